This design comes from an exercise in tuning for small area on the open sky130 flow, not from production work.
The RTL was checked by simulation tests, not by an equivalence proof against the original design.
The runs stand in the order in which they began. Some may have run side by side, so a run need not build on the results above it, and the first need not be the original design.
Some runs may be left out. An edit can pass the tests and still lose a function that they never use.
In runs 9 to 15 the design's own scripts or RTL, not TritonCTS, make the clock network.
The clock input has no modelled driver; a real chip could not lean on it and would need a root buffer or a full tree.

===== flow/run.sh =====
#!/bin/bash
# synth_recipe.tcl (not shown) runs the flow's synth.tcl, then flattens the netlist and writes it again
# the make line also repeats each setting of config.mk as NAME=value (left out here)
make -C /OpenROAD-flow-scripts/flow DESIGN_CONFIG=/design/flow/config.mk WORK_HOME=/design/flow/orfs CLKGATE_MAP_FILE= SYNTH_SCRIPT=/design/flow/synth_recipe.tcl finish

===== flow/config.mk =====
export PLATFORM = sky130hd
export DESIGN_NAME = dino_game
export DESIGN_NICKNAME = dino_game
export VERILOG_FILES = /design/flow/design.v
export SDC_FILE = /design/flow/constraint.sdc
export NUM_CORES = 4
export LEC_CHECK = 0
export CAP_MARGIN = 20
export CORE_MARGIN = 2
export CORE_UTILIZATION = 40
export SLEW_MARGIN = 20

===== flow/constraint.sdc =====
create_clock -name core_clock -period 10.0 [get_ports {clk}]
set_input_delay 2.0000 -clock core_clock [delete_from_list [all_inputs] [get_ports {clk}]]
set_output_delay 2.0000 -clock core_clock [all_outputs]
set_load 0.01 [all_outputs]

===== flow/design.v =====
module datapath
	(
		input clk,
		input ld_x, ld_y,
		input draw,
		input count_enable,
		input frame_counter,
		input reset_n,
		input jump,
		input is_erase,
		input is_change,
		output [7:0] x_out,
		output [6:0] y_out,
		output [2:0] color_out,
		output finish_dino,
		output reg finish_erase,
		output reg frame_updated,
		output reg is_jump
	);
	reg [4:0] count;
	wire enable_frame;
	reg [2:0] frame_count;
	reg [27:0] frame_counter_value;
	reg [2:0] count_x, count_y;
	reg [7:0] x;
	reg [6:0] y;
	reg [7:0] x_orig;
	reg [6:0] y_orig;
	reg [2:0] color;
	reg dir;
	always @(posedge clk) begin
		if (!reset_n)
			frame_counter_value <= 28'd0;
		else if(frame_counter_value == 28'd100000)
			frame_counter_value <= 28'd0;
		else if(frame_counter == 1'b1)
			frame_counter_value <= frame_counter_value + 1'b1;
	end
	assign finish_dino = (frame_counter_value == 28'd100000) ? 1 : 0;
		always @(posedge clk) begin
		if (!reset_n)
			is_jump <= 1'b0;
		else if (!jump)
			is_jump <= 1'b1;
	end
	always @(posedge clk) begin
		if (!reset_n) begin
			finish_erase <= 1'b0;
			count <= 5'd0;
			x_orig <= {1'b0, 7'b0001111};
			y_orig <= 7'b1100100;
			dir <= 1'b0;
			x <= 8'd0;
			y <= 7'd0;
			color <= 3'b000;
		end
		else begin
		if (finish_erase)begin
			count <= 5'd0;
			finish_erase <= 1'b0;
		end
		if (count_enable)
			count <= count + 1;
		if (ld_x)
				x_orig <= {1'b0, 7'b0001111};
		if (ld_y)
				y_orig <= 7'b1100100;
		if (y_orig == 7'b1101010)
				dir <= 1'b0;
		else if (y_orig == 7'b0111100)
				dir <= 1'b1;
		if (is_change)
			if (!dir)
				y_orig <= y_orig - 1;
			else
				y_orig <= y_orig + 1;
		if (draw || is_erase) begin
			if (draw)
				color <= 3'b111;
			else if(is_erase)
				color <= 3'b000;
			if (count == 0) begin
				x <= x_orig;
				y <= y_orig;
			end
			if (count == 1) begin
				x <= x_orig-1'b1;
				y <= y_orig;
			end
			if (count == 2) begin
				x <= x_orig-2'd2;
				y <= y_orig;
			end
			if (count == 3) begin
				x <= x_orig+1'b1;
				y <= y_orig;
			end
			if (count == 4) begin
				x <= x_orig+2'd2;
				y <= y_orig;
			end
			if (count == 5) begin
				x <= x_orig;
				y <= y_orig+1'b1;
			end
			if (count == 6) begin
				x <= x_orig;
				y <= y_orig + 2'd2;
			end
			if (count == 7) begin
				x <= x_orig;
				y <= y_orig - 1'b1;
			end
			if (count == 8) begin
				x <= x_orig;
				y <= y_orig - 2'd2;
			end
			if (count == 9) begin
				x <= x_orig - 1'b1;
				y <= y_orig + 2'd3;
			end
			if (count == 10) begin
				x <= x_orig + 1'b1;
				y <= y_orig + 2'd3;
			end
			if (count == 11) begin
				x <= x_orig + 2'd2;
				y <= y_orig + 3'd4;
			end
			if (count == 12) begin
				x <= x_orig - 2'd2;
				y <= y_orig + 3'd4;
			end
			if (count == 13) begin
				x <= x_orig + 2'd3;
				y <= y_orig + 3'd5;
			end
			if (count == 14) begin
				x <= x_orig - 2'd3;
				y <= y_orig + 3'd5;
			end
			if (count == 15) begin
				x <= x_orig - 2'd2;
				y <= y_orig - 3'd6;
			end
			if (count == 16) begin
				x <= x_orig - 2'd2;
				y <= y_orig - 3'd5;
			end
			if (count == 17) begin
				x <= x_orig - 2'd2;
				y <= y_orig - 3'd4;
			end
			if (count == 18) begin
				x <= x_orig - 2'd2;
				y <= y_orig - 3'd3;
			end
			if (count == 19) begin
				x <= x_orig - 1'b1;
				y <= y_orig - 3'd6;
			end
			if (count == 20) begin
				x <= x_orig - 1'b1;
				y <= y_orig - 3'd5;
			end
			if (count == 21) begin
				x <= x_orig - 1'b1;
				y <= y_orig - 3'd4;
			end
			if (count == 22) begin
				x <= x_orig - 1'b1;
				y <= y_orig - 3'd3;
			end
			if (count == 23) begin
				x <= x_orig;
				y <= y_orig - 3'd6;
			end
			if (count == 24) begin
				x <= x_orig;
				y <= y_orig - 3'd5;
			end
			if (count == 25) begin
				x <= x_orig;
				y <= y_orig - 3'd4;
			end
			if (count == 26) begin
				x <= x_orig;
				y <= y_orig - 3'd3;
			end
			if (count == 27) begin
				x <= x_orig + 1'b1;
				y <= y_orig - 3'd6;
			end
			if (count == 28) begin
				x <= x_orig + 1'b1;
				y <= y_orig - 3'd5;
			end
			if (count == 29) begin
				x <= x_orig + 1'b1;
				y <= y_orig - 3'd4;
			end
			if (count == 30) begin
				x <= x_orig + 1'b1;
				y <= y_orig - 3'd3;
				if(is_erase) begin
					finish_erase <= 1'b1;
				end
			end
		end
		end
	end
	assign x_out = x; 
	assign y_out = y;
   assign color_out = color;
endmodule
module control
	(
		input clk,
		input reset_n,
		input go,
		input finish_dino,
		input is_jump,
		input frame_updated,
		input finish_erase,
		output reg ld_x, ld_y, writeEn, draw, count_enable, is_erase, is_change, frame_counter
	);
	reg [2:0] current_state, next_state;
	localparam 	start = 3'd0,
					start_wait = 3'd1,
					draw_dino = 3'd2,
					wait_jump = 3'd3,
					erase = 3'd4,
					change_x_y = 3'd5;
	always @(*) begin
		case (current_state)
			start: next_state = go ? start : start_wait;
			start_wait: next_state = go ? draw_dino : start_wait;
			draw_dino: next_state = finish_dino ? wait_jump : draw_dino;
			wait_jump: next_state = is_jump  ? erase: wait_jump;
			erase : next_state = finish_erase ? change_x_y : erase;
			change_x_y : next_state = draw_dino;
			default : next_state = start;
		endcase
	end
	always @(*) begin
		ld_x = 1'b0;
		ld_y = 1'b0;
		writeEn = 1'b0;
		draw = 1'b0;
		count_enable = 1'b0;
		is_erase = 1'b0;
		is_change = 1'b0;
		frame_counter = 1'b0;
		case (current_state)
			start: begin
				ld_x = 1'b1;
				ld_y = 1'b1;
			end
			start_wait: begin
				ld_x = 1'b1;
				ld_y = 1'b1;
			end
			draw_dino: begin
				writeEn = 1'b1;
				draw = 1'b1;
				count_enable = 1'b1;
				frame_counter = 1'b1;
			end
			erase: begin
				writeEn = 1'b1;
				is_erase = 1'b1;
				count_enable = 1'b1;
			end
				change_x_y: begin
				is_change = 1'b1;
			end
		endcase
	end
	always @(posedge clk) begin
		if (!reset_n)
			current_state <= start;
		else
			current_state <= next_state;
	end
endmodule
module dino_game
	(
		input        clk,
		input        resetn,
		input        go,
		input        jump,
		output [7:0] x,
		output [6:0] y,
		output [2:0] colour,
		output       plot
	);
	wire ldx;
	wire ldy;
	wire finish_dino;
	wire draw;
	wire count_enable;
	wire erase;
	wire is_jump;
	wire change;
	wire finish_erase;
	wire frame_updated;
	wire frame_counter;
	datapath d0(
					.clk(clk),
					.ld_x(ldx),
					.ld_y(ldy),
					.reset_n(resetn),
					.is_erase(erase),
					.is_change(change),
					.x_out(x),
					.y_out(y),
					.jump(jump),
					.color_out(colour),
					.is_jump(is_jump),
					.finish_dino(finish_dino),
					.finish_erase(finish_erase),
					.draw(draw),
					.count_enable(count_enable),
					.frame_counter(frame_counter),
					.frame_updated(frame_updated));
    control c0(
				.clk(clk),
				.reset_n(resetn),
				.go(go),
				.finish_erase(finish_erase),
				.ld_x(ldx),
				.ld_y(ldy),
				.writeEn(plot),
				.draw(draw),
				.finish_dino(finish_dino),
				.count_enable(count_enable),
				.is_erase(erase),
				.is_change(change),
				.is_jump(is_jump),
				.frame_counter(frame_counter),
				.frame_updated(frame_updated));
endmodule

==> impl_metrics.json, run 1 <==
{
  "wire_per_inst_um": 19.9,
  "cts_buffers": 9,
  "status": "finished clean",
  "final.period_utilization_pct": 42.3,
  "antenna_found_initial": 0,
  "io_buffer_count": 19,
  "worstSetupStartpoint": "c0.current_state[2]",
  "place_congestion": 0.970,
  "path_cells": "nand2b_1 > a21o_1 > clkinv_1 > clkdlybuf4s50_1",
  "grt_usage_pct": 24.9,
  "start_kind": "register",
  "via_count": 6244,
  "synth-edff-count": 0,
  "viasPerCell": 6.33,
  "placementRows": 44,
  "io-pin-count": 23,
  "die_y_um": 125,
  "slew-limit-headroom_pct": 37.7,
  "dp_hpwl_mm": 13.9,
  "synth.distinct_cells": 88,
  "cp.depth": 4,
  "area_growth_pct": 7.49,
  "cts_tree": "yes",
  "clk-insertion-delay-late_ns": 0.34,
  "drc": 0,
  "drt_iter0_drc": 625,
  "grt_pass1_wl_mm": 31.7,
  "overflow": 0,
  "syn_avg_cell_area_um2": 7.14,
  "hold_depth": 2,
  "cts.htree.levels": 3,
  "tightest_slew_ns": 0.932,
  "maxCapViolations": 0,
  "synthCells": 823,
  "regToRegSetupSlack_ns": 6.39,
  "worstRegToRegCells": 8,
  "synth_ff_type": "dfxtp_1",
  "period_needed_ns": 4.23,
  "rsz0062_at_grt": "no",
  "syn_area_um2": 5880,
  "cts_num_sinks": 58,
  "cts-resized-gates": 0,
  "cts.clk_slew.worst_paths_ns": 0.06,
  "finalHoldViolCount": 0,
  "drv_slew": 0,
  "critPathKind": "reg -> out",
  "initial_core_util_pct": 40.7,
  "final_antenna_net_count": 0,
  "worst_path_max_delay_cell": "clkdlybuf4s50_1",
  "critical_path.top_delay_family": "buffers and inverters",
  "synth.yosys.seq_area_share_pct": 19.8,
  "clock.fmax_ghz": 0.236,
  "max_stage_delay_ns": 0.55,
  "hold_buffers": 0,
  "clockBufferDepth": 2,
  "required_ns": 8.00,
  "grt_max_degree": 45,
  "reg2reg_from": "d0.y_orig[3]",
  "grt_pass1_vias": 5779,
  "yosysWarnings": 2,
  "fin_setup_tns_ns": 0,
  "worstPathArrival_ns": 2.23,
  "hold_start": "d0.x[1]",
  "die_w_um": 125,
  "nFillCells": 1559,
  "drive_gt1_share_pct": 6.60,
  "setup_violations": 0,
  "fp.dieArea_um2": 15700,
  "root_buffer": "clkbuf_16",
  "antennaDiodeCount": 0,
  "nets": 823,
  "ys_ff_latch": 58,
  "wirelength_mm": 19.7,
  "drt_pass1_iterations": 10,
  "coreArea_um2": 14400,
  "hold_class": "reg -> reg",
  "async_flop_share_pct": 0,
  "path_max_fanout": 12,
  "finClkSkew_ns": 0.0137,
  "critPathBufInv": 2,
  "crit_path_end_kind": "output port",
  "post-cts-setup-buffers": 0
}
[area by class of cell]
type / count / area (um^2) / share of cell area (%)
tap: 184 / 230 / 3.64
sequential: 58 / 1160 / 18.4
inverter: 21 / 78.8 / 1.25
timing repair buffer: 29 / 265 / 4.20
multi-input combinational: 679 / 4290 / 67.9
clock buffer: 9 / 225 / 3.57
clock inverter: 7 / 68.8 / 1.09
[synthesized netlist by cell type, types with 10 or more instances]
master    count  area share [%]
nor3_1       21             1.8
a31oi_1      10             1.1
nand2_1      82             5.2
buf_4        10             1.3
and3_1       11             1.2
o221ai_1     10             1.5
nand3_1      42             3.6
xor2_1       23             3.4
nor2_1       92             5.9
buf_2        21             1.8
o211ai_1     11             1.4
nor2b_1      10             1.1
ha_1         21             4.5
o22ai_1      13             1.4
clkbuf_1     29             1.9
nand2b_1     14             1.5
a211oi_1     11             1.4
nand4_1      10             1.1
dfxtp_1      58              20
inv_1        19             1.2
o21ai_0      58             4.9
a21oi_1      62             5.3
xnor2_1      30             4.5
[tightest hold or removal path, cell delays in order, from the launching register on]
cell	delay (ns)
dfxtp_1	0.31
nand2_1	0.05
a21oi_1	0.05
[path summary, 6_finish.rpt]
path,endpoint
setup / recovery,plot
hold / removal,d0.x[1]
setup reg to reg,d0.y[6]
hold reg to reg,d0.x[1]
[cell families (layout without fill, tap and decap cells)]
group	after synthesis	after routing	share of synthesized area [%]
adder cells (fa/ha/maj)	21	21	4.47
buffers and inverters	88	66	7.41
flip-flops	58	58	19.8
XOR/XNOR	53	53	7.90
AND/OR/NAND/NOR	344	344	30.2
multiplexers	1	1	0.192
AO/OA/AOI/OAI	257	257	30.0
other	1	3	0.0638
[through the flow]
| step | instance area (um^2) | instances | util [%] | worst slack (ns) | hold WS (ns) |
|---|---|---|---|---|---|
| global placement | 6020 | 971 | 41.8 | 5.79 | 0.443 |
| finish | 6320 | 987 | 43.8 | 5.77 | 0.457 |
| CTS | 6320 | 987 | 43.8 | 5.77 | 0.463 |
| detailed placement | 6020 | 971 | 41.8 | 5.70 | 0.449 |
| floorplan | 5880 | 825 | - | 7.06 | 0.460 |
| global route | 6320 | 987 | 43.8 | 5.65 | 0.481 |
[registers in the layout, indices dropped and copies added (netlist names)]
signal / cells
d0.frame_counter_value: 28
d0.dir: 1
d0.y_orig: 7
d0.y: 7
d0.finish_erase: 1
d0.is_jump: 1
d0.count: 5
d0.x: 4
c0.current_state: 3
d0.color: 1
[cell usage in the layout, fill, tap and decap left out, types with 5 or more instances in the layout]
master	n
a221oi_1	7
clkdlybuf4s50_1	19
xnor2_1	30
a21oi_1	62
a21boi_0	5
a21o_1	8
nand4_1	10
nand3_1	42
nand2_1	82
a31oi_1	10
and3_1	11
nor3_1	21
nor4_1	6
o22ai_1	13
o21ai_0	58
and2_1	6
nand4b_1	5
a211oi_1	11
dfxtp_1	58
nand2b_1	14
nor2_1	92
ha_1	21
o221ai_1	10
clkbuf_16	9
or3_1	6
xor2_1	23
buf_4	10
inv_1	19
nor2b_1	10
o211ai_1	11
[per-layer routing]
metal	part of all wire (%)	GRT usage (%)
met4	3.6	11.0
met3	8.3	5.78
met2	44	37.7
met5	0	0
met1	44	33.8
Power of run 1 is not shown: the default activity estimate is doubtful for this run.
==> run 2, diff against run 1 <==
==> flow/design.v (replaced) <==
module dino_game
	(
		input        clk,
		input        resetn,
		input        go,
		input        jump,
		output [7:0] x,
		output [6:0] y,
		output [2:0] colour,
		output       plot
	);
	localparam S_START = 3'b000,
	           S_WAIT  = 3'b001,    
	           S_JUMP  = 3'b010,    
	           S_CHG   = 3'b011,    
	           S_DS    = 3'b100,    
	           S_DC    = 3'b101,    
	           S_DRAW  = 3'b110,
	           S_ERASE = 3'b111;
	reg [2:0]  state;
	reg        is_jump;
	reg [4:0]  L;         
	reg [11:0] U;         
	reg [6:0]  yo;        
	reg        dir;       
	wire drawing = (state == S_DS) | (state == S_DC) | (state == S_DRAW);
	wire finish  = (state == S_DRAW) & U[11] & U[10] & U[5] & U[4] & U[2] & U[0];
	always @(posedge clk) begin
		if (!resetn)
			state <= S_START;
		else case (state)
			S_START: state <= go ? S_START : S_WAIT;
			S_WAIT:  state <= go ? S_DS : S_WAIT;
			S_DS:    state <= S_DRAW;
			S_DC:    state <= S_DRAW;
			S_DRAW:  state <= finish ? S_JUMP : S_DRAW;
			S_JUMP:  state <= is_jump ? S_ERASE : S_JUMP;
			S_ERASE: state <= (&L) ? S_CHG : S_ERASE;
			default: state <= S_DC;
		endcase
	end
	always @(posedge clk) begin
		if (!resetn)
			is_jump <= 1'b0;
		else if (!jump)
			is_jump <= 1'b1;
	end
	always @(posedge clk) begin
		if (!resetn)
			L <= 5'd0;
		else if (state[2])
			L <= L + 1'b1;
	end
	always @(posedge clk) begin
		if (!drawing || finish)
			U <= 12'd0;
		else if (&L)
			U <= U + 1'b1;
	end
	always @(posedge clk) begin
		if (!resetn) begin
			yo  <= 7'd100;
			dir <= 1'b0;
		end else begin
			if (state == S_DC)
				yo <= dir ? yo + 1'b1 : yo - 1'b1;
			if (yo[6] & yo[5] & yo[3] & yo[1])         
				dir <= 1'b0;
			else if (!yo[6] & !yo[1] & !yo[0])         
				dir <= 1'b1;
		end
	end
	reg signed [3:0] dx, dy;
	always @(*) begin
		case (L)
			5'd1:  begin dx =  0; dy =  0; end
			5'd2:  begin dx = -1; dy =  0; end
			5'd3:  begin dx = -2; dy =  0; end
			5'd4:  begin dx =  1; dy =  0; end
			5'd5:  begin dx =  2; dy =  0; end
			5'd6:  begin dx =  0; dy =  1; end
			5'd7:  begin dx =  0; dy =  2; end
			5'd8:  begin dx =  0; dy = -1; end
			5'd9:  begin dx =  0; dy = -2; end
			5'd10: begin dx = -1; dy =  3; end
			5'd11: begin dx =  1; dy =  3; end
			5'd12: begin dx =  2; dy =  4; end
			5'd13: begin dx = -2; dy =  4; end
			5'd14: begin dx =  3; dy =  5; end
			5'd15: begin dx = -3; dy =  5; end
			5'd0:  begin dx =  1; dy = -3; end
			default: begin
				dx = {2'b00, L[3:2]} - 4'sd2;
				dy = {2'b00, L[1:0]} - 4'sd6;
			end
		endcase
	end
	wire blank = (state == S_DS);    
	wire [7:0] px = 8'd15 + {{4{dx[3]}}, dx};
	wire [6:0] py = yo + {{3{dy[3]}}, dy};
	assign x = blank ? 8'd0 : px;
	assign y = blank ? 7'd0 : py;
	assign colour = {3{(state == S_DRAW) | ((state == S_ERASE) & (L == 5'd1))}};
	assign plot = state[2];
endmodule
--- a/flow/config.mk
+++ b/flow/config.mk
@@ -5,6 +5,7 @@
 export SDC_FILE = /design/flow/constraint.sdc
 export NUM_CORES = 4
 export LEC_CHECK = 0
+export ABC_AREA = 1
 export CAP_MARGIN = 20
 export CORE_MARGIN = 2
 export CORE_UTILIZATION = 40
==> run 2 against run 1 <==
Net effect:
- critical path type unchanged
- synthesized cell count shrank 60%
- utilization grew 3.5 points
- cell count shrank 57%
- clock skew shrank 0.0081 ns
- critical path depth grew 15
- maximum frequency shrank 26%
- global-route usage shrank 8.8 points
- register-to-register slack gained 1.5 ns
- first-iteration DRC count shrank 84%
==> impl_metrics.json, run 2 <==
{
  "cts.htree.levels": 2,
  "reg.largest.list": "U (12), yo (7), L (5)",
  "regToRegSetupSlack_ns": 7.85,
  "syn_area_um2": 2240,
  "via_count": 2066,
  "coreArea_um2": 5470,
  "required_ns": 8.00,
  "die_w_um": 78.9,
  "drv_slew": 0,
  "place_congestion": 0.880,
  "grt_pass1_wl_mm": 8.05,
  "max_stage_delay_ns": 0.53,
  "regMostFlops": "U",
  "grt_max_degree": 13,
  "final.period_utilization_pct": 57.0,
  "worst_path_max_delay_cell": "clkdlybuf4s50_1",
  "ys_ff_latch": 29,
  "clockBufferDepth": 2,
  "synth.yosys.seq_area_share_pct": 25.9,
  "largest_reg_flops": 12,
  "path_max_fanout": 8,
  "wire_per_inst_um": 11.2,
  "synth-edff-count": 0,
  "slew-limit-headroom_pct": 58.5,
  "rsz0062_at_grt": "no",
  "nets": 373,
  "pre_cts_ws_ns": 4.60,
  "viasPerCell": 4.92,
  "top_layer_used": "met4",
  "initial_core_util_pct": 40.9,
  "drt_pass1_iterations": 4,
  "grt_usage_pct": 16.1,
  "antennaDiodeCount": 0,
  "setup_slack_ns": 4.30,
  "setup_violations": 0,
  "worstPathArrival_ns": 3.70,
  "synth.top_cell.area_share_pct": 25.9,
  "wl_met3_um": 131,
  "finalHoldViolCount": 0,
  "cts_num_sinks": 29,
  "yosysTopAreaCell": "dfxtp_1",
  "netlist_top_cells_area": "dfxtp_1 26%, ha_1 11%, nand2_1 11%, inv_1 7.7%, a21oi_1 6.0%",
  "hold_class": "reg -> reg",
  "worstSetupStartpoint": "L[0]",
  "clock.fmax_ghz": 0.175,
  "io-pin-count": 23,
  "dp_hpwl_mm": 3.59,
  "cts_buffers": 5,
  "m1WireLength_mm": 2.47,
  "io_buffer_count": 19,
  "area_growth_pct": 15.5,
  "nFillCells": 555,
  "wl_met2_mm": 2.03,
  "post-cts-setup-buffers": 0,
  "synthMostInstantiatedCell": "nand2_1",
  "tightest_slew_ns": 0.621,
  "async_flop_share_pct": 0,
  "cts.clk_slew.worst_paths_ns": 0.06,
  "mostFrequentLayoutCells": "63 x nand2_1, 46 x inv_1, 35 x nor2_1",
  "hold_start": "is_jump",
  "clk-insertion-delay-late_ns": 0.27,
  "antenna_found_initial": 0,
  "syn_avg_cell_area_um2": 6.85,
  "wirelength_mm": 4.72,
  "drt_iter0_drc": 103,
  "fp.dieArea_um2": 6220,
  "die_y_um": 78.9,
  "status": "finished clean",
  "synth_common_cells": "63 x nand2_1, 46 x inv_1, 35 x nor2_1, 29 x dfxtp_1, 27 x a21oi_1",
  "synth.distinct_cells": 34,
  "crit_path_end_kind": "output port",
  "start_kind": "register",
  "drive_gt1_share_pct": 8.91,
  "cts_tree": "yes",
  "maxCapViolations": 0,
  "synthCells": 327,
  "synth_ff_type": "dfxtp_1",
  "hold_buffers": 0,
  "period_needed_ns": 5.70,
  "final_antenna_net_count": 0,
  "overflow": 0,
  "reg2reg_from": "L[2]",
  "grt_pass1_vias": 1820,
  "placementRows": 27,
  "critPathKind": "reg -> out",
  "yosysWarnings": 1,
  "cts-resized-gates": 0,
  "finClkSkew_ns": 0.00564,
  "final_common_cell": "nand2_1",
  "path_cells": "ha_1 > inv_1 > nor2_1 > ha_1 > inv_1 > nand2_1 > nor2_1 > nand3_4 > nor2_1 > a21oi_1 > ha_1 > fa_1 > nand4_1 > nand3_1 > xor2_1 > nand2_1 > nand2_1 > nor2_2 > clkdlybuf4s50_1",
  "fin_setup_tns_ns": 0,
  "root_buffer": "clkbuf_8",
  "drc": 0
}
[run 2: cell count changes after synthesis, sizes merged, moves of 12 or more]
cell / change
nand2b: -14
o21ai: -49
xor2: -15
xnor2: -25
nor2: -54
o22ai: -12
nand3: -26
nand2: -17
a21oi: -37
nor3: -13
dfxtp: -29
inv: +34
buf: -32
clkbuf: -27
[run 2: final cells by class]
cell class                 instances  area, um^2  share of cell area, %
multi-input combinational        239        1410                   54.6
sequential                        29         581                   22.4
inverter                          53         199                   7.68
timing repair buffer              19         190                   7.35
tap                               72        90.1                   3.48
clock buffer                       7        86.3                   3.33
clock inverter                     1        30.0                   1.16
[run 2: path summary, 6_finish.rpt]
| check | endpoint | depth (start not counted) |
|---|---|---|
| setup reg to reg | U[11] | 9 |
| hold / removal | is_jump | 2 |
| hold reg to reg | is_jump | 2 |
| setup / recovery | y[6] | 19 |
[run 2: critical path: cells and delay by family, from the launching register on]
kind	cells	cell delay, ns
AO/OA/AOI/OAI	1	0.05
XOR/XNOR	1	0.17
adder cells (fa/ha/maj)	4	1.04
buffers and inverters	3	0.72
flip-flops	1	0.36
AND/OR/NAND/NOR	10	1.08
[run 2: layer usage]
metal / up-vias / track usage, %
li1: 1107 / -
met1: 917 / 21.8
met2: 35 / 25.6
met3: 7 / 2.73
met4: 0 / 6.21
met5: - / 0
[run 2: per-stage QoR]
stage                     util (%)  std cells  area [um^2]  hold WS [ns]
after floorplan                  -        329         2250         0.432
after global placement        45.2        412         2470         0.448
after detailed placement      45.2        412         2470         0.456
after CTS                     47.3        420         2590         0.463
after global routing          47.3        420         2590         0.508
final                         47.3        420         2590         0.460
[run 2: kinds of logic (layout without fill, tap and decap cells)]
family	count (synthesis)	count (layout)	synth area share [%]
other	1	3	0.167
xor gates and xnor gates	13	13	5.08
DFF	29	29	25.9
adders and majority gates	22	22	13.0
and+or+nand+nor	149	149	31.5
buffers and inverters	61	80	11.4
AOI/OAI and AO/OA	52	52	13.0
Power of run 2 is not shown: the default activity estimate is doubtful for this run.
==> run 3, diff against run 2 <==
==> flow/flow/run.sh (new file) <==
#!/bin/bash
# Own layout flow: the standard synthesis, then the combinational logic
# between the (unchanged) registers is re-mapped by ABC for area, then the
# standard ORFS layout, with small port buffers.
set -euo pipefail
W=$PWD
F=$W/flow
R=$W/orfs/results/$FLOW_PLATFORM/dino_game/base
LIB=$FLOW_HOME/platforms/$FLOW_PLATFORM/lib/sky130_fd_sc_hd__tt_025C_1v80.lib
YOSYS=${YOSYS_EXE:-$FLOW_HOME/../tools/install/yosys/bin/yosys}

# 1. standard synthesis
bash standard.sh synth > $W/log_synth.log 2>&1

# 2. re-map the combinational logic; registers keep their cells and names
cp $R/1_2_yosys.v $W/std_1_2_yosys.v
sed -e "s#@LIB@#$LIB#g" -e "s#@IN@#$W/std_1_2_yosys.v#g" -e "s#@OUT@#$W/reopt.v#g" \
    -e "s#@ABC@#$F/area.abc#g" $F/reopt.ys > $W/reopt.ys
$YOSYS -c $W/reopt.ys > $W/log_reopt.log 2>&1 || $YOSYS -s $W/reopt.ys > $W/log_reopt.log 2>&1
cp $W/reopt.v $R/1_2_yosys.v
rm -f $R/1_synth.odb $R/1_synth.sdc

# 3. layout
export BUFFER_PORTS_ARGS="-buffer_cell sky130_fd_sc_hd__buf_1"
bash standard.sh > $W/log_layout.log 2>&1
==> flow/flow/area.abc (new file) <==
strash
&get -n
&deepsyn -T 20
&put
dch -f
amap
topo
==> flow/flow/reopt.ys (new file) <==
read_liberty -ignore_miss_func @LIB@
read_verilog @IN@
hierarchy -top dino_game
setattr -mod -set keep_hierarchy 1 sky130_fd_sc_hd__dfxtp_1 sky130_fd_sc_hd__dfxtp_2 sky130_fd_sc_hd__dfxtp_4 sky130_fd_sc_hd__edfxtp_1
flatten
opt_clean -purge
abc -liberty @LIB@ -dont_use sky130_fd_sc_hd__probe_p_8 -dont_use sky130_fd_sc_hd__probec_p_8 -dont_use sky130_fd_sc_hd__lpflow_* -script @ABC@
opt_clean -purge
hilomap -singleton -hicell sky130_fd_sc_hd__conb_1 HI -locell sky130_fd_sc_hd__conb_1 LO
splitnets
opt_clean -purge
stat -liberty @LIB@
select dino_game
write_verilog -selected -noattr -nohex -nodec @OUT@
==> flow/standard.sh (new file) <==
#!/bin/bash
# synth_recipe.tcl (not shown) runs the flow's synth.tcl, then flattens the netlist and writes it again
# the make line also repeats each setting of config.mk as NAME=value (left out here)
make -C /OpenROAD-flow-scripts/flow DESIGN_CONFIG=/design/flow/config.mk WORK_HOME=/design/flow/orfs CLKGATE_MAP_FILE= SYNTH_SCRIPT=/design/flow/synth_recipe.tcl "${@:-finish}"
--- a/flow/config.mk
+++ b/flow/config.mk
@@ -9,4 +9,5 @@
 export CAP_MARGIN = 20
 export CORE_MARGIN = 2
 export CORE_UTILIZATION = 40
+export CTS_BUF_LIST = sky130_fd_sc_hd__clkbuf_4
 export SLEW_MARGIN = 20
removed: flow/run.sh
==> run 3 against run 2 <==
Net effect:
- sequential share of layout area grew 13 points
- clock-buffer cell count shrank 1
- utilization grew 1.3 points
- clock skew grew 0.0053 ns
- critical path depth shrank 4
- cell count shrank 33%
- wire length shrank 35%
- register-to-register slack lost 0.65 ns
- global-route usage grew 1.5 points
- critical path type unchanged
- flip-flop and latch count is the same
- non-clock buffer count grew 2
- highest routed layer unchanged
- via count shrank 31%
- largest cell class unchanged
==> impl_metrics.json, run 3 <==
{
  "grt_pass1_vias": 1383,
  "placementRows": 21,
  "drv_slew": 0,
  "regToRegSetupSlack_ns": 7.20,
  "coreArea_um2": 3390,
  "final.period_utilization_pct": 53.1,
  "grt_max_degree": 12,
  "setup_violations": 0,
  "start_kind": "register",
  "crit_path_end_kind": "output port",
  "die_w_um": 64.1,
  "antennaDiodeCount": 0,
  "drive_gt1_share_pct": 4.22,
  "cts_tree": "yes",
  "viasPerCell": 5.04,
  "reg.largest.list": "U (12), yo (7), L (5)",
  "final_common_cell": "nor2_1",
  "cts.htree.levels": 2,
  "clockBufferDepth": 2,
  "nets": 240,
  "finClkSkew_ns": 0.0109,
  "overflow": 0,
  "finalHoldViolCount": 0,
  "fin_setup_tns_ns": 0,
  "grt_usage_pct": 17.6,
  "cts_num_sinks": 29,
  "drc": 0,
  "drt_iter0_drc": 131,
  "grt_pass1_wl_mm": 5.73,
  "mostFrequentLayoutCells": "52 x nor2_1, 29 x dfxtp_1, 28 x clkinv_1",
  "cts-resized-gates": 0,
  "wirelength_mm": 3.06,
  "yosysWarnings": 1,
  "nFillCells": 364,
  "initial_core_util_pct": 42.6,
  "fp.dieArea_um2": 4110,
  "antenna_found_initial": 0,
  "root_buffer": "clkbuf_4",
  "drt_pass1_iterations": 4,
  "hold_class": "reg -> reg",
  "maxCapViolations": 0,
  "wire_per_inst_um": 10.8,
  "path_max_fanout": 10,
  "cts.clk_slew.worst_paths_ns": 0.09,
  "critPathKind": "reg -> out",
  "syn_area_um2": 1440,
  "io-pin-count": 23,
  "via_count": 1425,
  "clock.fmax_ghz": 0.188,
  "syn_avg_cell_area_um2": 6.98,
  "fin_cells": 283,
  "fin_util_pct": 48.6,
  "cts_buffers": 5,
  "rsz0062_at_grt": "no",
  "die_y_um": 64.1,
  "clk-insertion-delay-late_ns": 0.33,
  "place_congestion": 0.791,
  "status": "finished clean",
  "area_growth_pct": 14.0,
  "hold_buffers": 0,
  "final_antenna_net_count": 0,
  "dp.cells": 275,
  "regMostFlops": "U",
  "required_ns": 8.00,
  "synthCells": 207,
  "io_buffer_count": 19,
  "period_needed_ns": 5.31,
  "largest_reg_flops": 12,
  "worstPathArrival_ns": 3.31,
  "dp_hpwl_mm": 2.31,
  "post-cts-setup-buffers": 0
}
## run 3: critical path, stage by stage, from the launching register on
cell      delay [ns]
dfxtp_1         0.50
clkinv_1        0.14
nor4_1          0.37
a222oi_1        0.14
nor2_1          0.20
a21oi_1         0.08
and2_0          0.21
o21a_1          0.21
nor2_1          0.18
o32ai_1         0.16
nor2_1          0.17
clkinv_1        0.11
nor2_1          0.13
nor2_1          0.05
a211oi_1        0.16
buf_1           0.17
## run 3: worst paths after layout
kind	start	cells after the start	end
setup / recovery	L[1]	15	y[6]
hold / removal	is_jump	2	is_jump
setup reg to reg	L[4]	14	U[11]
hold reg to reg	is_jump	2	is_jump
## run 3: final cells by class
| class | count | area [um^2] | area share [%] |
|---|---|---|---|
| clock inverter | 2 | 10.0 | 0.608 |
| sequential | 29 | 581 | 35.3 |
| clock buffer | 6 | 45.0 | 2.74 |
| multi-input combinational | 151 | 762 | 46.3 |
| inverter | 28 | 105 | 6.38 |
| timing repair buffer | 21 | 86.3 | 5.24 |
| tap | 46 | 57.6 | 3.50 |
## run 3: metal layers
layer  part of all wire [%]  GRT usage, %
met1                     50          20.5
met2                     43          29.0
met3                    4.9          5.63
met4                    1.6          8.42
met5                      0             0
## run 3: per-stage QoR
step | hold WS, ns | setup slack, ns | area (um^2)
floorplan | 0.422 | 5.42 | 1450
global placement | 0.442 | 5.19 | 1590
detailed placement | 0.443 | 5.09 | 1590
CTS | 0.456 | 4.67 | 1650
global route | 0.471 | 4.15 | 1650
finish | 0.453 | 4.69 | 1650
Power of run 3 is not shown: the default activity estimate is doubtful for this run.
==> run 4, diff against run 3 <==
==> flow/design.v (replaced) <==
module dino_game
	(
		input        clk,
		input        resetn,
		input        go,
		input        jump,
		output [7:0] x,
		output [6:0] y,
		output [2:0] colour,
		output       plot
	);
	localparam S_START = 3'b000,
	           S_WAIT  = 3'b001,    
	           S_JUMP  = 3'b010,    
	           S_CHG   = 3'b011,    
	           S_DS    = 3'b100,    
	           S_DC    = 3'b101,    
	           S_DRAW  = 3'b110,
	           S_ERASE = 3'b111;
	reg [2:0]  state;
	reg        is_jump;
	reg [4:0]  L;         
	reg [11:0] U;         
	reg [6:0]  yb;        
	reg        dir;       
	wire drawing = (state == S_DS) | (state == S_DC) | (state == S_DRAW);
	wire finish  = (state == S_DRAW) & U[11] & U[10] & U[5] & U[4] & U[2] & U[0];
	always @(posedge clk) begin
		if (!resetn)
			state <= S_START;
		else case (state)
			S_START: state <= go ? S_START : S_WAIT;
			S_WAIT:  state <= go ? S_DS : S_WAIT;
			S_DS:    state <= S_DRAW;
			S_DC:    state <= S_DRAW;
			S_DRAW:  state <= finish ? S_JUMP : S_DRAW;
			S_JUMP:  state <= is_jump ? S_ERASE : S_JUMP;
			S_ERASE: state <= (&L) ? S_CHG : S_ERASE;
			default: state <= S_DC;
		endcase
	end
	always @(posedge clk) begin
		if (!resetn)
			is_jump <= 1'b0;
		else if (!jump)
			is_jump <= 1'b1;
	end
	always @(posedge clk) begin
		if (!resetn)
			L <= 5'd0;
		else if (state[2])
			L <= L + 1'b1;
	end
	always @(posedge clk) begin
		if (!drawing || finish)
			U <= 12'd0;
		else if (&L)
			U <= U + 1'b1;
	end
	reg [4:0] px;
	reg [3:0] dy;
	always @(*) begin
		case (L)
			5'd0:  begin px = 16; dy = 3;  end
			5'd1:  begin px = 15; dy = 6;  end
			5'd2:  begin px = 14; dy = 6;  end
			5'd3:  begin px = 13; dy = 6;  end
			5'd4:  begin px = 16; dy = 6;  end
			5'd5:  begin px = 17; dy = 6;  end
			5'd6:  begin px = 15; dy = 7;  end
			5'd7:  begin px = 15; dy = 8;  end
			5'd8:  begin px = 15; dy = 5;  end
			5'd9:  begin px = 15; dy = 4;  end
			5'd10: begin px = 14; dy = 9;  end
			5'd11: begin px = 16; dy = 9;  end
			5'd12: begin px = 17; dy = 10; end
			5'd13: begin px = 13; dy = 10; end
			5'd14: begin px = 18; dy = 11; end
			5'd15: begin px = 12; dy = 11; end
			default: begin
				px = 5'd13 + L[3:2];
				dy = {2'b00, L[1:0]};
			end
		endcase
	end
	reg [6:0] A;
	always @(*) begin
		if (state == S_CHG)
			A = dir ? 7'd1 : 7'd127;
		else if (state == S_DC)
			A = dir ? 7'd2 : 7'd4;
		else
			A = {3'b000, dy};
	end
	wire [6:0] row = yb + A;
	always @(posedge clk) begin
		if (!resetn) begin
			yb  <= 7'd94;
			dir <= 1'b0;
		end else begin
			if (state == S_CHG)
				yb <= row;
			if (yb[6] & yb[5] & yb[2])                 
				dir <= 1'b0;
			else if (!yb[6] & !yb[3] & !yb[0])         
				dir <= 1'b1;
		end
	end
	wire blank = (state == S_DS);
	assign x = {3'b000, px[4] & !blank, px[3:0]};
	assign y = blank ? 7'd0 : row;
	assign colour = {3{(state == S_DRAW) | ((state == S_ERASE) & (L == 5'd1))}};
	assign plot = state[2];
endmodule
--- a/flow/config.mk
+++ b/flow/config.mk
@@ -9,5 +9,7 @@
 export CAP_MARGIN = 20
 export CORE_MARGIN = 2
 export CORE_UTILIZATION = 40
-export CTS_BUF_LIST = sky130_fd_sc_hd__clkbuf_4
+export CTS_BUF_LIST = sky130_fd_sc_hd__clkbuf_8
+export CTS_CLUSTER_DIAMETER = 500
+export CTS_CLUSTER_SIZE = 30
 export SLEW_MARGIN = 20
==> run 4 against run 3 <==
Net effect:
- flip-flop and latch count unchanged
- cell area increased by 2.1%
- first-iteration DRC count shrank 63%
==> impl_metrics.json, run 4 <==
{
  "status": "finished clean",
  "placementRows": 21,
  "cts.clk_slew.worst_paths_ns": 0.06,
  "mostFrequentLayoutCells": "50 x nor2_1, 29 x dfxtp_1, 26 x clkinv_1",
  "die_w_um": 63.6,
  "coreArea_um2": 3360,
  "final_antenna_net_count": 0,
  "die_y_um": 63.6,
  "dp_hpwl_mm": 2.42,
  "initial_core_util_pct": 42.2,
  "drt_pass1_iterations": 6,
  "drt_iter0_drc": 49,
  "reg.largest.list": "U (12), yb (7), L (5)",
  "cts.htree.levels": 2,
  "whs_ns": 0.458,
  "synthCells": 202,
  "finalHoldViolCount": 0,
  "grt_usage_pct": 16.3,
  "drv_slew": 0,
  "fin_setup_tns_ns": 0,
  "drive_gt1_share_pct": 3.45,
  "maxCapViolations": 0,
  "via_count": 1404,
  "io-pin-count": 23,
  "largest_reg_flops": 12,
  "tightest_slew_ns": 0.735,
  "path_max_fanout": 9,
  "wire_per_inst_um": 11.3,
  "area_growth_pct": 18.3,
  "setup_violations": 0,
  "fin_util_pct": 50.0,
  "worstPathArrival_ns": 3.51,
  "slew-limit-headroom_pct": 50.2,
  "drc": 0,
  "place_area_um2": 1560,
  "critPathKind": "reg -> out",
  "fp.dieArea_um2": 4040,
  "period_needed_ns": 5.51,
  "regMostFlops": "U",
  "viasPerCell": 5.05,
  "cts-resized-gates": 0,
  "worst_path_max_delay_cell": "dfxtp_1",
  "nets": 235,
  "overflow": 0,
  "grt_pass1_vias": 1170,
  "cts_tree": "yes",
  "wirelength_mm": 3.15,
  "hold_class": "reg -> reg",
  "crit_path_end_kind": "output port",
  "antennaDiodeCount": 0,
  "io_buffer_count": 19,
  "path_cells": "clkinv_1 > nor2_1 > clkinv_1 > nor3_1 > o21ai_0 > o21ai_0 > nor2_1 > o21ai_0 > nor2_1 > a21oi_1 > nand2_1 > nand2_1 > nand2_1 > nor3_1 > o22ai_1 > a211oi_1 > buf_1",
  "final_area_um2": 1680,
  "place_congestion": 0.837,
  "start_kind": "register",
  "cts_buffers": 5,
  "antenna_found_initial": 0,
  "grt_pass1_wl_mm": 5.15,
  "final.period_utilization_pct": 55.1,
  "hold_buffers": 0,
  "critical_path.top_delay_family": "compound AO/OA/AOI/OAI gates",
  "yosysWarnings": 1,
  "syn_avg_cell_area_um2": 7.03,
  "critPathBufInv": 3,
  "cts_num_sinks": 29,
  "post-cts-setup-buffers": 0,
  "max_stage_delay_ns": 0.36,
  "required_ns": 8.00,
  "finClkSkew_ns": 0.00470,
  "clockBufferDepth": 2,
  "grt_max_degree": 10,
  "final_common_cell": "nor2_1",
  "syn_area_um2": 1420,
  "rsz0062_at_grt": "no",
  "clk-insertion-delay-late_ns": 0.28,
  "root_buffer": "clkbuf_8",
  "clock.fmax_ghz": 0.181
}
run 4: area by class of cell:
type / instances / area [um^2]
timing repair buffer: 20 / 78.8
clock inverter: 2 / 33.8
sequential: 29 / 581
clock buffer: 6 / 82.6
fill: 366 / 1680
inverter: 26 / 97.6
multi-input combinational: 149 / 749
tap: 46 / 57.6
run 4: through the flow:
stage / setup slack, ns / cells
final: 4.49 / 278
after global routing: 3.98 / 278
after CTS: 4.59 / 278
after detailed placement: 4.90 / 270
after global placement: 5.03 / 270
after floorplan: 5.32 / 204
run 4: final timing paths:
path	startpoint	endpoint	slack, ns	cells past startpoint
min reg2reg	is_jump	is_jump	0.46	2
max	L[2]	y[6]	4.49	17
max reg2reg	L[2]	yb[6]	6.71	18
min	is_jump	is_jump	0.46	2
run 4: worst register-to-register path, delay by kind of cell, from the launching register on:
family                 cells  cell delay, ns
AOI/OAI and AO/OA          7            1.30
and+or+nand+nor            9            1.21
DFF                        1            0.36
buffers and inverters      2            0.34
run 4: routing by layer:
layer  global-route usage (%)  up-vias  routed length (um)
li1                         -      756                   -
met5                        0        -                   0
met4                     6.52        0                  48
met1                     22.6      604                1650
met2                     23.4       40                1270
met3                     4.82        4                 174
Power of run 4 is not shown: the default activity estimate is doubtful for this run.
==> run 5, diff against run 4 <==
--- a/flow/config.mk
+++ b/flow/config.mk
@@ -9,7 +9,7 @@
 export CAP_MARGIN = 20
 export CORE_MARGIN = 2
 export CORE_UTILIZATION = 40
-export CTS_BUF_LIST = sky130_fd_sc_hd__clkbuf_8
+export CTS_BUF_LIST = sky130_fd_sc_hd__clkbuf_4
 export CTS_CLUSTER_DIAMETER = 500
 export CTS_CLUSTER_SIZE = 30
 export SLEW_MARGIN = 20
==> run 5 against run 4 <==
Net effect:
- still clean on timing, DRC and antenna
- global-route usage unchanged
- cell count is the same
- die area unchanged
- hold slack improved by 0.0027 ns
- sequential share of layout area grew 0.79 points
- worst setup slack improved by 0.027 ns
- critical path depth unchanged
- clock skew down 0.0013 ns
- via count shrank 0.71%
- synthesized cell count unchanged
- critical path type unchanged
- largest cell class unchanged
==> impl_metrics.json, run 5 <==
{
  "status": "finished clean",
  "worstPathArrival_ns": 3.49,
  "final_area_um2": 1640,
  "critPathKind": "reg -> out",
  "area_growth_pct": 15.7,
  "via_count": 1394,
  "cts_num_sinks": 29,
  "drc": 0,
  "grt_pass1_wl_mm": 5.18,
  "start_kind": "register",
  "syn_avg_cell_area_um2": 7.03,
  "place_congestion": 0.837,
  "setup_violations": 0,
  "antenna_found_initial": 0,
  "wirelength_mm": 3.09,
  "cts_buffers": 5,
  "worstSetupStartpoint": "L[2]",
  "fp.dieArea_um2": 4040,
  "reg2reg_to": "yb[6]",
  "root_buffer": "clkbuf_4",
  "fin_setup_tns_ns": 0,
  "grt_pass1_vias": 1175,
  "placementRows": 21,
  "final_antenna_net_count": 0,
  "hold_depth": 2,
  "drive_gt1_share_pct": 3.45,
  "rsz0062_at_grt": "no",
  "path_max_fanout": 9,
  "max_stage_delay_ns": 0.37,
  "worstRegToRegCells": 18,
  "crit_path_end_kind": "output port",
  "cts.htree.levels": 2,
  "grt_max_degree": 10,
  "hold_buffers": 0,
  "clockBufferDepth": 2,
  "io_buffer_count": 19,
  "cts.clk_slew.worst_paths_ns": 0.09,
  "path_cells": "clkinv_1 > nor2_1 > clkinv_1 > nor3_1 > o21ai_0 > o21ai_0 > nor2_1 > o21ai_0 > nor2_1 > a21oi_1 > nand2_1 > nand2_1 > nand2_1 > nor3_1 > o22ai_1 > a211oi_1 > buf_1",
  "finalHoldViolCount": 0,
  "reg.largest.list": "U (12), yb (7), L (5)",
  "post-cts-setup-buffers": 0,
  "regToRegSetupSlack_ns": 6.79,
  "worst_path_max_delay_cell": "dfxtp_1",
  "endpoint": "y[6]",
  "wire_per_inst_um": 11.1,
  "finClkSkew_ns": 0.00338,
  "coreArea_um2": 3360,
  "antennaDiodeCount": 0,
  "hold_class": "reg -> reg",
  "cts-resized-gates": 0,
  "drt_iter0_drc": 50,
  "maxCapViolations": 0,
  "clk-insertion-delay-late_ns": 0.32,
  "io-pin-count": 23,
  "slew-limit-headroom_pct": 50.0,
  "regMostFlops": "U",
  "final.period_utilization_pct": 54.9,
  "die_y_um": 63.6,
  "reg2reg_from": "L[2]",
  "overflow": 0,
  "grt_usage_pct": 16.3,
  "die_w_um": 63.6,
  "cts_tree": "yes",
  "mostFrequentLayoutCells": "50 x nor2_1, 29 x dfxtp_1, 27 x clkinv_1",
  "largest_reg_flops": 12,
  "drt_pass1_iterations": 4,
  "initial_core_util_pct": 42.2,
  "final_common_cell": "nor2_1",
  "place_area_um2": 1560,
  "syn_area_um2": 1420,
  "viasPerCell": 5.01,
  "dp_hpwl_mm": 2.42,
  "nets": 235,
  "drv_slew": 0,
  "clock.fmax_ghz": 0.182,
  "period_needed_ns": 5.49,
  "yosysWarnings": 1,
  "synthCells": 202,
  "required_ns": 8.00,
  "tightest_slew_ns": 0.738
}
## run 5: how the worst min path moves through the flow
| stage | from | end | slack (ns) |
|---|---|---|---|
| floorplan | is_jump | is_jump | 0.43 |
| global placement | is_jump | is_jump | 0.43 |
| detailed placement | yb[0] | yb[0] | 0.46 |
| CTS | yb[0] | yb[0] | 0.47 |
| global route | U[2] | U[2] | 0.49 |
| finish | is_jump | is_jump | 0.46 |
## run 5: worst max-delay path: cells and delay by family (launching register included)
family	cells	cell delay (ns)
compound gates	6	1.18
buf+inv	3	0.54
flops	1	0.37
simple gates	8	1.08
## run 5: cell type report
type | count | area, um^2
clock inverter | 2 | 33.8
fill | 375 | 1720
tap | 46 | 57.6
inverter | 26 | 97.6
sequential | 29 | 581
multi-input combinational | 149 | 749
clock buffer | 6 | 45.0
timing repair buffer | 20 | 78.8
## run 5: per-stage QoR
stage	hold slack, ns	cells	worst slack (ns)	util [%]
2_1_floorplan	0.425	204	5.32	-
3_3_place_gp	0.435	270	5.03	46.5
3_5_place_dp	0.455	270	4.90	46.5
4_1_cts	0.468	278	4.52	48.8
5_1_grt	0.492	278	3.91	48.8
6_report	0.461	278	4.51	48.8
## run 5: layer usage
layer | track usage, % | routed length [um]
met1 | 22.8 | 1630
met2 | 23.2 | 1280
met3 | 4.82 | 149
met4 | 6.52 | 34
met5 | 0 | 0
Power of run 5 is not shown: the default activity estimate is doubtful for this run.
==> run 6, diff against run 5 <==
--- a/flow/flow/run.sh
+++ b/flow/flow/run.sh
@@ -22,4 +22,5 @@
 
 # 3. layout
 export BUFFER_PORTS_ARGS="-buffer_cell sky130_fd_sc_hd__buf_1"
+export CTS_ARGS="-sink_clustering_enable -repair_clock_nets -sink_clustering_size 30 -sink_clustering_max_diameter 500 -buf_list sky130_fd_sc_hd__clkbuf_4 -dont_use_dummy_load"
 bash standard.sh > $W/log_layout.log 2>&1
--- a/flow/config.mk
+++ b/flow/config.mk
@@ -9,7 +9,4 @@
 export CAP_MARGIN = 20
 export CORE_MARGIN = 2
 export CORE_UTILIZATION = 40
-export CTS_BUF_LIST = sky130_fd_sc_hd__clkbuf_4
-export CTS_CLUSTER_DIAMETER = 500
-export CTS_CLUSTER_SIZE = 30
 export SLEW_MARGIN = 20
==> run 6 against run 5 <==
Net effect:
- cell count is 0.72% higher
- worst setup slack worse by 0.26 ns
- flip-flop and latch count stayed put
- clock skew is 0.015 ns higher
- global-route usage is 0.25 points higher
- highest routed layer unchanged
==> impl_metrics.json, run 6 <==
{
  "status": "finished clean",
  "required_ns": 8.00,
  "grt_pass1_vias": 1266,
  "cts_num_sinks": 29,
  "final.period_utilization_pct": 57.4,
  "cts_tree": "yes",
  "yosysWarnings": 1,
  "nFillCells": 369,
  "nets": 240,
  "io-pin-count": 23,
  "clk-insertion-delay-late_ns": 0.32,
  "antennaDiodeCount": 0,
  "finClkSkew_ns": 0.0184,
  "hold_start": "is_jump",
  "grt_usage_pct": 16.5,
  "cts.htree.levels": 2,
  "critPathKind": "reg -> out",
  "antenna_found_initial": 0,
  "place_congestion": 0.814,
  "setup_violations": 0,
  "tightest_slew_ns": 0.636,
  "drt_pass1_iterations": 4,
  "worstPathArrival_ns": 3.74,
  "hold_depth": 2,
  "syn_avg_cell_area_um2": 6.82,
  "dp_hpwl_mm": 2.32,
  "via_count": 1419,
  "drt_iter0_drc": 96,
  "synthCells": 208,
  "wire_per_inst_um": 10.8,
  "area_growth_pct": 13.1,
  "syn_area_um2": 1420,
  "clock.fmax_ghz": 0.174,
  "drc": 0,
  "reg2reg_from": "L[2]",
  "period_needed_ns": 5.74,
  "hold_buffers": 0,
  "whs_ns": 0.454,
  "drive_gt1_share_pct": 2.99,
  "path_max_fanout": 8,
  "start_kind": "register",
  "cts-resized-gates": 0,
  "reg.largest.list": "U (12), yb (7), L (5)",
  "drv_slew": 0,
  "mostFrequentLayoutCells": "57 x nor2_1, 29 x dfxtp_1, 27 x clkinv_1",
  "hold_class": "reg -> reg",
  "slew-limit-headroom_pct": 57.4,
  "grt_pass1_wl_mm": 5.24,
  "overflow": 0,
  "cts.clk_slew.worst_paths_ns": 0.09,
  "coreArea_um2": 3360,
  "maxCapViolations": 0,
  "worstRegToRegCells": 22,
  "grt_max_degree": 14,
  "crit_path_end_kind": "output port",
  "finalHoldViolCount": 0,
  "cts_buffers": 5,
  "clockBufferDepth": 2,
  "largest_reg_flops": 12,
  "die_w_um": 63.5,
  "wirelength_mm": 3.03,
  "rsz0062_at_grt": "no",
  "regMostFlops": "U",
  "final_antenna_net_count": 0,
  "post-cts-setup-buffers": 0,
  "root_buffer": "clkbuf_4",
  "viasPerCell": 5.07,
  "final_common_cell": "nor2_1",
  "placementRows": 21,
  "fp.dieArea_um2": 4040,
  "io_buffer_count": 19,
  "worstSetupStartpoint": "L[2]",
  "initial_core_util_pct": 42.2,
  "die_y_um": 63.5,
  "fin_setup_tns_ns": 0
}
-- run 6: worst paths after layout --
| check | end | slack, ns |
|---|---|---|
| setup / recovery | y[6] | 4.26 |
| hold / removal | is_jump | 0.45 |
| setup reg to reg | yb[6] | 6.55 |
| hold reg to reg | is_jump | 0.45 |
-- run 6: layer usage --
metal | vias to the layer above | global-route usage, % | wire length [um] | part of all wire (%)
met5 | - | 0 | 0 | 0
met4 | 0 | 5.71 | 24 | 0.79
met3 | 2 | 4.82 | 158 | 5.2
met2 | 28 | 27.8 | 1330 | 44
met1 | 621 | 20.0 | 1510 | 50
li1 | 768 | - | - | -
-- run 6: final cells by class --
class                   count  area [um^2]  share of cell area (%)
well taps                  46         57.6                    3.59
inverters                  27          101                    6.32
multi-input cells         154          754                    47.1
flip-flops and latches     29          581                    36.2
repair buffers             19         71.3                    4.45
clock buffers               5         37.5                    2.34
-- run 6: metrics by stage --
stage | std cells | util (%) | setup slack (ns) | instance area [um^2]
after floorplan | 210 | - | 5.14 | 1430
after global placement | 275 | 46.2 | 4.60 | 1550
after detailed placement | 275 | 46.2 | 4.60 | 1550
after CTS | 280 | 47.3 | 4.24 | 1590
after global routing | 280 | 47.7 | 3.70 | 1600
final | 280 | 47.7 | 4.26 | 1600
-- run 6: critical path, cell delays in order (launching register included) --
cell and delay (ns):
dfxtp_1 0.46, clkinv_1 0.20, nor2_1 0.29, o21a_1 0.21, nor3_1 0.05, nor2_1 0.09
nor2_1 0.06, nor2_1 0.16, clkinv_1 0.10, nor2_1 0.14, a21oi_1 0.08, a21oi_1 0.21
nor2_1 0.08, a21oi_1 0.17, nand2_1 0.12, o21ai_0 0.11, nand2_1 0.10, clkinv_1 0.05
o21ai_0 0.08, nor2_1 0.15, o22ai_1 0.10, o21ai_0 0.21, nor2_1 0.07, buf_1 0.15
Power of run 6 is not shown: the default activity estimate is doubtful for this run.
==> run 7, diff against run 6 <==
==> flow/flow/run.sh (replaced) <==
#!/bin/bash
# Own layout flow:
#  1. the standard synthesis (standard.sh synth), unchanged;
#  2. the combinational logic between the registers is re-mapped by ABC for
#     area, from several random seeds; registers keep their cells and names.
#     Each candidate is proved equivalent to the standard netlist (registers
#     paired by name) and the smallest is kept;
#  3. the standard ORFS layout from floorplan on, with buf_1 port buffers and
#     a clock tree of clkbuf_4 without dummy loads.
set -euo pipefail
W=$PWD
F=$W/flow
R=$W/orfs/results/$FLOW_PLATFORM/dino_game/base
LIB=$FLOW_HOME/platforms/$FLOW_PLATFORM/lib/sky130_fd_sc_hd__tt_025C_1v80.lib
YOSYS=$FLOW_HOME/../tools/install/yosys/bin/yosys
[ -x "$YOSYS" ] || YOSYS=yosys

# 1. standard synthesis
bash standard.sh synth > $W/log_synth.log 2>&1
cp $R/1_2_yosys.v $W/std.v

# 2. re-map
python3 $F/cutff.py $W/std.v $W/std_cut.v
best=""; bestarea=""
run_seed() {
  local s=$1
  printf 'strash\n&get -n\n&deepsyn -T 20 -S %s\n&put\ndch -f\namap\ntopo\n' $s > $W/seed$s.abc
  sed -e "s#@LIB@#$LIB#g" -e "s#@IN@#$W/std.v#g" -e "s#@OUT@#$W/reopt$s.v#g" \
      -e "s#@ABC@#$W/seed$s.abc#g" $F/reopt.ys > $W/reopt$s.ys
  $YOSYS -s $W/reopt$s.ys > $W/log_reopt$s.log 2>&1 || return 0
  # equivalence with the standard netlist, registers cut and paired by name
  python3 $F/cutff.py $W/reopt$s.v $W/reopt${s}_cut.v
  cat > $W/eq$s.ys <<EOS
read_liberty -ignore_miss_func $LIB
read_verilog $W/std_cut.v
rename dino_game gold
read_verilog $W/reopt${s}_cut.v
rename dino_game gate
hierarchy -check
flatten
opt_clean
miter -equiv -flatten gold gate miter
hierarchy -top miter
sat -verify -prove trigger 0 miter
EOS
  if $YOSYS -s $W/eq$s.ys > $W/log_eq$s.log 2>&1; then
    grep -m1 "Chip area" $W/log_reopt$s.log | awk -v s=$s '{print $NF, s}' >> $W/reopt_areas.txt
  fi
}
: > $W/reopt_areas.txt
for s in 1 2 3 4; do run_seed $s & done; wait
for s in 5 6 7 8; do run_seed $s & done; wait
if [ -s $W/reopt_areas.txt ]; then
  s=$(sort -n $W/reopt_areas.txt | head -1 | awk '{print $2}')
  echo "using seed $s: $(sort -n $W/reopt_areas.txt | head -1)" > $W/reopt_choice.txt
  cp $W/reopt$s.v $R/1_2_yosys.v
  rm -f $R/1_synth.odb $R/1_synth.sdc
else
  echo "no re-mapped netlist passed; standard netlist kept" > $W/reopt_choice.txt
fi

# 3. layout
export BUFFER_PORTS_ARGS="-buffer_cell sky130_fd_sc_hd__buf_1"
export CTS_ARGS="-sink_clustering_enable -repair_clock_nets -sink_clustering_size 30 -sink_clustering_max_diameter 500 -buf_list sky130_fd_sc_hd__clkbuf_4 -dont_use_dummy_load"
bash standard.sh > $W/log_layout.log 2>&1
==> flow/flow/cutff.py (new file) <==
import re, sys
# cutff.py in.v out.v : turn each dfxtp/edfxtp flop into a module input (Q) and output (D/DE)
src = open(sys.argv[1]).read()
inst = re.compile(r'\n\s*(sky130_fd_sc_hd__e?dfxtp_\d)\s+(\\\S+|\w+)\s*\((.*?)\);', re.S)
ports, body = [], []
n = [0]
def repl(m):
    name = m.group(2)
    key = re.sub(r'\W', '_', name.lstrip('\\'))
    conns = dict(re.findall(r'\.(\w+)\(\s*(.*?)\s*\)\s*(?:,|$)', m.group(3).strip(), re.S))
    out = []
    for pin, net in conns.items():
        if pin == 'CLK': continue
        if pin == 'Q':
            ports.append(('input', 'q_' + key)); out.append(f'  assign {net} = q_{key};')
        else:
            ports.append(('output', f'{pin.lower()}_{key}')); out.append(f'  assign {pin.lower()}_{key} = {net};')
    return '\n' + '\n'.join(out)
src = inst.sub(repl, src)
m = re.search(r'module\s+dino_game\s*\((.*?)\);', src, re.S)
plist = m.group(1) + ''.join(', ' + p for _, p in sorted(ports, key=lambda t: t[1]))
decl = ''.join(f'\n  {d} {p};' for d, p in sorted(ports, key=lambda t: t[1]))
src = src[:m.start()] + f'module dino_game({plist});{decl}' + src[m.end():]
open(sys.argv[2], 'w').write(src)
removed: flow/flow/area.abc
==> run 7 against run 6 <==
Net effect:
- hold slack worse by 0.0032 ns
- synthesized area is 1.1% lower
- register-to-register slack worse by 0.24 ns
- sequential share of layout area is 0.37 points higher
- wire length is 0.99% higher
- utilization is 0.48 points lower
- synthesized cell count is 3.4% lower
- non-clock buffer count is 1 higher
- worst setup slack worse by 0.22 ns
- clock skew is 0.0023 ns lower
- via count is 3.1% lower
- clock-buffer cell count stayed put
- critical path type unchanged
==> impl_metrics.json, run 7 <==
{
  "path_cells": "clkinv_1 > nor3_1 > clkinv_1 > o21ai_0 > nand2b_1 > a21oi_1 > nor2_1 > nor2_1 > a21oi_1 > a21oi_1 > nor2_1 > nor2_1 > nor2_1 > nand2_1 > nor2_1 > o22ai_1 > nor2_1 > a21oi_1 > nor2_1 > buf_1",
  "initial_core_util_pct": 41.7,
  "rsz0062_at_grt": "no",
  "status": "finished clean",
  "place_congestion": 0.846,
  "syn_avg_cell_area_um2": 6.97,
  "synthCells": 201,
  "mostFrequentLayoutCells": "55 x nor2_1, 29 x dfxtp_1, 22 x clkinv_1",
  "place_area_um2": 1540,
  "grt_pass1_wl_mm": 5.26,
  "fp.dieArea_um2": 3990,
  "cts.clk_slew.worst_paths_ns": 0.09,
  "fin_util_pct": 47.2,
  "die_y_um": 63.2,
  "path_max_fanout": 7,
  "reg2reg_from": "state[1]",
  "coreArea_um2": 3360,
  "dp_hpwl_mm": 2.32,
  "yosysWarnings": 1,
  "clock.fmax_ghz": 0.168,
  "regToRegSetupSlack_ns": 6.31,
  "die_w_um": 63.2,
  "antennaDiodeCount": 0,
  "cts_tree": "yes",
  "grt_pass1_vias": 1232,
  "final_common_cell": "nor2_1",
  "maxCapViolations": 0,
  "setup_violations": 0,
  "drt_iter0_drc": 118,
  "start_kind": "register",
  "crit_path_end_kind": "output port",
  "final_area_um2": 1590,
  "worstRegToRegCells": 19,
  "period_needed_ns": 5.96,
  "cts_buffers": 5,
  "max_stage_delay_ns": 0.64,
  "cts-resized-gates": 0,
  "clockBufferDepth": 2,
  "via_count": 1375,
  "drc": 0,
  "tightest_slew_ns": 0.756,
  "critPathKind": "reg -> out",
  "hold_start": "is_jump",
  "hold_depth": 2,
  "antenna_found_initial": 0,
  "critical_path.top_delay_family": "simple AND/OR/NAND/NOR gates",
  "worst_path_max_delay_cell": "nor3_1",
  "reg2reg_to": "yb[6]",
  "drt_pass1_iterations": 4,
  "finClkSkew_ns": 0.0161,
  "post-cts-setup-buffers": 0,
  "nets": 234,
  "drv_slew": 0,
  "root_buffer": "clkbuf_4",
  "viasPerCell": 5.02,
  "hold_buffers": 0,
  "wirelength_mm": 3.06,
  "fin_setup_tns_ns": 0,
  "grt_usage_pct": 17.0,
  "reg.largest.list": "U (12), yb (7), L (5)",
  "cts_num_sinks": 29,
  "overflow": 0,
  "holdPathEnd": "is_jump",
  "io_buffer_count": 19,
  "nFillCells": 403,
  "placementRows": 21,
  "grt_max_degree": 14,
  "regMostFlops": "U",
  "syn_area_um2": 1400,
  "finalHoldViolCount": 0,
  "clk-insertion-delay-late_ns": 0.33,
  "largest_reg_flops": 12,
  "slew-limit-headroom_pct": 49.2,
  "hold_class": "reg -> reg",
  "area_growth_pct": 13.2,
  "wire_per_inst_um": 11.2,
  "cpMostUsedCell": "nor2_1",
  "final.period_utilization_pct": 59.6,
  "cts.htree.levels": 2,
  "io-pin-count": 23,
  "drive_gt1_share_pct": 3.07,
  "final_antenna_net_count": 0,
  "required_ns": 8.00,
  "worstPathArrival_ns": 3.96,
  "critPathBufInv": 3
}
run 7: how the worst max path moves through the flow:
stage                     depth (start not counted)     start  slack [ns]  endpoint
after detailed placement                         20  state[1]        4.36      y[6]
after CTS                                        20  state[1]        4.02      y[6]
final                                            20  state[1]        4.04      y[6]
after floorplan                                  18  state[1]        5.05      y[6]
after global placement                           20  state[1]        4.47      y[6]
after global routing                             20  state[1]        3.33      y[6]
run 7: worst register-to-register path: stages, from the launching register on:
cell,delay (ns)
dfxtp_1,0.42
clkinv_1,0.16
nor3_1,0.65
clkinv_1,0.32
o21ai_0,0.22
nand2b_1,0.11
a21oi_1,0.15
nor2_1,0.07
nor2_1,0.13
a21oi_1,0.08
a21oi_1,0.20
nor2_1,0.08
nor2_1,0.16
nor2_1,0.08
nand2_1,0.12
nor2_1,0.07
o22ai_1,0.19
nor2_1,0.06
a21oi_1,0.17
a32oi_1,0.12
run 7: layout make-up:
cell class	count	area [um^2]	share of cell area, %
Tap cell	46	57.6	3.63
Inverter	22	82.6	5.21
Timing Repair Buffer	20	76.3	4.81
Clock buffer	5	37.5	2.37
Multi-Input combinational cell	152	752	47.4
Sequential cell	29	581	36.6
run 7: through the flow:
step,std cells,hold WS (ns),setup WS (ns)
after global placement,268,0.440,4.47
after CTS,273,0.456,4.02
final,274,0.451,4.04
after detailed placement,268,0.441,4.36
after global routing,274,0.476,3.33
after floorplan,203,0.425,5.05
run 7: per-layer routing:
layer / global-route usage, % / vias up / part of all wire, %
li1: - / 764 / -
met1: 21.3 / 583 / 52
met2: 26.3 / 21 / 43
met3: 6.43 / 7 / 3.5
met4: 7.07 / 0 / 1.7
met5: 0 / - / 0
Power of run 7 is not shown: the default activity estimate is doubtful for this run.
==> run 8, diff against run 7 <==
--- a/flow/config.mk
+++ b/flow/config.mk
@@ -6,7 +6,7 @@
 export NUM_CORES = 4
 export LEC_CHECK = 0
 export ABC_AREA = 1
-export CAP_MARGIN = 20
+export CAP_MARGIN = 0
 export CORE_MARGIN = 2
 export CORE_UTILIZATION = 40
-export SLEW_MARGIN = 20
+export SLEW_MARGIN = 0
==> run 8 against run 7 <==
Net effect:
- critical endpoint unchanged
- clock skew about the same
- via count down 1.2%
- cell count is 0.73% lower
- global-route usage is 0.38 points lower
- flip-flop and latch count did not move
- still clean on timing, DRC and antenna
- clock-buffer cell count did not move
- register-to-register slack improved by 0.60 ns
- largest cell class unchanged
- non-clock buffer count unchanged
- worst setup slack improved by 0.49 ns
- first-iteration DRC count decreased by 73%
==> impl_metrics.json, run 8 <==
{
  "coreArea_um2": 3340,
  "holdPathEnd": "is_jump",
  "ff_latch_area_um2": 581,
  "wirelength_mm": 3.01,
  "pre_cts_ws_ns": 4.90,
  "final.period_utilization_pct": 54.7,
  "drive_gt1_share_pct": 2.65,
  "maxCapViolations": 0,
  "root_buffer": "clkbuf_4",
  "area_growth_pct": 13.0,
  "status": "finished clean",
  "multi_input_area_um2": 733,
  "critPathKind": "reg -> out",
  "regToRegSetupSlack_ns": 6.91,
  "slew-limit-headroom_pct": 61.7,
  "nets": 232,
  "final_antenna_net_count": 0,
  "mostFrequentLayoutCells": "44 x nor2_1, 29 x dfxtp_1, 25 x clkinv_1",
  "wire_per_inst_um": 11.1,
  "path_max_fanout": 7,
  "io_buffer_count": 19,
  "reg.largest.list": "U (12), yb (7), L (5)",
  "antennaDiodeCount": 0,
  "post-cts-setup-buffers": 0,
  "rsz0062_at_grt": "no",
  "clockBufferDepth": 2,
  "cts_num_sinks": 29,
  "regMostFlops": "U",
  "largest_reg_flops": 12,
  "fp.dieArea_um2": 3990,
  "cts.htree.levels": 2,
  "cts-resized-gates": 0,
  "cts.clk_slew.worst_paths_ns": 0.07,
  "die_w_um": 63.2,
  "reg2reg_from": "L[1]",
  "place_congestion": 0.821,
  "die_y_um": 63.2,
  "drt_iter0_drc": 32,
  "nFillCells": 363,
  "grt_pass1_vias": 1181,
  "worstPathArrival_ns": 3.47,
  "tightest_slew_ns": 0.573,
  "drc": 0,
  "grt_max_degree": 14,
  "setup_slack_ns": 4.53,
  "reg2reg_to": "yb[6]",
  "synthCells": 199,
  "fin_setup_tns_ns": 0,
  "antenna_found_initial": 0,
  "finalHoldViolCount": 0,
  "grt_usage_pct": 16.6,
  "io-pin-count": 23,
  "placementRows": 21,
  "clk-insertion-delay-late_ns": 0.32,
  "final_common_cell": "nor2_1",
  "period_needed_ns": 5.47,
  "drt_pass1_iterations": 4,
  "dp_hpwl_mm": 2.34,
  "viasPerCell": 4.99,
  "required_ns": 8.00,
  "hold_class": "reg -> reg",
  "hold_buffers": 0,
  "crit_path_end_kind": "output port",
  "clock.fmax_ghz": 0.183,
  "finClkSkew_ns": 0.0162,
  "syn_avg_cell_area_um2": 7.04,
  "yosysWarnings": 1,
  "start_kind": "register",
  "drv_slew": 0,
  "worstSetupStartpoint": "L[1]",
  "grt_pass1_wl_mm": 5.23,
  "cts_tree": "yes",
  "worstRegToRegCells": 18,
  "overflow": 0,
  "via_count": 1358,
  "hold_depth": 2,
  "cts_buffers": 5,
  "syn_area_um2": 1400,
  "setup_violations": 0,
  "hold_start": "is_jump",
  "initial_core_util_pct": 42.0
}
run 8: cell type report:
cell class	count	share of cell area (%)
well taps	46	3.64
flip-flops and latches	29	36.7
multi-input cells	147	46.4
repair buffers	20	4.98
clock buffers	5	2.37
inverters	25	5.93
run 8: metrics by stage:
step                      instance area, um^2  instances  utilization, %  hold WS, ns
after detailed placement                 1540        267            46.3        0.444
after global placement                   1540        267            46.3        0.450
after CTS                                1580        272            47.4        0.457
after floorplan                          1410        201               -        0.426
after global routing                     1580        272            47.4        0.473
final                                    1580        272            47.4        0.455
run 8: worst max path at each step:
stage,to,slack (ns),cells after the start
after detailed placement,y[6],4.90,21
after CTS,y[6],4.54,18
final,y[6],4.53,18
after floorplan,y[6],5.32,17
after global routing,y[6],4.05,18
after global placement,y[6],4.93,18
run 8: layer usage:
metal | wire length, um | global-route usage, % | vias up
li1 | - | - | 745
met1 | 1540 | 21.5 | 587
met2 | 1320 | 25.7 | 24
met3 | 129 | 5.71 | 2
met4 | 19 | 6.11 | 0
met5 | 0 | 0 | -
run 8: worst max-delay path: stages, from the launching register on:
cell	delay (ns)
dfxtp_1	0.37
nor2_1	0.25
clkinv_1	0.13
nor3_1	0.29
nor3_1	0.10
o32ai_1	0.44
nand2_1	0.09
o21ai_0	0.11
nor2_1	0.09
a21oi_1	0.18
nand2_1	0.12
o21a_1	0.13
nand2_1	0.07
nand3_1	0.09
nor2_1	0.13
o22ai_1	0.10
a21oi_1	0.19
nor2b_1	0.14
buf_1	0.15
Power of run 8 is not shown: the default activity estimate is doubtful for this run.
==> run 9, diff against run 8 <==
--- a/flow/flow/run.sh
+++ b/flow/flow/run.sh
@@ -6,7 +6,8 @@
 #     Each candidate is proved equivalent to the standard netlist (registers
 #     paired by name) and the smallest is kept;
 #  3. the standard ORFS layout from floorplan on, with buf_1 port buffers and
-#     a clock tree of clkbuf_4 without dummy loads.
+#     the clock tree made by clock_tree.tcl: two clkbuf_8 fed by the clock
+#     port, each driving half of the flip-flops.
 set -euo pipefail
 W=$PWD
 F=$W/flow
@@ -61,5 +62,5 @@
 
 # 3. layout
 export BUFFER_PORTS_ARGS="-buffer_cell sky130_fd_sc_hd__buf_1"
-export CTS_ARGS="-sink_clustering_enable -repair_clock_nets -sink_clustering_size 30 -sink_clustering_max_diameter 500 -buf_list sky130_fd_sc_hd__clkbuf_4 -dont_use_dummy_load"
+export PRE_CTS_TCL=$F/clock_tree.tcl
 bash standard.sh > $W/log_layout.log 2>&1
==> flow/flow/clock_tree.tcl (new file) <==
# PRE_CTS_TCL hook: the clock tree is built here instead of by
# clock_tree_synthesis. The clock port drives nb leaf buffers of one type,
# each driving an equal share of the flip-flops (cut into runs by x), placed at
# the centre of its flip-flops; detailed placement then legalises them. All
# flip-flops are one buffer from the port, so their clock arrivals match.
set block [ord::get_db_block]
set db [ord::get_db]
set nb 2
set master [$db findMaster sky130_fd_sc_hd__clkbuf_8]
set clknet [$block findNet clk]
set sinks {}
foreach it [$clknet getITerms] {
  set i [$it getInst]
  set b [$i getBBox]
  lappend sinks [list $it [expr {([$b xMin] + [$b xMax]) / 2.0}] [expr {([$b yMin] + [$b yMax]) / 2.0}]]
}
# balanced groups: flip-flops sorted by x, cut into nb equal runs
set sorted [lsort -real -index 1 $sinks]
set n [llength $sorted]
set sinks {}
set assign {}
set cx [lrepeat $nb 0.0]; set cy [lrepeat $nb 0.0]; set sc [lrepeat $nb 0]
set idx 0
foreach s $sorted {
  set k [expr {int($idx * $nb / $n)}]
  lappend sinks $s; lappend assign $k
  lset cx $k [expr {[lindex $cx $k] + [lindex $s 1]}]
  lset cy $k [expr {[lindex $cy $k] + [lindex $s 2]}]
  lset sc $k [expr {[lindex $sc $k] + 1}]
  incr idx
}
for {set k 0} {$k < $nb} {incr k} {
  lset cx $k [expr {[lindex $cx $k] / [lindex $sc $k]}]
  lset cy $k [expr {[lindex $cy $k] / [lindex $sc $k]}]
}
for {set k 0} {$k < $nb} {incr k} {
  set net [odb::dbNet_create $block clknet_leaf_$k]
  $net setSigType CLOCK
  set inst [odb::dbInst_create $block $master clkbuf_leaf_$k]
  [$inst findITerm A] connect $clknet
  [$inst findITerm X] connect $net
  $inst setLocation [expr {int([lindex $cx $k])}] [expr {int([lindex $cy $k])}]
  $inst setPlacementStatus PLACED
  lappend nets $net
}
foreach s $sinks a $assign {
  set it [lindex $s 0]
  $it disconnect
  $it connect [lindex $nets $a]
}
puts "manual clock buffers: $nb x [$master getName], sinks per buffer: $sc"

set_propagated_clock [all_clocks]
# the tree is built: make cts.tcl's call of clock_tree_synthesis a no-op
rename clock_tree_synthesis cts_clock_tree_synthesis_unused
proc clock_tree_synthesis { args } {
  puts "clock_tree_synthesis skipped: the clock tree was built by the PRE_CTS_TCL hook"
}
--- a/flow/config.mk
+++ b/flow/config.mk
@@ -6,7 +6,7 @@
 export NUM_CORES = 4
 export LEC_CHECK = 0
 export ABC_AREA = 1
-export CAP_MARGIN = 0
+export CAP_MARGIN = 20
 export CORE_MARGIN = 2
 export CORE_UTILIZATION = 40
-export SLEW_MARGIN = 0
+export SLEW_MARGIN = 20
==> run 9 against run 8 <==
Net effect:
- flip-flop and latch count did not move
- worst setup slack better by 0.13 ns
- die area did not move
- first-iteration DRC count is 38% higher
- global-route usage shrank 1.3 points
- cell area down 0.63%
- register-to-register slack got worse by 0.03 ns
- clock skew down 0.011 ns
- sequential share of layout area is 0.23 points higher
- synthesized area stayed put
- critical path type unchanged
- highest routed layer unchanged
==> impl_metrics.json, run 9 <==
{
  "worstPathArrival_ns": 3.35,
  "final.period_utilization_pct": 53.4,
  "synthCells": 199,
  "viasPerCell": 4.99,
  "nets": 229,
  "yosysWarnings": 1,
  "drc": 0,
  "start_kind": "register",
  "antennaDiodeCount": 0,
  "max_stage_delay_ns": 0.44,
  "setup_violations": 0,
  "fin_util_pct": 47.1,
  "overflow": 0,
  "cts-resized-gates": 0,
  "wire_per_inst_um": 11.1,
  "slew-limit-headroom_pct": 62.3,
  "hold_class": "reg -> reg",
  "coreArea_um2": 3340,
  "clk-insertion-delay-late_ns": 0.15,
  "syn_avg_cell_area_um2": 7.04,
  "critPathKind": "reg -> out",
  "initial_core_util_pct": 42.0,
  "regMostFlops": "U",
  "final_common_cell": "nor2_1",
  "finalHoldViolCount": 0,
  "dp_hpwl_mm": 2.34,
  "die_w_um": 63.2,
  "grt_max_degree": 16,
  "placementRows": 21,
  "drive_gt1_share_pct": 1.35,
  "place_area_um2": 1540,
  "hold_buffers": 0,
  "clock.fmax_ghz": 0.187,
  "crit_path_end_kind": "output port",
  "finClkSkew_ns": 0.00500,
  "io_buffer_count": 19,
  "place_congestion": 0.821,
  "mostFrequentLayoutCells": "44 x nor2_1, 29 x dfxtp_1, 25 x clkinv_1",
  "final_antenna_net_count": 0,
  "reg.largest.list": "U (12), yb (7), L (5)",
  "critical_path.top_delay_family": "simple AND/OR/NAND/NOR gates",
  "pre_cts_ws_ns": 4.90,
  "path_cells": "nor2_1 > clkinv_1 > nor3_1 > nor3_1 > o32ai_1 > nand2_1 > o21ai_0 > nor2_1 > a21oi_1 > nand2_1 > o21a_1 > nand2_1 > nand3_1 > nor2_1 > o22ai_1 > a21oi_1 > nor2b_1 > buf_1",
  "grt_pass1_vias": 1184,
  "grt_pass1_wl_mm": 5.23,
  "die_y_um": 63.2,
  "required_ns": 8.00,
  "rsz0062_at_grt": "no",
  "fin_setup_tns_ns": 0,
  "drt_iter0_drc": 44,
  "tightest_slew_ns": 0.563,
  "period_needed_ns": 5.35,
  "final_area_um2": 1570,
  "syn_area_um2": 1400,
  "drt_pass1_iterations": 4,
  "drv_slew": 0,
  "area_growth_pct": 12.2,
  "cts.clk_slew.worst_paths_ns": 0.09,
  "setup_slack_ns": 4.66,
  "maxCapViolations": 0,
  "io-pin-count": 23,
  "largest_reg_flops": 12,
  "antenna_found_initial": 0,
  "critPathBufInv": 2,
  "fp.dieArea_um2": 3990,
  "wirelength_mm": 2.99,
  "path_max_fanout": 7,
  "grt_usage_pct": 15.4,
  "status": "finished clean",
  "worst_path_max_delay_cell": "o32ai_1",
  "via_count": 1341,
  "post-cts-setup-buffers": 0
}
## run 9: worst paths after layout
path	from	end	slack, ns	depth (start not counted)
max reg2reg	L[1]	yb[6]	6.88	18
min reg2reg	is_jump	is_jump	0.46	2
min	is_jump	is_jump	0.46	2
max	L[1]	y[6]	4.66	18
## run 9: through the flow
step,hold WS (ns),cells
global placement,0.450,267
floorplan,0.426,201
finish,0.456,269
CTS,0.457,269
global route,0.478,269
detailed placement,0.444,267
## run 9: tightest hold or removal path: cells and delay by family (launching register included)
family / cells / cell delay (ns)
buf+inv: 1 / 0.04
flops: 1 / 0.32
compound gates: 1 / 0.05
## run 9: final cells by class
cell class              instances  area, um^2
multi-input cells             147         733
inverters                      25        93.8
flip-flops and latches         29         581
repair buffers                 20        78.8
plain buffers                   2        27.5
fillers                       363        1770
well taps                      46        57.6
## run 9: routing by layer
metal  global-route usage (%)  vias to the layer above  part of all wire (%)
met4                     1.11                        0                  0.53
met1                     21.4                      581                    52
met2                     27.0                       22                    44
met3                     1.25                        2                   3.8
li1                         -                      736                     -
met5                        0                        -                     0
Power of run 9 is not shown: the default activity estimate is doubtful for this run.
==> run 10, diff against run 9 <==
--- a/flow/design.v
+++ b/flow/design.v
@@ -24,7 +24,7 @@
 	reg [6:0]  yb;        
 	reg        dir;       
 	wire drawing = (state == S_DS) | (state == S_DC) | (state == S_DRAW);
-	wire finish  = (state == S_DRAW) & U[11] & U[10] & U[5] & U[4] & U[2] & U[0];
+	wire finish  = ((U & 12'd3805) == 12'd1620);
 	always @(posedge clk) begin
 		if (!resetn)
 			state <= S_START;
@@ -55,7 +55,7 @@
 		if (!drawing || finish)
 			U <= 12'd0;
 		else if (&L)
-			U <= U + 1'b1;
+			U <= {U[10:0], ~(U[11] ^ U[10])};
 	end
 	reg [4:0] px;
 	reg [3:0] dy;
==> run 10 against run 9 <==
Net effect:
- flip-flop and latch count unchanged
- clock skew increased by 0.0070 ns
- critical endpoint unchanged
- utilization decreased by 0.91 points
- register-to-register slack lost 0.31 ns
- hold slack got worse by 0.0014 ns
- worst setup slack worse by 0.22 ns
- wire length rose by 2.2%
- cell area is 2.7% lower
==> impl_metrics.json, run 10 <==
{
  "status": "finished clean",
  "nets": 217,
  "finalHoldViolCount": 0,
  "io_buffer_count": 19,
  "drc": 0,
  "finClkSkew_ns": 0.0120,
  "tightest_slew_ns": 0.851,
  "wirelength_mm": 3.06,
  "drt_iter0_drc": 51,
  "io-pin-count": 23,
  "placementRows": 21,
  "final_antenna_net_count": 0,
  "synthCells": 188,
  "drv_slew": 0,
  "nFillCells": 374,
  "grt_pass1_wl_mm": 5.12,
  "grt_usage_pct": 15.3,
  "via_count": 1366,
  "clock.fmax_ghz": 0.180,
  "path_max_fanout": 7,
  "grt_pass1_vias": 1200,
  "regMostFlops": "U",
  "maxCapViolations": 0,
  "viasPerCell": 5.32,
  "clk-insertion-delay-late_ns": 0.15,
  "cts.clk_slew.worst_paths_ns": 0.08,
  "mostFrequentLayoutCells": "33 x clkinv_1, 31 x nor2_1, 29 x dfxtp_1",
  "hold_buffers": 0,
  "critPathKind": "reg -> out",
  "rsz0062_at_grt": "no",
  "slew-limit-headroom_pct": 43.1,
  "start_kind": "register",
  "area_growth_pct": 12.0,
  "path_cells": "clkinv_1 > nor2b_1 > nand2_1 > o21ai_0 > a21oi_1 > a211oi_1 > nand2_1 > o21a_1 > nand2_1 > nand2_1 > nor2_1 > a21oi_1 > o21ai_0 > nor2_1 > o21ai_0 > nor2_1 > o22ai_1 > nor2_1 > a21oi_1 > nor2_1 > buf_1",
  "overflow": 0,
  "setup_violations": 0,
  "yosysWarnings": 1,
  "wire_per_inst_um": 11.9,
  "syn_area_um2": 1370,
  "reg.largest.list": "U (12), yb (7), L (5)",
  "cts-resized-gates": 0,
  "hold_class": "reg -> reg",
  "antennaDiodeCount": 0,
  "place_congestion": 0.866,
  "regToRegSetupSlack_ns": 6.57,
  "drt_pass1_iterations": 4,
  "worst_path_max_delay_cell": "dfxtp_1",
  "fp.dieArea_um2": 3900,
  "fin_setup_tns_ns": 0,
  "antenna_found_initial": 0,
  "place_area_um2": 1500,
  "ff_latch_area_um2": 581,
  "final.period_utilization_pct": 55.6,
  "largest_reg_flops": 12,
  "coreArea_um2": 3310,
  "period_needed_ns": 5.56,
  "drive_gt1_share_pct": 0.948,
  "worstPathArrival_ns": 3.56,
  "crit_path_end_kind": "output port",
  "multi_input_area_um2": 668,
  "grt_max_degree": 16,
  "max_stage_delay_ns": 0.45,
  "cpMostUsedCell": "nor2_1",
  "final_area_um2": 1530,
  "post-cts-setup-buffers": 0,
  "dp_hpwl_mm": 2.39,
  "initial_core_util_pct": 41.2,
  "final_common_cell": "clkinv_1",
  "die_w_um": 62.4,
  "syn_avg_cell_area_um2": 7.26,
  "required_ns": 8.00,
  "die_y_um": 62.4
}
[run 10: per-layer routing]
layer | vias up | share of wire (%) | routed length (um) | global-route usage (%)
met5 | - | 0 | 0 | 0
met4 | 0 | 0.72 | 22 | 0.833
met3 | 2 | 4.4 | 136 | 1.08
met2 | 28 | 48 | 1460 | 28.5
met1 | 624 | 47 | 1440 | 20.1
li1 | 712 | - | - | -
[run 10: worst max-delay path, delay by kind of cell, from the launching register on]
family / cells / cell delay, ns
compound gates: 9 / 1.55
simple gates: 10 / 1.09
flops: 1 / 0.45
buf+inv: 2 / 0.30
[run 10: layout make-up]
type | count | share of cell area [%]
multi-input cells | 128 | 43.7
flip-flops and latches | 29 | 38.0
inverters | 33 | 8.10
repair buffers | 19 | 4.66
well taps | 46 | 3.76
plain buffers | 2 | 1.80
[run 10: path summary, 6_finish.rpt]
check	startpoint	end	cells past startpoint
hold / removal	is_jump	is_jump	2
hold reg to reg	is_jump	is_jump	2
setup / recovery	L[1]	y[6]	21
setup reg to reg	L[1]	yb[6]	20
[run 10: per-stage QoR]
stage / hold slack, ns / cells / utilization (%) / setup slack [ns]
floorplan: 0.421 / 190 / - / 5.24
global placement: 0.434 / 255 / 45.4 / 4.81
detailed placement: 0.446 / 255 / 45.4 / 4.65
CTS: 0.459 / 257 / 46.2 / 4.45
global route: 0.479 / 257 / 46.2 / 3.94
finish: 0.454 / 257 / 46.2 / 4.44
Power of run 10 is not shown: the default activity estimate is doubtful for this run.
==> run 11, diff against run 10 <==
--- a/flow/design.v
+++ b/flow/design.v
@@ -21,7 +21,7 @@
 	reg        is_jump;
 	reg [4:0]  L;         
 	reg [11:0] U;         
-	reg [6:0]  yb;        
+	reg [5:0]  yb;        
 	reg        dir;       
 	wire drawing = (state == S_DS) | (state == S_DC) | (state == S_DRAW);
 	wire finish  = ((U & 12'd3805) == 12'd1620);
@@ -83,32 +83,34 @@
 			end
 		endcase
 	end
-	reg [6:0] A;
+	reg [5:0] A;
 	always @(*) begin
 		if (state == S_CHG)
-			A = dir ? 7'd1 : 7'd127;
+			A = dir ? 6'd1 : 6'd63;
 		else if (state == S_DC)
-			A = dir ? 7'd2 : 7'd4;
+			A = dir ? 6'd53 : 6'd55;
+		else if (state == S_DS)
+			A = 6'd21;
 		else
-			A = {3'b000, dy};
+			A = 6'd51 + {2'b00, dy};
 	end
-	wire [6:0] row = yb + A;
+	wire [6:0] row = {1'b0, yb} + {1'b0, A};
 	always @(posedge clk) begin
 		if (!resetn) begin
-			yb  <= 7'd94;
+			yb  <= 6'd43;
 			dir <= 1'b0;
 		end else begin
 			if (state == S_CHG)
-				yb <= row;
-			if (yb[6] & yb[5] & yb[2])                 
+				yb <= row[5:0];
+			if (yb[0] & yb[4] & yb[5])         
 				dir <= 1'b0;
-			else if (!yb[6] & !yb[3] & !yb[0])         
+			else if (!yb[2] & !yb[3] & !yb[4] & !yb[5])         
 				dir <= 1'b1;
 		end
 	end
 	wire blank = (state == S_DS);
 	assign x = {3'b000, px[4] & !blank, px[3:0]};
-	assign y = blank ? 7'd0 : row;
+	assign y = {row[6] & !blank, row[5:0]};
 	assign colour = {3{(state == S_DRAW) | ((state == S_ERASE) & (L == 5'd1))}};
 	assign plot = state[2];
 endmodule
==> run 11 against run 10 <==
Net effect:
- still clean
- maximum frequency hardly changed
- worst setup slack better by 0.0034 ns
- critical path depth is 2 lower
- utilization is 1.8 points higher
- first-iteration DRC count rose by 7.8%
- via count is 1.1% lower
- die area decreased by 2.7%
- synthesized cell count shrank 1.6%
- largest cell class unchanged
==> impl_metrics.json, run 11 <==
{
  "drc": 0,
  "start_kind": "register",
  "synthCells": 185,
  "reg.largest.list": "U (12), yb (6), L (5)",
  "final.period_utilization_pct": 55.6,
  "regMostFlops": "U",
  "fin_util_pct": 47.9,
  "viasPerCell": 5.36,
  "mostFrequentLayoutCells": "34 x nor2_1, 32 x clkinv_1, 28 x dfxtp_1",
  "required_ns": 8.00,
  "cpMostUsedCell": "a21oi_1",
  "overflow": 0,
  "place_congestion": 0.899,
  "drt_iter0_drc": 55,
  "syn_area_um2": 1330,
  "die_y_um": 61.6,
  "max_stage_delay_ns": 0.38,
  "use_met1_pct": 19.6,
  "worstSetupStartpoint": "state[1]",
  "drv_slew": 0,
  "finalHoldViolCount": 0,
  "grt_max_degree": 15,
  "placementRows": 20,
  "syn_avg_cell_area_um2": 7.17,
  "post-cts-setup-buffers": 0,
  "final_common_cell": "nor2_1",
  "critPathKind": "reg -> out",
  "path_cells": "clkinv_1 > nor2_1 > nand2_1 > o21ai_0 > clkinv_1 > o221ai_1 > nor2b_1 > nor2_1 > a21oi_1 > a21oi_1 > nor2_1 > a21oi_1 > a21oi_1 > nand2_1 > a21oi_1 > o22ai_1 > nor2_1 > a21o_1 > buf_1",
  "nets": 214,
  "place_area_um2": 1460,
  "period_needed_ns": 5.56,
  "hold_buffers": 0,
  "gr-usage-met2_pct": 34.0,
  "grt_pass1_vias": 1212,
  "dp_hpwl_mm": 2.34,
  "yosysWarnings": 1,
  "io-pin-count": 23,
  "regToRegSetupSlack_ns": 6.50,
  "drt_pass1_iterations": 4,
  "grt_util_met3_pct": 1.47,
  "grt_pass1_wl_mm": 5.07,
  "path_max_fanout": 5,
  "fin_setup_tns_ns": 0,
  "reg2reg_from": "state[1]",
  "critPathBufInv": 3,
  "setup_violations": 0,
  "tightest_slew_ns": 0.569,
  "initial_core_util_pct": 42.7,
  "area_growth_pct": 12.2,
  "coreArea_um2": 3100,
  "finClkSkew_ns": 0.00610,
  "final_antenna_net_count": 0,
  "grt_usage_pct": 17.0,
  "io_buffer_count": 19,
  "antenna_found_initial": 0,
  "worst_path_max_delay_cell": "dfxtp_1",
  "clock.fmax_ghz": 0.180,
  "antennaDiodeCount": 0,
  "hold_start": "is_jump",
  "wirelength_mm": 2.96,
  "rsz0062_at_grt": "no",
  "fp.dieArea_um2": 3790,
  "nFillCells": 334,
  "clk-insertion-delay-late_ns": 0.15,
  "final_area_um2": 1490,
  "maxCapViolations": 0,
  "cts.clk_slew.worst_paths_ns": 0.09,
  "drive_gt1_share_pct": 0.962,
  "busiest_layer": "met2",
  "die_w_um": 61.6,
  "slew-limit-headroom_pct": 61.8,
  "critical_path.top_delay_family": "compound AO/OA/AOI/OAI gates",
  "wire_per_inst_um": 11.7,
  "crit_path_end_kind": "output port",
  "cts-resized-gates": 0,
  "status": "finished clean",
  "largest_reg_flops": 12,
  "worstPathArrival_ns": 3.56,
  "hold_class": "reg -> reg",
  "via_count": 1351
}
run 11: final timing paths:
check             to  cells past startpoint
max             y[5]                     19
min          is_jump                      2
max reg2reg    yb[5]                     19
min reg2reg  is_jump                      2
run 11: layout make-up:
class / count / area, um^2 / area share [%]
Buffer: 2 / 27.5 / 1.85
Inverter: 32 / 120 / 8.07
Multi-Input combinational cell: 127 / 653 / 43.9
Sequential cell: 28 / 561 / 37.7
Tap cell: 44 / 55.1 / 3.70
Timing Repair Buffer: 19 / 71.3 / 4.79
run 11: worst register-to-register path, delay by kind of cell (launching register included):
kind                   cells  cell delay (ns)
and+or+nand+nor            8             1.29
buffers and inverters      2             0.30
DFF                        1             0.38
AOI/OAI and AO/OA          9             1.43
run 11: per-stage QoR:
stage	setup slack (ns)	hold WS, ns	cells
floorplan	5.15	0.425	187
global placement	4.91	0.434	250
detailed placement	4.64	0.444	250
CTS	4.45	0.458	252
global route	3.84	0.473	252
finish	4.44	0.456	252
run 11: per-layer routing:
metal	vias to the layer above	routed length, um
met5	-	0
met4	0	34
met3	4	121
met2	28	1510
met1	618	1300
li1	701	-
Power of run 11 is not shown: the default activity estimate is doubtful for this run.
==> run 12, diff against run 11 <==
--- a/flow/flow/run.sh
+++ b/flow/flow/run.sh
@@ -6,8 +6,8 @@
 #     Each candidate is proved equivalent to the standard netlist (registers
 #     paired by name) and the smallest is kept;
 #  3. the standard ORFS layout from floorplan on, with buf_1 port buffers and
-#     the clock tree made by clock_tree.tcl: two clkbuf_8 fed by the clock
-#     port, each driving half of the flip-flops.
+#     the clock tree made by clock_tree.tcl: three clkbuf_4 fed by the clock
+#     port, each driving a third of the flip-flops.
 set -euo pipefail
 W=$PWD
 F=$W/flow
--- a/flow/flow/clock_tree.tcl
+++ b/flow/flow/clock_tree.tcl
@@ -5,8 +5,8 @@
 # flip-flops are one buffer from the port, so their clock arrivals match.
 set block [ord::get_db_block]
 set db [ord::get_db]
-set nb 2
-set master [$db findMaster sky130_fd_sc_hd__clkbuf_8]
+set nb 3
+set master [$db findMaster sky130_fd_sc_hd__clkbuf_4]
 set clknet [$block findNet clk]
 set sinks {}
 foreach it [$clknet getITerms] {
==> run 12 against run 11 <==
Net effect:
- via count rose by 1.5%
- synthesized area did not move
- maximum frequency barely moved
- synthesized cell count did not move
- first-iteration DRC count fell by 24%
- worst setup slack improved by 0.0027 ns
- hold slack improved by 0.00084 ns
- largest cell class unchanged
==> impl_metrics.json, run 12 <==
{
  "status": "finished clean",
  "hold_class": "reg -> reg",
  "yosysWarnings": 1,
  "setup_violations": 0,
  "overflow": 0,
  "tightest_slew_ns": 0.577,
  "drc": 0,
  "antenna_found_initial": 0,
  "required_ns": 8.00,
  "grt_util_met3_pct": 1.89,
  "grt_usage_pct": 17.0,
  "viasPerCell": 5.42,
  "drt_iter0_drc": 42,
  "pre_cts_ws_ns": 4.64,
  "io-pin-count": 23,
  "syn_area_um2": 1330,
  "worstPathArrival_ns": 3.55,
  "area_growth_pct": 11.8,
  "fp.dieArea_um2": 3790,
  "coreArea_um2": 3100,
  "slew-limit-headroom_pct": 61.2,
  "synthCells": 185,
  "rsz0062_at_grt": "no",
  "syn_avg_cell_area_um2": 7.17,
  "finClkSkew_ns": 0.00506,
  "drv_slew": 0,
  "die_w_um": 61.6,
  "clk-insertion-delay-late_ns": 0.16,
  "period_needed_ns": 5.55,
  "drt_pass1_iterations": 5,
  "regMostFlops": "U",
  "mostFrequentLayoutCells": "34 x nor2_1, 32 x clkinv_1, 28 x dfxtp_1",
  "die_y_um": 61.6,
  "use_met1_pct": 19.0,
  "critPathKind": "reg -> out",
  "finalHoldViolCount": 0,
  "drive_gt1_share_pct": 1.44,
  "largest_reg_flops": 12,
  "path_max_fanout": 5,
  "setup_slack_ns": 4.45,
  "place_congestion": 0.899,
  "reg.largest.list": "U (12), yb (6), L (5)",
  "dp_hpwl_mm": 2.34,
  "grt_pass1_wl_mm": 5.09,
  "fin_setup_tns_ns": 0,
  "final.period_utilization_pct": 55.5,
  "gr-usage-met2_pct": 34.3,
  "initial_core_util_pct": 42.7,
  "grt_max_degree": 13,
  "via_count": 1371,
  "start_kind": "register",
  "cts.clk_slew.worst_paths_ns": 0.09,
  "clock.fmax_ghz": 0.180,
  "antennaDiodeCount": 0,
  "cts-resized-gates": 0,
  "placementRows": 20,
  "grt_pass1_vias": 1236,
  "hold_buffers": 0,
  "post-cts-setup-buffers": 0,
  "maxCapViolations": 0,
  "busiest_layer": "met2",
  "crit_path_end_kind": "output port",
  "io_buffer_count": 19,
  "nets": 215,
  "final_antenna_net_count": 0,
  "wirelength_mm": 2.97,
  "wire_per_inst_um": 11.7,
  "final_common_cell": "nor2_1"
}
==> run 12: final timing paths <==
check	cells after the start	start	to	slack, ns
worst max-delay path	19	state[1]	y[5]	4.45
worst min register to register	2	is_jump	is_jump	0.46
worst max register to register	19	state[1]	yb[5]	6.51
worst min-delay path	2	is_jump	is_jump	0.46
==> run 12: layer usage <==
layer / vias up / part of all wire (%)
met4: 0 / 1.4
met5: - / 0
met3: 4 / 4.7
met2: 38 / 51
met1: 631 / 43
li1: 698 / -
==> run 12: area by class of cell <==
class	count	area (um^2)
timing repair buffer	19	71.3
buffer	3	22.5
inverter	32	120
tap	44	55.1
fill	337	1620
sequential	28	561
multi-input combinational	127	653
==> run 12: stage by stage <==
step | util, % | cell area [um^2] | cells | hold slack (ns)
after floorplan | - | 1330 | 187 | 0.425
after detailed placement | 47.1 | 1460 | 250 | 0.444
after CTS | 47.8 | 1480 | 253 | 0.459
after global routing | 47.8 | 1480 | 253 | 0.475
final | 47.8 | 1480 | 253 | 0.457
after global placement | 47.1 | 1460 | 250 | 0.434
==> run 12: worst max-delay path: stages, from the launching register on <==
cell	delay [ns]
dfxtp_1	0.39
clkinv_1	0.15
nor2_1	0.25
nand2_1	0.15
o21ai_0	0.19
clkinv_1	0.16
o221ai_1	0.11
nor2b_1	0.25
nor2_1	0.09
a21oi_1	0.21
a21oi_1	0.13
nor2_1	0.16
a21oi_1	0.08
a21oi_1	0.19
nand2_1	0.10
a21oi_1	0.24
o22ai_1	0.13
nor2_1	0.16
a21o_1	0.12
buf_1	0.16
Power of run 12 is not shown: the default activity estimate is doubtful for this run.
==> run 13, diff against run 12 <==
==> flow/flow/run.sh (replaced) <==
#!/bin/bash
# Own layout flow:
#  1. the standard synthesis (standard.sh synth), unchanged;
#  2. the combinational logic between the registers is re-mapped by ABC for
#     area by 40 ABC scripts (five pre-passes, eight &deepsyn seeds);
#     registers keep their cells and names.
#     Each candidate is proved equivalent to the standard netlist (registers
#     paired by name) and the smallest is kept;
#  3. the standard ORFS layout from floorplan on, with buf_1 port buffers and
#     the clock tree made by clock_tree.tcl: three clkbuf_4 fed by the clock
#     port, each driving a third of the flip-flops.
set -euo pipefail
W=$PWD
F=$W/flow
R=$W/orfs/results/$FLOW_PLATFORM/dino_game/base
LIB=$FLOW_HOME/platforms/$FLOW_PLATFORM/lib/sky130_fd_sc_hd__tt_025C_1v80.lib
YOSYS=$FLOW_HOME/../tools/install/yosys/bin/yosys
[ -x "$YOSYS" ] || YOSYS=yosys

# 1. standard synthesis
bash standard.sh synth > $W/log_synth.log 2>&1
cp $R/1_2_yosys.v $W/std.v

# 2. re-map
python3 $F/cutff.py $W/std.v $W/std_cut.v
# candidate ABC scripts: a pre-pass (none, dc2, &syn2, &syn3, &dc2) then
# &deepsyn from a seed (stopping after 100 steps without improvement), then
# area mapping
pre_pass() {
  case $1 in
    none) ;;
    dc2) echo 'dc2' ;;
    syn2) printf '&get -n\n&syn2\n&put\n' ;;
    syn3) printf '&get -n\n&syn3\n&put\n' ;;
    gdc2) printf '&get -n\n&dc2\n&put\n' ;;
  esac
}
run_cand() {
  local p=$1 s=$2 c=$1_$2
  { echo strash; pre_pass $p; printf '&get -n\n&deepsyn -J 100 -T 100 -S %s\n&put\ndch -f\namap\ntopo\n' $s; } > $W/cand_$c.abc
  sed -e "s#@LIB@#$LIB#g" -e "s#@IN@#$W/std.v#g" -e "s#@OUT@#$W/cand_$c.v#g" \
      -e "s#@ABC@#$W/cand_$c.abc#g" $F/reopt.ys > $W/cand_$c.ys
  $YOSYS -s $W/cand_$c.ys > $W/log_cand_$c.log 2>&1 || return 0
  # equivalence with the standard netlist, registers cut and paired by name
  python3 $F/cutff.py $W/cand_$c.v $W/cand_${c}_cut.v
  cat > $W/eq_$c.ys <<EOS
read_liberty -ignore_miss_func $LIB
read_verilog $W/std_cut.v
rename dino_game gold
read_verilog $W/cand_${c}_cut.v
rename dino_game gate
hierarchy -check
flatten
opt_clean
miter -equiv -flatten gold gate miter
hierarchy -top miter
sat -verify -prove trigger 0 miter
EOS
  if $YOSYS -s $W/eq_$c.ys > $W/log_eq_$c.log 2>&1; then
    grep -m1 "Chip area" $W/log_cand_$c.log | awk -v c=$c '{print $NF, c}' >> $W/reopt_areas.txt
  fi
}
: > $W/reopt_areas.txt
n=0
for p in none dc2 syn2 syn3 gdc2; do
  for s in 1 2 3 4 5 6 7 8; do
    run_cand $p $s &
    n=$((n + 1))
    if [ $((n % NUM_CORES)) -eq 0 ]; then wait; fi
  done
done
wait
if [ -s $W/reopt_areas.txt ]; then
  c=$(sort -n $W/reopt_areas.txt | head -1 | awk '{print $2}')
  echo "using candidate $c: $(sort -n $W/reopt_areas.txt | head -1)" > $W/reopt_choice.txt
  cp $W/cand_$c.v $R/1_2_yosys.v
  rm -f $R/1_synth.odb $R/1_synth.sdc
else
  echo "no re-mapped netlist passed; standard netlist kept" > $W/reopt_choice.txt
fi

# 3. layout
export BUFFER_PORTS_ARGS="-buffer_cell sky130_fd_sc_hd__buf_1"
export PRE_CTS_TCL=$F/clock_tree.tcl
bash standard.sh > $W/log_layout.log 2>&1
==> run 13 against run 12 <==
Net effect:
- flip-flop and latch count unchanged
- utilization barely moved
- sequential share of layout area grew 0.29 points
- via count is 2.0% lower
- synthesized area fell by 0.85%
- hold slack hardly changed
- global-route usage up 0.87 points
- wire length increased by 2.3%
- highest routed layer unchanged
- maximum frequency grew 3.9%
==> impl_metrics.json, run 13 <==
{
  "cpMostUsedCell": "a21oi_1",
  "place_area_um2": 1450,
  "final.period_utilization_pct": 53.5,
  "cts.clk_slew.worst_paths_ns": 0.09,
  "mostFrequentLayoutCells": "31 x clkinv_1, 28 x dfxtp_1, 26 x nor2_1",
  "placementRows": 20,
  "place_congestion": 0.907,
  "coreArea_um2": 3080,
  "overflow": 0,
  "initial_core_util_pct": 42.7,
  "die_y_um": 61.3,
  "path_max_fanout": 11,
  "final_antenna_net_count": 0,
  "worstPathArrival_ns": 3.35,
  "worstSetupStartpoint": "L[4]",
  "status": "finished clean",
  "start_kind": "register",
  "reg2reg_from": "L[4]",
  "slew-limit-headroom_pct": 41.1,
  "nets": 208,
  "hold_class": "reg -> reg",
  "crit_path_end_kind": "output port",
  "cts-resized-gates": 0,
  "whs_ns": 0.458,
  "hold_buffers": 0,
  "maxCapViolations": 0,
  "drv_slew": 0,
  "fp.dieArea_um2": 3760,
  "path_cells": "clkinv_1 > a21oi_1 > a31oi_1 > nor4_1 > nor4b_1 > a21oi_1 > nor2_1 > a21oi_1 > nand2_1 > o21ai_0 > nor2_1 > a21oi_1 > nor2_1 > a21oi_1 > a21oi_1 > nand2_1 > o21a_1 > buf_1",
  "rsz0062_at_grt": "no",
  "yosysWarnings": 1,
  "dp_hpwl_mm": 2.40,
  "regToRegSetupSlack_ns": 6.74,
  "critPathBufInv": 2,
  "drt_pass1_iterations": 4,
  "period_needed_ns": 5.35,
  "worst_path_max_delay_cell": "dfxtp_1",
  "required_ns": 8.00,
  "setup_violations": 0,
  "regMostFlops": "U",
  "post-cts-setup-buffers": 0,
  "syn_area_um2": 1320,
  "largest_reg_flops": 12,
  "max_stage_delay_ns": 0.56,
  "viasPerCell": 5.46,
  "grt_usage_pct": 17.9,
  "fin_setup_tns_ns": 0,
  "finalHoldViolCount": 0,
  "reg.largest.list": "U (12), yb (6), L (5)",
  "critPathKind": "reg -> out",
  "critical_path.top_delay_family": "compound AO/OA/AOI/OAI gates",
  "grt_pass1_vias": 1195,
  "area_growth_pct": 11.9,
  "drt_iter0_drc": 51,
  "tightest_slew_ns": 0.879,
  "drc": 0,
  "antenna_found_initial": 0,
  "clk-insertion-delay-late_ns": 0.16,
  "wire_per_inst_um": 12.3,
  "final_area_um2": 1470,
  "final_common_cell": "clkinv_1",
  "finClkSkew_ns": 0.00191,
  "synthCells": 178,
  "via_count": 1344,
  "io_buffer_count": 19,
  "syn_avg_cell_area_um2": 7.39,
  "cp.depth": 18,
  "antennaDiodeCount": 0,
  "endpoint": "y[5]",
  "clock.fmax_ghz": 0.187,
  "grt_pass1_wl_mm": 5.31,
  "reg2reg_to": "yb[5]",
  "wirelength_mm": 3.03,
  "grt_max_degree": 13,
  "worstRegToRegCells": 17,
  "die_w_um": 61.3,
  "drive_gt1_share_pct": 1.49,
  "io-pin-count": 23
}
run 13: routing by layer:
layer,global-route usage (%),share of wire (%)
met1,26.5,48
met2,29.0,46
met3,1.26,4.5
met4,3.34,1.5
met5,0,0
run 13: final cells by class:
class / instances / area [um^2]
tap: 44 / 55.1
sequential: 28 / 561
buffer: 3 / 22.5
fill: 325 / 1610
inverter: 31 / 116
multi-input combinational: 121 / 646
timing repair buffer: 19 / 71.3
run 13: worst register-to-register path, cell delays in order, from the launching register on:
cell and delay (ns):
dfxtp_1 0.56, clkinv_1 0.29, a21oi_1 0.25, a31oi_1 0.09, nor4_1 0.30, nor4b_1 0.10
a21oi_1 0.22, nor2_1 0.06, a21oi_1 0.14, nand2_1 0.08, o21ai_0 0.10, nor2_1 0.08
a21oi_1 0.16, nor2_1 0.08, a21oi_1 0.20, a21oi_1 0.12, o21a_1 0.19, o22a_1 0.15
run 13: worst min path at each step:
stage	slack [ns]	cells past startpoint	to	from
finish	0.46	2	is_jump	is_jump
global route	0.48	2	U[6]	U[5]
CTS	0.47	2	is_jump	is_jump
detailed placement	0.45	2	is_jump	is_jump
global placement	0.44	2	is_jump	is_jump
floorplan	0.43	2	is_jump	is_jump
run 13: through the flow:
stage	setup slack [ns]	util, %	instances
after floorplan	5.41	-	180
after global placement	4.88	47.1	243
after detailed placement	4.88	47.1	243
after CTS	4.67	47.8	246
after global routing	4.10	47.8	246
final	4.65	47.8	246
Power of run 13 is not shown: the default activity estimate is doubtful for this run.
==> run 14, diff against run 13 <==
--- a/flow/flow/run.sh
+++ b/flow/flow/run.sh
@@ -8,7 +8,8 @@
 #     paired by name) and the smallest is kept;
 #  3. the standard ORFS layout from floorplan on, with buf_1 port buffers and
 #     the clock tree made by clock_tree.tcl: three clkbuf_4 fed by the clock
-#     port, each driving a third of the flip-flops.
+#     port, each driving a third of the flip-flops; and one tie cell for
+#     the three constant outputs (ties.tcl).
 set -euo pipefail
 W=$PWD
 F=$W/flow
@@ -82,4 +83,5 @@
 # 3. layout
 export BUFFER_PORTS_ARGS="-buffer_cell sky130_fd_sc_hd__buf_1"
 export PRE_CTS_TCL=$F/clock_tree.tcl
+export POST_FLOORPLAN_TCL=$F/ties.tcl
 bash standard.sh > $W/log_layout.log 2>&1
==> flow/flow/ties.tcl (new file) <==
# POST_FLOORPLAN_TCL hook: floorplan's repair_tie_fanout gave each constant
# output port its own tie cell; one tie cell per constant value drives them
# all instead (the ports still have one driver each, the tie cell's pin).
set block [ord::get_db_block]
set ties {}
foreach inst [$block getInsts] {
  if {[[$inst getMaster] getName] eq "sky130_fd_sc_hd__conb_1"} { lappend ties $inst }
}
foreach pin {LO HI} {
  set keep ""
  foreach inst $ties {
    set net [[$inst findITerm $pin] getNet]
    if {$net eq "NULL"} { continue }
    if {$keep eq ""} { set keep $net; continue }
    set other [expr {$pin eq "LO" ? "HI" : "LO"}]
    if {[[$inst findITerm $other] getNet] ne "NULL"} { continue }
    foreach bt [$net getBTerms] { $bt disconnect; $bt connect $keep }
    foreach it [$net getITerms] {
      if {[$it getInst] ne $inst} { $it disconnect; $it connect $keep }
    }
    puts "ties.tcl: merged [$inst getName] into the tie cell of [$keep getName]"
    odb::dbInst_destroy $inst
    odb::dbNet_destroy $net
  }
  # keep only the tie cells not destroyed for the next pass
  set alive {}
  foreach inst [$block getInsts] {
    if {[[$inst getMaster] getName] eq "sky130_fd_sc_hd__conb_1"} { lappend alive $inst }
  }
  set ties $alive
}
==> run 14 against run 13 <==
Net effect:
- clock skew rose by 0.00090 ns
- die area unchanged
- still clean
- cell area shrank 0.51%
- synthesized cell count unchanged
- flip-flop and latch count did not move
- cell count down 0.81%
- maximum frequency decreased by 0.66%
- largest cell class unchanged
==> impl_metrics.json, run 14 <==
{
  "fp.dieArea_um2": 3760,
  "maxCapViolations": 0,
  "via_count": 1293,
  "nFillCells": 326,
  "largest_reg_flops": 12,
  "wirelength_mm": 3.13,
  "synthCells": 178,
  "wl_met2_mm": 1.42,
  "worstPathArrival_ns": 3.38,
  "overflow": 0,
  "clk-insertion-delay-late_ns": 0.16,
  "syn_area_um2": 1320,
  "period_needed_ns": 5.38,
  "slew-limit-headroom_pct": 41.5,
  "wire_per_inst_um": 12.8,
  "start_kind": "register",
  "mostFrequentLayoutCells": "31 x clkinv_1, 28 x dfxtp_1, 26 x nor2_1",
  "coreArea_um2": 3080,
  "finClkSkew_ns": 0.00281,
  "drt_iter0_drc": 45,
  "yosysWarnings": 1,
  "top_layer_used": "met4",
  "m1WireLength_mm": 1.54,
  "io_buffer_count": 19,
  "crit_path_end_kind": "output port",
  "cts-resized-gates": 0,
  "die_y_um": 61.3,
  "initial_core_util_pct": 42.7,
  "placementRows": 20,
  "cts.clk_slew.worst_paths_ns": 0.09,
  "antennaDiodeCount": 0,
  "setup_slack_ns": 4.62,
  "wl_met3_um": 117,
  "tightest_slew_ns": 0.874,
  "io-pin-count": 23,
  "hold_class": "reg -> reg",
  "grt_usage_pct": 18.2,
  "worst_path_max_delay_cell": "dfxtp_1",
  "finalHoldViolCount": 0,
  "dp_hpwl_mm": 2.49,
  "status": "finished clean",
  "final_common_cell": "clkinv_1",
  "required_ns": 8.00,
  "drt_pass1_iterations": 5,
  "rsz0062_at_grt": "no",
  "area_growth_pct": 11.3,
  "regMostFlops": "U",
  "fin_setup_tns_ns": 0,
  "viasPerCell": 5.30,
  "grt_pass1_wl_mm": 5.42,
  "hold_buffers": 0,
  "drive_gt1_share_pct": 1.50,
  "cpMostUsedCell": "a21oi_1",
  "max_stage_delay_ns": 0.55,
  "nets": 206,
  "antenna_found_initial": 0,
  "drv_slew": 0,
  "post-cts-setup-buffers": 0,
  "critPathKind": "reg -> out",
  "die_w_um": 61.3,
  "place_congestion": 0.912,
  "reg.largest.list": "U (12), yb (6), L (5)",
  "grt_max_degree": 13,
  "grt_pass1_vias": 1207,
  "pre_cts_ws_ns": 4.85,
  "path_cells": "clkinv_1 > a21oi_1 > a31oi_1 > nor4_1 > nor4b_1 > a21oi_1 > nor2_1 > a21oi_1 > nand2_1 > o21ai_0 > nor2_1 > a21oi_1 > nor2_1 > a21oi_1 > a21oi_1 > nand2_1 > o21a_1 > buf_1",
  "drc": 0,
  "setup_violations": 0,
  "syn_avg_cell_area_um2": 7.39,
  "path_max_fanout": 11,
  "clock.fmax_ghz": 0.186,
  "final.period_utilization_pct": 53.8,
  "final_antenna_net_count": 0
}
-- run 14: cell type report --
| type | instances | area (um^2) | share of cell area, % |
|---|---|---|---|
| multi-input combinational | 119 | 638 | 43.6 |
| buffer | 3 | 22.5 | 1.54 |
| inverter | 31 | 116 | 7.95 |
| timing repair buffer | 19 | 71.3 | 4.87 |
| tap | 44 | 55.1 | 3.76 |
| sequential | 28 | 561 | 38.3 |
-- run 14: final timing paths --
check / end / depth (start not counted) / slack, ns / from
worst max-delay path: y[5] / 18 / 4.62 / L[4]
worst min-delay path: is_jump / 2 / 0.46 / is_jump
worst max register to register: yb[5] / 17 / 6.71 / L[4]
worst min register to register: is_jump / 2 / 0.46 / is_jump
-- run 14: stage by stage --
stage	cell area, um^2	hold WS, ns	std cells	utilization, %
after floorplan	1320	0.425	180	-
after global routing	1460	0.495	244	47.6
after global placement	1440	0.443	241	46.8
after CTS	1460	0.462	244	47.6
after detailed placement	1440	0.448	241	46.8
final	1460	0.457	244	47.6
-- run 14: routing by layer --
metal	track usage, %	vias up
met3	1.47	7
met4	3.34	0
met2	31.8	29
met5	0	-
li1	-	687
met1	24.9	570
-- run 14: worst max-delay path: cells and delay by family (launching register included) --
kind | cells | cell delay (ns)
buffers and inverters | 2 | 0.42
AOI/OAI and AO/OA | 9 | 1.45
DFF | 1 | 0.55
and+or+nand+nor | 7 | 0.79
Power of run 14 is not shown: the default activity estimate is doubtful for this run.
==> run 15, diff against run 14 <==
--- a/flow/design.v
+++ b/flow/design.v
@@ -9,14 +9,14 @@
 		output [2:0] colour,
 		output       plot
 	);
-	localparam S_START = 3'b000,
-	           S_WAIT  = 3'b001,    
-	           S_JUMP  = 3'b010,    
-	           S_CHG   = 3'b011,    
-	           S_DS    = 3'b100,    
+	localparam S_START = 3'b001,
+	           S_WAIT  = 3'b011,    
+	           S_JUMP  = 3'b000,    
+	           S_CHG   = 3'b010,    
+	           S_DS    = 3'b111,    
 	           S_DC    = 3'b101,    
-	           S_DRAW  = 3'b110,
-	           S_ERASE = 3'b111;
+	           S_DRAW  = 3'b100,
+	           S_ERASE = 3'b110;
 	reg [2:0]  state;
 	reg        is_jump;
 	reg [4:0]  L;         
==> run 15 against run 14 <==
Net effect:
- still clean
- first-iteration DRC count increased by 89%
- global-route usage decreased by 1.7 points
- highest routed layer unchanged
- maximum frequency increased by 5.8%
- utilization barely moved
- clock skew increased by 0.017 ns
- hold slack got worse by 0.0087 ns
- critical path type unchanged
==> impl_metrics.json, run 15 <==
{
  "tightest_slew_ns": 0.547,
  "fin_util_pct": 47.5,
  "coreArea_um2": 3080,
  "cpMostUsedCell": "clkinv_1",
  "holdPathEnd": "is_jump",
  "path_max_fanout": 5,
  "hold_buffers": 0,
  "cts.clk_slew.worst_paths_ns": 0.09,
  "path_cells": "clkinv_1 > nor3_1 > clkinv_1 > nor2_1 > clkinv_1 > o31ai_1 > nor2_1 > a21oi_1 > nand2_1 > o21ai_0 > nand2_1 > a21oi_1 > o22ai_1 > o21ai_0 > buf_1",
  "drt_pass1_iterations": 4,
  "nets": 211,
  "largest_reg_flops": 12,
  "worstPathArrival_ns": 3.09,
  "grt_usage_pct": 16.5,
  "fp.dieArea_um2": 3760,
  "period_needed_ns": 5.09,
  "overflow": 0,
  "setup_violations": 0,
  "fin_setup_tns_ns": 0,
  "required_ns": 8.00,
  "hold_start": "is_jump",
  "worst_path_max_delay_cell": "nor3_1",
  "final_antenna_net_count": 0,
  "antennaDiodeCount": 0,
  "area_growth_pct": 11.3,
  "critPathBufInv": 4,
  "slew-limit-headroom_pct": 63.3,
  "drt_iter0_drc": 85,
  "rsz0062_at_grt": "no",
  "die_w_um": 61.3,
  "yosysWarnings": 1,
  "post-cts-setup-buffers": 0,
  "reg2reg_to": "yb[4]",
  "finalHoldViolCount": 0,
  "syn_area_um2": 1310,
  "hold_class": "reg -> reg",
  "clk-insertion-delay-late_ns": 0.17,
  "mostFrequentLayoutCells": "33 x nor2_1, 29 x clkinv_1, 28 x dfxtp_1",
  "regToRegSetupSlack_ns": 7.04,
  "reg.largest.list": "U (12), yb (6), L (5)",
  "wirelength_mm": 2.95,
  "initial_core_util_pct": 42.7,
  "syn_avg_cell_area_um2": 7.18,
  "grt_max_degree": 13,
  "grt_pass1_wl_mm": 4.78,
  "dp_hpwl_mm": 2.31,
  "reg2reg_from": "state[1]",
  "via_count": 1301,
  "cts-resized-gates": 0,
  "drive_gt1_share_pct": 1.46,
  "placementRows": 20,
  "place_congestion": 0.833,
  "die_y_um": 61.3,
  "drc": 0,
  "final_common_cell": "nor2_1",
  "status": "finished clean",
  "synthCells": 183,
  "clock.fmax_ghz": 0.197,
  "final.period_utilization_pct": 50.9,
  "wire_per_inst_um": 11.8,
  "critical_path.top_delay_family": "simple AND/OR/NAND/NOR gates",
  "io-pin-count": 23,
  "io_buffer_count": 19,
  "worstRegToRegCells": 18,
  "max_stage_delay_ns": 0.48,
  "start_kind": "register",
  "crit_path_end_kind": "output port",
  "viasPerCell": 5.22,
  "drv_slew": 0,
  "critPathKind": "reg -> out",
  "hold_depth": 2,
  "antenna_found_initial": 0,
  "grt_pass1_vias": 1087,
  "regMostFlops": "U",
  "maxCapViolations": 0,
  "finClkSkew_ns": 0.0194
}
==> run 15: changes by cell type in the layout (fill, tap and decap cells not counted), sizes merged, moves of 2 or more <==
cell    before  now
nor2        26   33
o211ai       2    0
a32o         2    0
nor4         5    1
o21ai        9   15
o221ai       2    0
nand3        3    0
nand2       15   17
a21oi       15   17
clkinv      31   29
a211oi       4    2
==> run 15: worst max-delay path by stage <==
stage               endpoint  slack [ns]  cells after the start     start
floorplan               y[5]        5.56                     14  state[1]
global placement        y[5]        5.23                     15  state[1]
detailed placement      y[5]        5.16                     15  state[1]
CTS                     y[5]        4.95                     15  state[1]
global route            y[4]        4.39                     17  state[1]
finish                  y[5]        4.91                     15  state[1]
==> run 15: final cells by class <==
class	count	area [um^2]
multi-input cells	126	644
repair buffers	19	71.3
fillers	322	1620
flip-flops and latches	28	561
well taps	44	55.1
plain buffers	3	22.5
inverters	29	109
==> run 15: through the flow <==
stage	worst slack, ns	instance area (um^2)	hold WS [ns]	std cells
2_1_floorplan	5.56	1320	0.420	185
3_3_place_gp	5.23	1440	0.434	246
3_5_place_dp	5.16	1440	0.436	246
4_1_cts	4.95	1460	0.451	249
5_1_grt	4.39	1460	0.464	249
6_report	4.91	1460	0.448	249
==> run 15: routing by layer <==
metal / routed length, um / up-vias / track usage (%)
met5: 0 / - / 0
met2: 1500 / 25 / 29.5
met4: 18 / 0 / 2.48
met1: 1260 / 586 / 21.5
met3: 166 / 2 / 2.31
li1: - / 688 / -
==> run 15: worst reg2reg max path, delay by kind of cell, from the launching register on <==
kind	cells	cell delay, ns
simple gates	9	1.30
compound gates	5	0.66
buf+inv	4	0.56
flops	1	0.37
Power of run 15 is not shown: the default activity estimate is doubtful for this run.

-- re-timing with driven ports --
The results above use ideal ports. As a check the final layouts listed here were re-extracted and re-timed, cells and wires unchanged.
Step 1: set_driving_cell puts a clkbuf_16 on clk and a buf_2 on each other input, an assumption about the parent block.
Step 2 adds t to the input delays and takes it off the output delays; t is the mean of the earliest and latest rising clock arrival at the registers after step 1. Input paths then give back, and output paths get back, about the clock's delay inside the block.
Slacks: ideal ports / drivers / drivers and shift; pairs: ideal ports / drivers.
run | t, ns | slack for setup (ns) | clock arrival spread, ns
run 1 | 0.378 | 5.770 / 5.727 / 5.677 | 0.014 / 0.014
run 2 | 0.299 | 4.296 / 4.268 / 4.567 | 0.006 / 0.006
run 3 | 0.349 | 4.692 / 4.671 / 5.020 | 0.011 / 0.011
run 4 | 0.302 | 4.486 / 4.460 / 4.762 | 0.004 / 0.004
run 5 | 0.338 | 4.513 / 4.491 / 4.829 | 0.004 / 0.004
run 6 | 0.335 | 4.258 / 4.235 / 4.570 | 0.019 / 0.018
run 7 | 0.344 | 4.042 / 4.021 / 4.365 | 0.016 / 0.016
run 8 | 0.332 | 4.529 / 4.508 / 4.840 | 0.017 / 0.016
run 9 | 0.179 | 4.655 / 4.624 / 4.803 | 0.005 / 0.005
run 10 | 0.182 | 4.439 / 4.406 / 4.588 | 0.012 / 0.012
run 11 | 0.180 | 4.442 / 4.411 / 4.591 | 0.006 / 0.006
run 12 | 0.191 | 4.445 / 4.410 / 4.601 | 0.006 / 0.005
run 13 | 0.191 | 4.653 / 4.618 / 4.809 | 0.002 / 0.002
run 14 | 0.191 | 4.618 / 4.582 / 4.772 | 0.003 / 0.003
run 15 | 0.198 | 4.914 / 4.879 / 5.077 | 0.019 / 0.019
After both steps every run listed still meets setup and hold. The setup slack of run 1, which loses most, moves by -0.043 ns with the drivers and by -0.093 ns with both steps.
